Source: an optimization exercise on an open RTL-to-GDS flow (aim: small area). Production flows keep margins and buffers that such runs may drop.
RTL that was checked went through simulation tests only; none was proved equivalent to the original.
Order is by start time. A run may have started before the one above it ended, and the first run may already hold edits.
The series may have gaps, and a smaller design here may also do less where the tests do not look.
No functional check of the RTL was part of runs 3, 4 and 7.
In runs 7 to 10 the design's own scripts or RTL, not TritonCTS, make the clock network.
The clock input has no modelled driver; a real chip could not lean on it and would need a root buffer or a full tree.

File: run.sh
#!/bin/bash
# synth_recipe.tcl (not shown) runs the flow's synth.tcl, then flattens the netlist and writes it again
# the make line also repeats each setting of config.mk as NAME=value (left out here)
make -C /OpenROAD-flow-scripts/flow DESIGN_CONFIG=/design/flow/config.mk WORK_HOME=/design/flow/orfs CLKGATE_MAP_FILE= SYNTH_SCRIPT=/design/flow/synth_recipe.tcl finish
File: config.mk
export PLATFORM = sky130hd
export DESIGN_NAME = uart
export DESIGN_NICKNAME = uart
export VERILOG_FILES = /design/flow/design.v
export SDC_FILE = /design/flow/constraint.sdc
export NUM_CORES = 4
export LEC_CHECK = 0
export CAP_MARGIN = 20
export CORE_MARGIN = 2
export CORE_UTILIZATION = 40
export SLEW_MARGIN = 20
File: constraint.sdc
create_clock -name core_clock -period 20.0 [get_ports {clock}]
set_input_delay 4.0000 -clock core_clock [delete_from_list [all_inputs] [get_ports {clock}]]
set_output_delay 4.0000 -clock core_clock [all_outputs]
set_load 0.01 [all_outputs]
File: design.v
module uart_rx #(
    parameter BAUD_RATE = 9600,
    parameter CLOCK_FREQ = 50000000,
    parameter DATA_BITS = 8
)
(
    input  logic clock, reset,
    input  logic rx,
    output logic [DATA_BITS-1:0] rx_data,
    output logic rx_valid
);
localparam int BIT_CYCLES = CLOCK_FREQ / BAUD_RATE;  
localparam int HALF_BIT_CYCLES = BIT_CYCLES / 2;  
int clock_count;
int bit_count;
logic HALF_BIT, FULL_BIT;
assign FULL_BIT = (clock_count == BIT_CYCLES);
assign HALF_BIT = (clock_count == HALF_BIT_CYCLES);
logic RX_COMPLETE;
assign RX_COMPLETE = (bit_count == DATA_BITS-1);
typedef enum logic [1:0] {
    IDLE,
    START,
    DATA,
    STOP
} state_t;
state_t state;
always_ff @(posedge clock, posedge reset) begin
    rx_valid <= 0;  
    if (reset) begin
        state <= IDLE;
    end
    else begin
        case (state) 
            IDLE: begin
                clock_count <= 0;
                bit_count <= 0;
                if (rx == 1'b0) begin
                    state <= START;
                end
                else begin
                    state <= IDLE;
                end
            end
            START: begin
                if (HALF_BIT) begin
                    if (rx == 1'b0) begin
                        clock_count <= 0;
                        bit_count <= 0;
                        state <= DATA;
                    end
                    else begin
                        state <= IDLE;  
                    end
                end
                else begin
                    clock_count <= clock_count + 1;
                    state <= START;
                end
            end
            DATA: begin
                if (FULL_BIT) begin
                    clock_count <= 0;
                    rx_data[bit_count] <= rx;
                    if (RX_COMPLETE) begin
                        state <= STOP;
                    end
                    else begin
                        bit_count <= bit_count + 1;
                        state <= DATA;
                    end
                end
                else begin
                    clock_count <= clock_count + 1;
                    state <= DATA;
                end
            end
            STOP: begin
                if (FULL_BIT) begin
                    if (rx == 1'b1) begin
                        rx_valid <= 1;
                    end
                    state <= IDLE;
                end
                else begin
                    clock_count <= clock_count + 1;
                    state <= STOP;
                end
            end
        endcase
    end
end
endmodule
module uart_tx #(
    parameter int BAUD_RATE = 9600,
    parameter int CLOCK_FREQ = 50000000,
    parameter int DATA_BITS = 8
)
(
    input  logic clock, reset,
    input  logic [DATA_BITS-1:0] tx_data,
    input  logic tx_send,
    output logic tx_busy,
    output logic tx
);
    localparam int BIT_CYCLES = CLOCK_FREQ / BAUD_RATE;
    int clock_count, bit_count;
    logic FULL_BIT;
    assign FULL_BIT = (clock_count == BIT_CYCLES);
    logic TX_COMPLETE;
    assign TX_COMPLETE = (bit_count == DATA_BITS-1);
    logic [DATA_BITS-1:0] tx_shift_reg;
    assign tx_busy = (state != IDLE);
    typedef enum logic [1:0] {
        IDLE,
        START,
        DATA,
        STOP
    } state_t;
    state_t state;
    always_ff @(posedge clock, posedge reset) begin
        if (reset) begin
            clock_count <= 0;
            bit_count <= 0;
            tx_shift_reg <= '0;
            tx <= 1;
            state <= IDLE;
        end
        else begin
            case (state)
                IDLE: begin
                    clock_count <= 0;
                    bit_count <= 0;
                    tx <= 1;
                    if (tx_send) begin
                        tx_shift_reg <= tx_data;
                        state <= START;
                    end
                    else
                        state <= IDLE;
                end
                START: begin
                    tx <= 0;
                    if (FULL_BIT) begin
                        clock_count <= 0;
                        state <= DATA;
                    end
                    else begin
                        clock_count <= clock_count + 1;
                        state <= START;
                    end
                end
                DATA: begin
                    tx <= tx_shift_reg[0];
                    if (FULL_BIT) begin
                        tx_shift_reg <= {1'b0, tx_shift_reg[DATA_BITS-1:1]};
                        clock_count <= 0;
                        if (TX_COMPLETE) begin
                            state <= STOP;
                        end
                        else begin
                            bit_count <= bit_count + 1;
                            state <= DATA;
                        end
                    end
                    else begin
                        clock_count <= clock_count + 1;
                        state <= DATA;
                    end
                end
                STOP: begin
                    tx <= 1;
                    if (FULL_BIT) begin
                        state <= IDLE;
                    end
                    else begin
                        clock_count <= clock_count + 1;
                        state <= STOP;
                    end
                end
                default: state <= IDLE;
            endcase
        end
    end
endmodule
module uart #(
    parameter BAUD_RATE   = 9600,
    parameter CLOCK_FREQ  = 50000000,
    parameter DATA_BITS   = 8
)
(   input  logic        clock,
    input  logic        reset,
    input  logic [DATA_BITS-1:0]  tx_data,
    input  logic        tx_send,
    output logic        tx_busy,
    output logic [DATA_BITS-1:0]  rx_data,
    output logic        rx_valid,
    input  logic        rx,      
    output logic        tx       
);
  uart_rx #(
    .BAUD_RATE   (BAUD_RATE),
    .CLOCK_FREQ  (CLOCK_FREQ),
    .DATA_BITS   (DATA_BITS)
  )
  rx_inst (.*);
  uart_tx #(
    .BAUD_RATE   (BAUD_RATE),
    .CLOCK_FREQ  (CLOCK_FREQ),
    .DATA_BITS   (DATA_BITS)
  ) 
  tx_inst (.*);
endmodule
==> summary.md, run 1 <==
| Metric | Value |
|---|---|
| Crit path from | `tx_inst.state[0]` |
| R2r startpoint | `rx_inst.bit_count[1]` |
| Transition time of the tightest slew-check pin | `901 ps` |
| First-pass GRT wire length | `about 35 mm` |
| Commonest non-fill, non-tap cell in the layout | `nor2_1` |
| Pre-Repair DR Iteration Count | `5` |
| Crit. End Element | `primary output` |
| Routed WL per cell | `14.9 um` |
| Worst Setup Start Kind | `flop` |
| Clk slew on worst S/H paths | `70 ps` |
| Detailed Place HPWL | `13.8 mm` |
| HP Class | `flop to flop` |
| Syn_nets | `1071` |
| Final ANT Viol Nets | `0` |
| Drt drc | `0` |
| Port bufs | `22` |
| Ant. Diodes | `0` |
| Slew Limit Fails | `0` |
| I/O pins | `23` |
| Worst R2R End | `rx_inst.rx_data[1]` |
| WHS Endpoint | `tx_inst.tx_shift_reg[6]` |
| Routability-driven placement congestion ratio | `0.828` |
| Initial antenna violation count | `0` |
| Clock Path Buffers | `2` |
| Row count | `56` |
| Post-Route Skew | `roughly 18 ps` |
| CP arrival | `roughly 1900 ps` |
| Core ar. | `23400 um^2` |
| All-Layer GR Usage | `17.3%` |
| CTS Hold Bufs | `0` |
| CTS sink cnt | `150` |
| Netlist Area Pre-Place | `between 9000 and 10000 um^2` |
| Number of synthesized flops with an enable pin | `72` |
| Maximum net fanout on the critical path | `6` |
| RSZ-0062 raised after global routing | `false` |
| Fin. Hold Viols | `0` |
| Critical Path RT | `16000 ps` |
| MaxCap Viol Count | `0` |
| Worst hold start | `tx_inst.tx_shift_reg[6]` |
| Vias per cell | `5.37` |
| Synth Register Bits | `150` |
| Synth Flop Type | `dfrtp_1` |
| F_max | `169 MHz` |
| CTS tree | `done` |
| Vias in the first global route | `7036` |
| Layout cell share with drive strength beyond 1 | `7.15%` |
| Setup TNS | `0 ps` |
| Post-synth ARST share | `between 50 and 60%` |
| Crit share post-route | `29.6%` |
| Detailed Route Iter0 Violations | `514` |
| Status | `finished clean` |
| Post-synth top area cell | `edfxtp_1` |
| Htree depth | `4` |
| Die area | `about 25000 um^2` |
| Post-cts resize count | `0` |
| Sequential fraction of the synthesis area | `~43%` |
| Reg2reg setup slack | `15750 ps` |
| Rel. slew slack | `39.4%` |
| Cells on worst reg2reg path | `11` |
| DIE WIDTH | `158 um` |
| Yosys top cell area share | `22.8%` |
| Clock latency (worst-skew pair) | `430 ps` |
| Mapped Cells | `around 1.0k` |
| Synth warn | `2` |
| Vias | `roughly 7.4k` |
| Largest net degree at the start of global routing | `79` |
| Crit Path Category | `flop to primary output` |
| Final setup fails | `0` |
| Root Buffer Master | `clkbuf_16` |
| Post-synth cell types | `70` |
| Area contributors post-synth | `edfxtp_1, dfrtp_1, nor2_1, xnor2_1, xor2_1` |
| Area Growth Syn to Fin | `10.9%` |
| Nets | `about 1.1k` |
| Total gr overflow | `0` |
| DIE HEIGHT | `158 um` |
| Initial Util | `40.6%` |
| Mapped Avg Cell Area | `9.09 um^2` |
| CTS Buf Count | `17` |
| Post-CTS Setup Bufs | `0` |
| Worst hold stages | `2` |
| Total wire length | `20.3 mm` |
| Most frequent cells in the layout | `nor2_1, nand2_1, dfrtp_1` |
| Clock period minus final worst setup slack | `5910 ps` |
[logic make-up after synthesis]
kind of cell               count (synthesis)  share of synthesized area [%]
buffers and inverters                     99                           4.44
and+or+nand+nor                          521                           29.1
DFF                                      150                           43.3
xor gates and xnor gates                 109                           10.1
adders and majority gates                 14                           1.84
muxes                                     20                           2.23
AOI/OAI and AO/OA                        132                           9.02
[worst max-delay path by stage]
stage | end | slack [ps] | cells past startpoint
after floorplan | rx_inst.bit_count[0] | 12150 | 2
final | tx_busy | 14090 | 4
after global placement | rx_inst.bit_count[21] | 14040 | 4
after CTS | tx_busy | 14060 | 4
after global routing | tx_busy | 13990 | 4
after detailed placement | rx_inst.bit_count[21] | 14010 | 4
[stage by stage]
step | setup slack, ps | util (%) | area, um^2 | hold WS (ps) | std cells
after floorplan | 12150 | - | 9500 | 450 | 1045
after global placement | 14040 | 42.5 | 9940 | 472 | 1336
after detailed placement | 14010 | 42.5 | 9950 | 474 | 1336
after CTS | 14060 | 45.0 | 10500 | 491 | 1368
after global routing | 13990 | 45.0 | 10500 | 535 | 1368
final | 14090 | 45.0 | 10500 | 488 | 1368
[synth_stat cells, drive strengths merged (9+ instances only)]
master,number
a21oi,27
and3,24
and4,10
buf,20
clkbuf,41
dfrtp,77
edfxtp,72
ha,14
inv,38
mux2,9
mux2i,11
nand2,94
nand3,50
nand4,44
nor2,159
nor3,30
nor4,32
nor4b,14
o21ai,42
or3,21
or4,12
xnor2,56
xor2,53
[area by class of cell]
| cell class | count | area (um^2) |
|---|---|---|
| fillers | 2266 | 12900 |
| multi-input cells | 796 | 4980 |
| flip-flops and latches | 150 | 4120 |
| clock buffers | 18 | 430 |
| well taps | 319 | 399 |
| repair buffers | 33 | 307 |
| clock inverters | 14 | 150 |
| inverters | 38 | 144 |
[per-layer routing]
metal  track usage [%]  vias up  share of wire (%)
li1                  -     3741                  -
met1              24.2     3473                 49
met2              27.9      124                 47
met3              3.12       13                3.1
met4              4.20        0               0.82
met5                 0        -                  0
[critical path: stages, from the launching register on]
cell	delay (ps)
dfrtp_1	420
inv_1	100
ha_1	290
inv_1	120
clkdlybuf4s50_1	550
Power of run 1 is not shown: the default activity estimate is doubtful for this run.
==> run 2: changes to the inputs <==
==> design.v (replaced) <==
module uart_rx (
    input  logic       clock, reset,
    input  logic       rx,
    output logic [7:0] rx_data,
    output logic       rx_valid
);
    localparam logic [12:0] T_MASK = 13'b0111011100111;
    localparam logic [12:0] T_END  = 13'b0000100011001;
    localparam logic [12:0] T_HALF = 13'b0101000000110;
    localparam logic [12:0] T_FULL = 13'b0100010000010;
    logic [12:0] t;
    logic [8:0]  r;
    logic        busy, start;
    wire tick = ((t & T_MASK) == (T_END & T_MASK));
    always_ff @(posedge clock)
        if (!busy)     t <= T_HALF;
        else if (tick) t <= T_FULL;
        else           t <= {t[11:0], t[11] ^ t[12]};
    always_ff @(posedge clock)
        start <= !busy || (start && !tick);
    always_ff @(posedge clock)
        if (!busy)               r <= 9'b1_0000_0000;
        else if (tick && !start) r <= {rx, r[8:1]};
    always_ff @(posedge clock, posedge reset)
        if (reset) busy <= 1'b0;
        else       busy <= busy ? !(tick && (start ? rx : r[0])) : !rx;
    always_ff @(posedge clock, posedge reset)
        if (reset) rx_valid <= 1'b0;
        else       rx_valid <= busy && tick && r[0] && rx;
    assign rx_data = r[7:0];
endmodule
module uart_tx (
    input  logic       clock, reset,
    input  logic [7:0] tx_data,
    input  logic       tx_send,
    output logic       tx_busy,
    output logic       tx
);
    localparam logic [12:0] T_MASK = 13'b0111011100111;
    localparam logic [12:0] T_END  = 13'b0000100011001;
    localparam logic [12:0] T_LOAD = 13'b0100010000010;
    logic [12:0] t;
    logic [9:0]  c;
    logic        busy;
    wire tick = ((t & T_MASK) == (T_END & T_MASK));
    wire done = tick & ~|c[9:1];
    always_ff @(posedge clock)
        if (!busy || tick) t <= T_LOAD;
        else               t <= {t[11:0], t[11] ^ t[12]};
    always_ff @(posedge clock)
        if (!busy)     c <= {1'b1, tx_data, 1'b0};
        else if (tick) c <= {1'b0, c[9:1]};
    always_ff @(posedge clock, posedge reset)
        if (reset) busy <= 1'b0;
        else       busy <= busy ? !done : tx_send;
    always_ff @(posedge clock, posedge reset)
        if (reset) tx <= 1'b1;
        else       tx <= !busy || c[0];
    assign tx_busy = busy;
endmodule
module uart #(
    parameter BAUD_RATE   = 9600,
    parameter CLOCK_FREQ  = 50000000,
    parameter DATA_BITS   = 8
)
(   input  logic        clock,
    input  logic        reset,
    input  logic [DATA_BITS-1:0]  tx_data,
    input  logic        tx_send,
    output logic        tx_busy,
    output logic [DATA_BITS-1:0]  rx_data,
    output logic        rx_valid,
    input  logic        rx,      
    output logic        tx       
);
  uart_rx rx_inst (.*);
  uart_tx tx_inst (.*);
endmodule
==> run 2 against run 1 <==
Compared with the run above:
- via count down 84%
- cell area down 80%
- clock-buffer cell count down 12
- global-route usage down 5.0 points
- sequential share of layout area up 12 points
- worst setup slack worse by 46 ps
- synthesized cell count down 84%
- sequential cell count down 100
- non-clock buffer count down 11
- core utilization up 3.9 points
==> summary.md, run 2 <==
| Metric | Value |
|---|---|
| Netlist Area Pre-Place | `1840 um^2` |
| Rel. slew slack | `a little under two fifths` |
| Final ANT Viol Nets | `0` |
| Post-cts resize count | `0` |
| Root Buffer Master | `clkbuf_8` |
| Critical-path top delay cell | `dfrtp_1` |
| Post-synth cell types | `36` |
| Routability-driven placement congestion ratio | `0.763` |
| CTS sink cnt | `50` |
| First-pass GRT wire length | `between 4 and 5 mm` |
| Area contributors post-synth | `dfxtp_1, edfxtp_1, mux2i_1, dfrtp_1, nand2_1` |
| Row count | `24` |
| Last element of the critical path | `tx_busy` |
| Worst hold start | `rx_inst.t[8]` |
| Detailed Route Iter0 Violations | `67` |
| Crit path from | `tx_inst.busy` |
| Most frequent cell after synthesis | `dfxtp_1` |
| Commonest non-fill, non-tap cell in the layout | `dfxtp_1` |
| Post-synth top area cell | `dfxtp_1` |
| Mapped Avg Cell Area | `around 11 um^2` |
| Crit. End Element | `primary output` |
| Clock period minus final worst setup slack | `5960 ps` |
| CP Cell Sequence | `clkdlybuf4s50_1` |
| CP Depth | `1` |
| Clock Path Buffers | `2` |
| Number of synthesized flops with an enable pin | `8` |
| Port bufs | `22` |
| CTS Hold Bufs | `0` |
| F_max | `168 MHz` |
| Buf+Inv Stages, Crit Path | `1` |
| Final setup fails | `0` |
| Mapped Cells | `170` |
| Synth Flop Type | `dfxtp_1` |
| CTS Buf Count | `5` |
| All-Layer GR Usage | `12.3%` |
| Ant. Diodes | `0` |
| Nets | `195` |
| Layout cell share with drive strength beyond 1 | `7.61%` |
| Worst hold stages | `1` |
| Fin area | `2140 um^2` |
| Slew Limit Fails | `0` |
| Crit Path Category | `flop to primary output` |
| Post-CTS Setup Bufs | `0` |
| Cells on worst reg2reg path | `3` |
| DIE HEIGHT | `71.9 um` |
| Clk slew on worst S/H paths | `around 90 ps` |
| HP Class | `flop to flop` |
| Fin. Hold Viols | `0` |
| Placed instance area | `between 2000 and 2500 um^2` |
| Worst path max stage delay | `960 ps` |
| Post-synth ARST share | `8.00%` |
| Top flop regs | `rx_inst.t x13, tx_inst.t x13, tx_inst.c x10` |
| Detailed Place HPWL | `roughly 2.1 mm` |
| I/O pins | `23` |
| Initial Util | `42.0%` |
| Syn_nets | `182` |
| Reg2reg setup slack | `17930 ps` |
| Synth warn | `2` |
| DIE WIDTH | `71.9 um` |
| Initial antenna violation count | `0` |
| Yosys top cell area share | `41.3%` |
| R2r startpoint | `tx_inst.t[10]` |
| Sequential fraction of the synthesis area | `59.8%` |
| MaxCap Viol Count | `0` |
| Pre-Repair DR Iteration Count | `4` |
| Worst Setup Start Kind | `flop` |
| Drt drc | `0` |
| Synth Register Bits | `50` |
| Most frequent cells in the layout | `dfxtp_1, clkdlybuf4s50_1, nand2_1` |
| Die area | `5170 um^2` |
| Setup TNS | `0 ps` |
| Transition time of the tightest slew-check pin | `approximately 940 ps` |
| CP arrival | `1960 ps` |
| Synth cell count leaders | `dfxtp_1, nand2_1, inv_1` |
| Vias | `1199` |
| Worst R2R End | `tx_inst.c[2]` |
| Routed WL per cell | `12.5 um` |
| Core ar. | `about 4400 um^2` |
| Clock latency (worst-skew pair) | `300 ps` |
| Vias in the first global route | `around 1.1k` |
| Crit share post-route | `29.8%` |
| Htree depth | `2` |
| Post-Route Skew | `7.31 ps` |
| Status | `finished clean` |
| Maximum net fanout on the critical path | `37` |
| Critical path's top delay family | `flip-flops` |
| Area Growth Syn to Fin | `16.2%` |
| Critical Path RT | `approximately 16000 ps` |
| Vias per cell | `5.08` |
| Total wire length | `2.95 mm` |
| RSZ-0062 raised after global routing | `false` |
| CTS tree | `done` |
| Largest net degree at the start of global routing | `38` |
| Total gr overflow | `0` |
## run 2: worst min-delay path by stage
stage	to	slack, ps
3_5_place_dp	rx_inst.t[9]	420
3_3_place_gp	rx_inst.t[1]	420
2_1_floorplan	rx_inst.t[1]	400
5_1_grt	tx_inst.tx	460
4_1_cts	rx_inst.t[9]	440
6_report	rx_inst.t[9]	440
## run 2: layer usage
metal / wire length, um / global-route usage (%) / vias to the layer above / share of wire [%]
met3: 173 / 4.22 / 5 / 5.9
met4: 51 / 5.66 / 0 / 1.7
met5: 0 / 0 / - / 0
li1: - / - / 589 / -
met1: 1420 / 15.4 / 571 / 48
met2: 1310 / 19.2 / 34 / 44
## run 2: area by class of cell
type | instances | area [um^2]
clock buffer | 6 | 72.6
clock inverter | 2 | 36.3
fill | 391 | 2240
inverter | 13 | 48.8
multi-input combinational | 91 | 597
sequential | 50 | 1100
tap | 52 | 65.1
timing repair buffer | 22 | 220
## run 2: kinds of logic after synthesis
kind of cell	share of synthesized area, %
DFF	59.8
muxes	4.89
and+or+nand+nor	20.0
AOI/OAI and AO/OA	6.59
buffers and inverters	7.81
xor gates and xnor gates	0.951
## run 2: metrics by stage
step / util, % / hold WS (ps) / setup WS [ps] / std cells
final: 48.9 / 437 / 14040 / 236
after global routing: 48.9 / 462 / 13890 / 236
after CTS: 48.9 / 441 / 14040 / 236
after detailed placement: 46.4 / 421 / 14390 / 228
after global placement: 46.4 / 423 / 14400 / 228
after floorplan: - / 400 / 15480 / 170
Power of run 2 is not shown: the default activity estimate is doubtful for this run.
==> run 3: changes to the inputs <==
--- a/design.v
+++ b/design.v
@@ -4,10 +4,10 @@
     output logic [7:0] rx_data,
     output logic       rx_valid
 );
-    localparam logic [12:0] T_MASK = 13'b0111011100111;
-    localparam logic [12:0] T_END  = 13'b0000100011001;
-    localparam logic [12:0] T_HALF = 13'b0101000000110;
-    localparam logic [12:0] T_FULL = 13'b0100010000010;
+    localparam logic [12:0] T_MASK = 13'b1110111111001;
+    localparam logic [12:0] T_END  = 13'b1100111100111;
+    localparam logic [12:0] T_HALF = 13'b0001000010000;
+    localparam logic [12:0] T_FULL = 13'b0000010001000;
     logic [12:0] t;
     logic [8:0]  r;
     logic        busy, start;
@@ -15,7 +15,7 @@
     always_ff @(posedge clock)
         if (!busy)     t <= T_HALF;
         else if (tick) t <= T_FULL;
-        else           t <= {t[11:0], t[11] ^ t[12]};
+        else           t <= {~t[11:0], t[2] ^ t[12]};
     always_ff @(posedge clock)
         start <= !busy || (start && !tick);
     always_ff @(posedge clock)
@@ -36,9 +36,9 @@
     output logic       tx_busy,
     output logic       tx
 );
-    localparam logic [12:0] T_MASK = 13'b0111011100111;
-    localparam logic [12:0] T_END  = 13'b0000100011001;
-    localparam logic [12:0] T_LOAD = 13'b0100010000010;
+    localparam logic [12:0] T_MASK = 13'b1110111111001;
+    localparam logic [12:0] T_END  = 13'b1100111100111;
+    localparam logic [12:0] T_LOAD = 13'b0000010001000;
     logic [12:0] t;
     logic [9:0]  c;
     logic        busy;
@@ -46,10 +46,9 @@
     wire done = tick & ~|c[9:1];
     always_ff @(posedge clock)
         if (!busy || tick) t <= T_LOAD;
-        else               t <= {t[11:0], t[11] ^ t[12]};
+        else               t <= {~t[11:0], t[2] ^ t[12]};
     always_ff @(posedge clock)
-        if (!busy)     c <= {1'b1, tx_data, 1'b0};
-        else if (tick) c <= {1'b0, c[9:1]};
+        if (!busy || tick) c <= busy ? {1'b0, c[9:1]} : {1'b1, tx_data, 1'b0};
     always_ff @(posedge clock, posedge reset)
         if (reset) busy <= 1'b0;
         else       busy <= busy ? !done : tx_send;
==> flow/run.sh (new file) <==
#!/bin/bash
# Own layout flow: the standard ORFS flow (standard.sh, unchanged synthesis,
# floorplan, power grid and tap cells), with three changes to how the layout
# is made:
#  - port buffers are the smallest buffer (buf_1) instead of the default pick;
#  - clock tree: small clock buffers and no dummy loads;
#  - power recovery downsizes gates that have slack to spare.
set -euo pipefail
cd "$(dirname "$0")/.."
export BUFFER_PORTS_ARGS="-buffer_cell sky130_fd_sc_hd__buf_1"
export CTS_ARGS="-sink_clustering_enable -repair_clock_nets -dont_use_dummy_load -buf_list sky130_fd_sc_hd__clkbuf_4 -root_buf sky130_fd_sc_hd__clkbuf_8"
bash standard.sh finish > standard_flow.log 2>&1
==> standard.sh (new file) <==
#!/bin/bash
# synth_recipe.tcl (not shown) runs the flow's synth.tcl, then flattens the netlist and writes it again
# the make line also repeats each setting of config.mk as NAME=value (left out here)
make -C /OpenROAD-flow-scripts/flow DESIGN_CONFIG=/design/flow/config.mk WORK_HOME=/design/flow/orfs CLKGATE_MAP_FILE= SYNTH_SCRIPT=/design/flow/synth_recipe.tcl "${@:-finish}"
removed: run.sh
==> run 3 against run 2 <==
Compared with the run above:
- still clean on timing, DRC and antenna
- critical path depth is the same
- non-clock buffer count is the same
- via count is 14% lower
- core utilization shrank 5.0 points
- final cell count fell by 9.7%
- first-iteration DRC count is 10% lower
- sequential share of layout area increased by 8.1 points
- critical endpoint unchanged
- largest cell class unchanged
==> summary.md, run 3 <==
| Metric | Value |
|---|---|
| Crit. End Element | `primary output` |
| RSZ-0062 raised after global routing | `false` |
| Post-synth ARST share | `8.00%` |
| Largest net degree at the start of global routing | `22` |
| Maximum net fanout on the critical path | `15` |
| Vias | `1037` |
| CTS tree | `done` |
| I/O pins | `23` |
| Placed cells | `208` |
| Crit share post-route | `25.7%` |
| Mapped Cells | `146` |
| Worst Setup Start Kind | `flop` |
| Vias in the first global route | `approximately 1.1k` |
| R2r startpoint | `rx_inst.t[4]` |
| Transition time of the tightest slew-check pin | `692 ps` |
| Total wire length | `2.67 mm` |
| Worst hold start | `rx_inst.t[8]` |
| DIE HEIGHT | `70.1 um` |
| Clk slew on worst S/H paths | `90 ps` |
| Final ANT Viol Nets | `0` |
| Mapped Avg Cell Area | `12.0 um^2` |
| Register Area | `1120 um^2` |
| WHS Endpoint | `rx_inst.t[9]` |
| Post-synth cell types | `32` |
| WHS | `372 ps` |
| Synth warn | `2` |
| Syn_nets | `158` |
| HP Class | `flop to flop` |
| CP arrival | `about 1100 ps` |
| Slew Limit Fails | `0` |
| Layout cell share with drive strength beyond 1 | `10.6%` |
| Total gr overflow | `0` |
| Vias per cell | `4.87` |
| Most frequent cell after synthesis | `dfxtp_1` |
| Post-synth top area cell | `dfxtp_1` |
| Detailed Route Iter0 Violations | `60` |
| CTS Hold Bufs | `0` |
| DIE WIDTH | `70.1 um` |
| Status | `finished clean` |
| Detailed Place HPWL | `1.89 mm` |
| Synth Flop Type | `dfxtp_1` |
| Initial antenna violation count | `0` |
| Pre-Repair DR Iteration Count | `4` |
| Worst hold stages | `1` |
| Most frequent cells in the layout | `dfxtp_1, buf_1, nor2_1` |
| Critical Path RT | `about 16000 ps` |
| Nets | `175` |
| Routability-driven placement congestion ratio | `between 0.7 and 0.8` |
| Area Growth Syn to Fin | `7.65%` |
| Die area | `a little under 5000 um^2` |
| Setup TNS | `0 ps` |
| Buf+Inv Stages, Crit Path | `1` |
| CTS sink cnt | `50` |
| CTS Buf Count | `5` |
| Core ar. | `4290 um^2` |
| Clock Path Buffers | `2` |
| CP Cell Sequence | `buf_1` |
| Critical path's top delay family | `flip-flops` |
| Port bufs | `22` |
| Htree depth | `2` |
| Clock latency (worst-skew pair) | `310 ps` |
| Clock period minus final worst setup slack | `just over 5000 ps` |
| Row count | `24` |
| Routed WL per cell | `12.5 um` |
| Initial Util | `40.7%` |
| Final setup fails | `0` |
| All-Layer GR Usage | `12.6%` |
| MaxCap Viol Count | `0` |
| Post-Route Skew | `24.2 ps` |
| Multi-input gate area | `526 um^2` |
| Commonest non-fill, non-tap cell in the layout | `dfxtp_1` |
| Fin. Hold Viols | `0` |
| Reg2reg setup slack | `18160 ps` |
| Critical-path top delay cell | `dfrtp_1` |
| Post-CTS Setup Bufs | `0` |
| Worst R2R End | `rx_inst.r[7]` |
| Crit Path Category | `flop to primary output` |
| FILL cells | `415` |
| Netlist Area Pre-Place | `1750 um^2` |
| Rel. slew slack | `about 54%` |
| Area contributors post-synth | `dfxtp_1, edfxtp_1, mux2_2, mux2i_1, dfrtp_1` |
| Synth Register Bits | `50` |
| Yosys top cell area share | `41.2%` |
| Post-Layout Cell Count | `213` |
| Worst path max stage delay | `roughly 650 ps` |
| Root Buffer Master | `clkbuf_8` |
| Post-cts resize count | `0` |
| Sequential fraction of the synthesis area | `64.2%` |
| Cells on worst reg2reg path | `3` |
| F_max | `a little under 200 MHz` |
| First-pass GRT wire length | `roughly 4.8 mm` |
| Ant. Diodes | `0` |
| Synth cell count leaders | `dfxtp_1, nor2_1, nand2_1` |
| Top flop regs | `rx_inst.t x13, tx_inst.t x13, tx_inst.c x10` |
| Drt drc | `0` |
| Number of synthesized flops with an enable pin | `10` |
## run 3: cell types whose count changed after synthesis, sizes merged, moves of 3 or more
cell    delta
inv        -8
nand2b     -3
clkbuf     -3
nor2      +12
and2       -9
mux2       +8
and3       -8
nor2b      +4
nand2      -6
o22ai      -8
## run 3: cell type report
| type | count | area share [%] |
|---|---|---|
| Tap cell | 52 | 3.46 |
| Multi-Input combinational cell | 79 | 27.9 |
| Inverter | 5 | 0.997 |
| Timing Repair Buffer | 22 | 4.39 |
| Sequential cell | 50 | 59.6 |
| Clock buffer | 5 | 3.65 |
## run 3: kinds of logic after synthesis
family                 synth area share, %
buffers and inverters                 5.79
XOR/XNOR                              1.00
AND/OR/NAND/NOR                       14.5
AO/OA/AOI/OAI                         4.79
flip-flops                            64.2
multiplexers                          9.73
## run 3: per-stage QoR
stage / util (%) / instance area [um^2] / setup slack (ps)
after floorplan: - / 1750 / 15480
after global placement: 42.2 / 1810 / 15190
after detailed placement: 42.2 / 1810 / 15160
after CTS: 43.9 / 1880 / 14830
after global routing: 43.9 / 1880 / 14760
final: 43.9 / 1880 / 14860
## run 3: how the worst max path moves through the flow
| stage | startpoint | endpoint | depth (start not counted) |
|---|---|---|---|
| 4_1_cts | tx_inst.busy | tx_busy | 1 |
| 6_report | tx_inst.busy | tx_busy | 1 |
| 2_1_floorplan | tx_inst.tx | tx | 0 |
| 5_1_grt | tx_inst.busy | tx_busy | 1 |
| 3_3_place_gp | tx_inst.busy | tx_busy | 1 |
| 3_5_place_dp | tx_inst.busy | tx_busy | 1 |
## run 3: routing by layer
metal | part of all wire [%] | vias up | GRT usage [%]
met5 | 0 | - | 0
met3 | 3.7 | 6 | 3.90
met1 | 45 | 493 | 15.5
met4 | 2.4 | 0 | 7.05
li1 | - | 523 | -
met2 | 49 | 15 | 19.5
Power of run 3 is not shown: the default activity estimate is doubtful for this run.
==> run 4: changes to the inputs <==
--- a/flow/run.sh
+++ b/flow/run.sh
@@ -9,4 +9,5 @@
 cd "$(dirname "$0")/.."
 export BUFFER_PORTS_ARGS="-buffer_cell sky130_fd_sc_hd__buf_1"
 export CTS_ARGS="-sink_clustering_enable -repair_clock_nets -dont_use_dummy_load -buf_list sky130_fd_sc_hd__clkbuf_4 -root_buf sky130_fd_sc_hd__clkbuf_8"
+export RECOVER_POWER=100
 bash standard.sh finish > standard_flow.log 2>&1
==> run 4 against run 3 <==
Compared with the run above:
- final cell count did not move
- routed wire length rose by 0.37%
- critical path type unchanged
- fmax barely moved
- sequential cell count did not move
- critical path depth did not move
- cell area fell by 1.0%
- first-iteration DRC count rose by 23%
- area after synthesis did not move
- now fails the layout checks on max-capacitance violations, max-slew violations
- global-route usage did not move
- clock-buffer cell count did not move
- via count barely moved
==> summary.md, run 4 <==
| Metric | Value |
|---|---|
| Status | `finished with violations` |
| Violated Checks | `max-capacitance violations, max-slew violations` |
| Synth Register Bits | `50` |
| Synth cell count leaders | `dfxtp_1, nor2_1, nand2_1` |
| WHS Endpoint | `rx_inst.t[9]` |
| Worst path max stage delay | `650 ps` |
| HP Class | `flop to flop` |
| Largest net degree at the start of global routing | `22` |
| Critical path's top delay family | `flip-flops` |
| RSZ-0062 raised after global routing | `false` |
| R2r startpoint | `rx_inst.t[4]` |
| Post-synth ARST share | `8.00%` |
| Post-Route Skew | `24.7 ps` |
| Clock period minus final worst setup slack | `5140 ps` |
| Initial Util | `40.7%` |
| Synth Flop Type | `dfxtp_1` |
| Sequential fraction of the synthesis area | `~64%` |
| Netlist Area Pre-Place | `1750 um^2` |
| Number of synthesized flops with an enable pin | `10` |
| Area contributors post-synth | `dfxtp_1, edfxtp_1, mux2_2, mux2i_1, dfrtp_1` |
| Worst R2R End | `rx_inst.r[7]` |
| Drt drc | `0` |
| Nets | `175` |
| Pre-Repair DR Iteration Count | `4` |
| Worst hold stages | `1` |
| Vias | `1038` |
| F_max | `195 MHz` |
| Core ar. | `4290 um^2` |
| CP Cell Sequence | `buf_1` |
| Cells on worst reg2reg path | `3` |
| Clock latency (worst-skew pair) | `310 ps` |
| CTS sink cnt | `50` |
| Yosys top cell area share | `41.2%` |
| Vias in the first global route | `1064` |
| Fin. Hold Viols | `0` |
| Layout cell share with drive strength beyond 1 | `8.70%` |
| Commonest non-fill, non-tap cell in the layout | `dfxtp_1` |
| CTS Hold Bufs | `0` |
| DIE HEIGHT | `70.1 um` |
| Slew Limit Fails | `9` |
| Critical-path top delay cell | `dfrtp_1` |
| Detailed Route Iter0 Violations | `74` |
| Routability-driven placement congestion ratio | `0.794` |
| Mapped Avg Cell Area | `12.0 um^2` |
| Maximum net fanout on the critical path | `15` |
| Crit share post-route | `about 26%` |
| Crit. End Element | `primary output` |
| Initial antenna violation count | `0` |
| Uppermost layer routed | `met4` |
| Setup TNS | `0 ps` |
| Routed WL per cell | `12.6 um` |
| Clk slew on worst S/H paths | `90 ps` |
| Post-synth cell types | `32` |
| Final ANT Viol Nets | `0` |
| CP arrival | `1140 ps` |
| MaxCap Viol Count | `1` |
| Most frequent cells in the layout | `dfxtp_1, buf_1, nor2_1` |
| Post-cts resize count | `0` |
| Mapped Cells | `146` |
| First-pass GRT wire length | `4.79 mm` |
| Clock Path Buffers | `2` |
| Worst hold start | `rx_inst.t[8]` |
| Reg2reg setup slack | `17120 ps` |
| Post-synth top area cell | `dfxtp_1` |
| Worst Setup Start Kind | `flop` |
| I/O pins | `23` |
| Die area | `a little under 5000 um^2` |
| Final setup fails | `0` |
| Rel. slew slack | `-30.3%` |
| Met1 WL | `1.22 mm` |
| CTS tree | `done` |
| Port bufs | `22` |
| Htree depth | `2` |
| Critical Path RT | `16000 ps` |
| Root Buffer Master | `clkbuf_8` |
| Crit Path Category | `flop to primary output` |
| Transition time of the tightest slew-check pin | `1940 ps` |
| Synth warn | `2` |
| Routed met2 length | `1.29 mm` |
| Post-CTS Setup Bufs | `0` |
| Wire length on met3 | `102 um` |
| CTS Buf Count | `5` |
| Row count | `24` |
| Vias per cell | `4.87` |
| Buf+Inv Stages, Crit Path | `1` |
| All-Layer GR Usage | `between 10% and 20%` |
| Detailed Place HPWL | `1.89 mm` |
| Top flop regs | `rx_inst.t x13, tx_inst.t x13, tx_inst.c x10` |
| DIE WIDTH | `~70 um` |
| FILL cells | `416` |
| Total wire length | `between 2 and 3 mm` |
| Area Growth Syn to Fin | `6.58%` |
| Total gr overflow | `0` |
| Ant. Diodes | `0` |
| Most frequent cell after synthesis | `dfxtp_1` |
| Syn_nets | `between 150 and 200` |
run 4: cell counts after synthesis:
Identical to the previous run, type by type.
run 4: logic make-up after synthesis:
logic type / count (synthesis) / share of synthesized area, %
simple gates: 50 / 14.5
flops: 50 / 64.2
compound gates: 11 / 4.79
xor+xnor: 2 / 1.00
mux: 16 / 9.73
buf+inv: 17 / 5.79
run 4: layout make-up:
type	count	area [um^2]	share of cell area (%)
Clock buffer	5	68.8	3.69
Tap cell	52	65.1	3.49
Multi-Input combinational cell	79	507	27.2
Sequential cell	50	1120	60.2
Timing Repair Buffer	22	82.6	4.43
Inverter	5	18.8	1.01
run 4: how the worst max path moves through the flow:
| stage | startpoint | slack, ps | to | cells after the start |
|---|---|---|---|---|
| after detailed placement | tx_inst.busy | 15160 | tx_busy | 1 |
| final | tx_inst.busy | 14860 | tx_busy | 1 |
| after floorplan | tx_inst.tx | 15480 | tx | 0 |
| after global placement | tx_inst.busy | 15190 | tx_busy | 1 |
| after CTS | tx_inst.busy | 14830 | tx_busy | 1 |
| after global routing | tx_inst.busy | 14760 | tx_busy | 1 |
run 4: stage by stage:
step	util (%)	hold slack (ps)	cell area, um^2	std cells	setup slack, ps
after floorplan	-	358	1750	146	15480
after global placement	42.2	365	1810	208	15190
after detailed placement	42.2	371	1810	208	15160
after CTS	43.9	372	1880	213	14830
after global routing	43.4	370	1860	213	14760
final	43.4	371	1860	213	14860
run 4: per-layer routing:
metal,global-route usage [%],vias to the layer above
li1,-,521
met1,15.5,494
met2,19.5,17
met3,3.90,6
met4,7.05,0
met5,0,-
Power of run 4 is not shown: the default activity estimate is doubtful for this run.
==> run 5: changes to the inputs <==
--- a/design.v
+++ b/design.v
@@ -16,17 +16,16 @@
         if (!busy)     t <= T_HALF;
         else if (tick) t <= T_FULL;
         else           t <= {~t[11:0], t[2] ^ t[12]};
-    always_ff @(posedge clock)
-        start <= !busy || (start && !tick);
+    always_ff @(posedge clock, posedge reset)
+        if (reset) start <= 1'b1;
+        else       start <= !busy || (start && !(tick && !rx));
     always_ff @(posedge clock)
         if (!busy)               r <= 9'b1_0000_0000;
         else if (tick && !start) r <= {rx, r[8:1]};
     always_ff @(posedge clock, posedge reset)
         if (reset) busy <= 1'b0;
         else       busy <= busy ? !(tick && (start ? rx : r[0])) : !rx;
-    always_ff @(posedge clock, posedge reset)
-        if (reset) rx_valid <= 1'b0;
-        else       rx_valid <= busy && tick && r[0] && rx;
+    assign rx_valid = !busy && !start && r[8];
     assign rx_data = r[7:0];
 endmodule
 module uart_tx (
==> flow/run.sh (replaced) <==
#!/bin/bash
# Own layout flow: the standard ORFS flow (standard.sh: unchanged
# synthesis, floorplan, power grid and tap cells), with these changes to how
# the layout is made:
#  - port buffers are the smallest buffer (buf_1) instead of the default pick;
#  - clock tree: clkbuf_8 from CTS, no dummy loads, then shrunk further
#    where the clock pin slew allows (flow/post_cts.tcl);
#  - gates with slack to spare are downsized after CTS (flow/post_cts.tcl).
# standard.sh's full output goes to standard_flow.log here; each ORFS step
# also keeps its own log under orfs/logs/.
set -euo pipefail
cd "$(dirname "$0")/.."
export BUFFER_PORTS_ARGS="-buffer_cell sky130_fd_sc_hd__buf_1"
export CTS_ARGS="-sink_clustering_enable -repair_clock_nets -dont_use_dummy_load -buf_list sky130_fd_sc_hd__clkbuf_8 -root_buf sky130_fd_sc_hd__clkbuf_8"
export POST_CTS_TCL="$PWD/flow/post_cts.tcl"
bash standard.sh finish > standard_flow.log 2>&1
==> flow/post_cts.tcl (new file) <==
# Runs at the end of ORFS's CTS step (POST_CTS_TCL).
# 1. Shrink the clock tree that CTS built: the root buffer only drives the
#    leaf buffers, so it becomes clkbuf_1; each leaf buffer becomes clkbuf_4
#    unless that leaves a clock pin slew above the limit below, in which case
#    it stays as CTS made it.
# 2. Downsize gates with slack to spare (repair_timing -recover_power), then
#    repair slew and capacitance again.
set db [ord::get_db]
set block [ord::get_db_block]
set slew_limit 0.105

proc leaf_worst_slew { inst } {
  set w 0
  foreach it [[[$inst findITerm X] getNet] getITerms] {
    if {[$it isInputSignal]} {
      set p [get_pins [[$it getInst] getName]/[[$it getMTerm] getName]]
      set s [get_property $p slew_max]
      if {$s > $w} { set w $s }
    }
  }
  return $w
}

set_propagated_clock [all_clocks]
set root ""
set leaves {}
foreach it [[$block findNet clock] getITerms] {
  if {[$it isInputSignal]} { set root [$it getInst] }
}
foreach it [[[$root findITerm X] getNet] getITerms] {
  if {[$it isInputSignal] && [string match *clkbuf* [[[$it getInst] getMaster] getName]]} {
    lappend leaves [$it getInst]
  }
}
if {[llength $leaves] > 0} {
  $root swapMaster [$db findMaster sky130_fd_sc_hd__clkbuf_1]
  estimate_parasitics -placement
  if {[leaf_worst_slew [lindex $leaves 0]] > $slew_limit} {
    $root swapMaster [$db findMaster sky130_fd_sc_hd__clkbuf_2]
  }
  foreach leaf $leaves {
    set old [$leaf getMaster]
    $leaf swapMaster [$db findMaster sky130_fd_sc_hd__clkbuf_4]
    estimate_parasitics -placement
    if {[leaf_worst_slew $leaf] > $slew_limit} { $leaf swapMaster $old }
  }
}
estimate_parasitics -placement
foreach leaf $leaves { puts "clock leaf [$leaf getName] [[$leaf getMaster] getName] slew [leaf_worst_slew $leaf]" }
puts "clock root [$root getName] [[$root getMaster] getName]"

repair_timing -recover_power 100 -verbose
estimate_parasitics -placement
repair_design -verbose -slew_margin 20 -cap_margin 20 -match_cell_footprint
detailed_placement
check_placement -verbose
estimate_parasitics -placement
report_check_types -max_slew -max_capacitance -violators
==> run 5 against run 4 <==
Compared with the run above:
- the run now finishes clean
- fmax is 9.0% lower
- synthesized cell count is 0.68% lower
- final cell count stayed put
- sequential share of layout area is 0.97 points lower
- critical path depth is 1 higher
==> summary.md, run 5 <==
| Metric | Value |
|---|---|
| Status | `finished clean` |
| Syn_nets | `157` |
| Crit share post-route | `28.2%` |
| MaxCap Viol Count | `0` |
| Synth Register Bits | `49` |
| Initial antenna violation count | `0` |
| Sequential fraction of the synthesis area | `between 60 and 70%` |
| Clk slew on worst S/H paths | `100 ps` |
| Slew Limit Fails | `0` |
| Port bufs | `22` |
| Transition time of the tightest slew-check pin | `830 ps` |
| Final ANT Viol Nets | `0` |
| Synth warn | `2` |
| Ant. Diodes | `0` |
| Detailed Route Iter0 Violations | `37` |
| Drt drc | `0` |
| Core ar. | `4290 um^2` |
| Routability-driven placement congestion ratio | `roughly 0.7` |
| Crit. End Element | `primary output` |
| Crit Path Category | `flop to primary output` |
| Row count | `24` |
| Met1 WL | `1.23 mm` |
| RSZ-0062 raised after global routing | `false` |
| Post-Layout Cell Count | `213` |
| Fin. Hold Viols | `0` |
| HP Class | `flop to flop` |
| Worst hold start | `rx_inst.t[9]` |
| Top flop regs | `rx_inst.t x13, tx_inst.t x13, tx_inst.c x10` |
| Vias per cell | `4.84` |
| Layout cell share with drive strength beyond 1 | `10.6%` |
| Placed cells | `207` |
| Number of synthesized flops with an enable pin | `10` |
| Die area | `4960 um^2` |
| Mapped Cells | `145` |
| Setup TNS | `0 ps` |
| First-pass GRT wire length | `4.64 mm` |
| Worst Setup Start Kind | `flop` |
| Clock period minus final worst setup slack | `5640 ps` |
| Netlist Area Pre-Place | `1770 um^2` |
| CP Cell Sequence | `nor3b_1 -> buf_1` |
| Nets | `175` |
| Post-synth ARST share | `8.16%` |
| Placed instance area | `1830 um^2` |
| Clock latency (worst-skew pair) | `~520 ps` |
| Wire length on met3 | `128 um` |
| Final setup fails | `0` |
| All-Layer GR Usage | `12.1%` |
| FILL cells | `400` |
| CTS tree | `done` |
| Detailed Place HPWL | `roughly 1.9 mm` |
| Synth cell count leaders | `dfxtp_1, nor2_1, edfxtp_1, nand2_1, mux2i_1` |
| Crit path from | `rx_inst.busy` |
| Routed met2 length | `around 1.3 mm` |
| Total gr overflow | `0` |
| Post-Place Worst Slack | `14920 ps` |
| Total wire length | `2.68 mm` |
| Commonest non-fill, non-tap cell in the layout | `dfxtp_1` |
| Post-synth cell types | `34` |
| F_max | `177 MHz` |
| Area contributors post-synth | `dfxtp_1, edfxtp_1, mux2i_1, mux2_2, nor2_1` |
| Maximum net fanout on the critical path | `23` |
| Largest net degree at the start of global routing | `24` |
| Worst path max stage delay | `610 ps` |
| Yosys top cell area share | `39.7%` |
| Synth Flop Type | `dfxtp_1` |
| Critical Path RT | `16000 ps` |
| Post-Route Skew | `approximately 28 ps` |
| R2r startpoint | `tx_inst.t[12]` |
| Rel. slew slack | `44.2%` |
| DIE HEIGHT | `roughly 70 um` |
| I/O pins | `23` |
| Uppermost layer routed | `met4` |
| Vias | `1030` |
| CP arrival | `between 1500 and 2000 ps` |
| Mapped Avg Cell Area | `12.2 um^2` |
| Final WS setup | `between 10000 and 15000 ps` |
| Area Growth Syn to Fin | `5.53%` |
| DIE WIDTH | `70.4 um` |
| Most frequent cells in the layout | `dfxtp_1, buf_1, nor2_1` |
| Pre-Repair DR Iteration Count | `3` |
| Critical-path top delay cell | `dfrtp_1` |
| CTS sink cnt | `49` |
| Routed WL per cell | `about 13 um` |
| Fin area | `1860 um^2` |
| Post-synth top area cell | `dfxtp_1` |
| Vias in the first global route | `1042` |
| Most frequent cell after synthesis | `dfxtp_1` |
| Initial Util | `41.1%` |
-- run 5: critical path: cells and delay by family (launching register included) --
family | cells | cell delay [ps]
and+or+nand+nor | 1 | 330
buffers and inverters | 1 | 180
DFF | 1 | 610
-- run 5: final cells by class --
class | count | area, um^2 | area share (%)
multi-input cells | 80 | 537 | 28.8
inverters | 3 | 11.3 | 0.604
clock buffers | 5 | 52.6 | 2.82
flip-flops and latches | 49 | 1100 | 59.2
repair buffers | 24 | 93.8 | 5.04
well taps | 52 | 65.1 | 3.49
-- run 5: logic make-up after synthesis --
logic type	Yosys count	share of synthesized area (%)
and+or+nand+nor	52	16.2
DFF	49	62.5
muxes	17	10.2
buffers and inverters	16	5.67
AOI/OAI and AO/OA	9	4.39
xor gates and xnor gates	2	0.992
-- run 5: path summary, 6_finish.rpt --
check | endpoint | slack (ps) | cells after the start
max | rx_valid | 14360 | 2
min | rx_inst.t[10] | 380 | 1
max reg2reg | tx_inst.c[7] | 17890 | 3
min reg2reg | rx_inst.t[10] | 380 | 1
max in group asynchronous | rx_inst.start | 16420 | 2
min in group asynchronous | rx_inst.busy | 3320 | 2
-- run 5: per-layer routing --
layer,up-vias,global-route usage [%]
met1,488,14.4
met4,0,5.77
li1,519,-
met2,17,18.8
met3,6,5.19
met5,-,0
-- run 5: stage by stage --
step	hold slack (ps)	utilization [%]
3_5_place_dp	375	42.7
6_report	385	43.4
5_1_grt	407	43.4
2_1_floorplan	368	-
3_3_place_gp	371	42.7
Power of run 5 is not shown: the default activity estimate is doubtful for this run.
==> run 6: changes to the inputs <==
==> flow/run.sh (replaced) <==
#!/bin/bash
# Own layout flow: the standard ORFS flow (standard.sh: unchanged
# synthesis, floorplan, power grid and tap cells), with these changes to how
# the layout is made:
#  - the gates between the standard synthesis's flip-flops are mapped again
#    for area (flow/resyn.sh); the flip-flops are kept as they are;
#  - port buffers are the smallest buffer (buf_1) instead of the default pick;
#  - clock tree: clkbuf_8 from CTS, no dummy loads, then shrunk further
#    where the clock pin slew allows (flow/post_cts.tcl);
#  - gates with slack to spare are downsized after CTS (flow/post_cts.tcl).
# Each tool's output goes to its own log here (synth.log, resyn_yosys.log,
# standard_flow.log); each ORFS step also keeps its log under orfs/logs/.
set -euo pipefail
cd "$(dirname "$0")/.."
export BUFFER_PORTS_ARGS="-buffer_cell sky130_fd_sc_hd__buf_1"
export CTS_ARGS="-sink_clustering_enable -repair_clock_nets -dont_use_dummy_load -buf_list sky130_fd_sc_hd__clkbuf_8 -root_buf sky130_fd_sc_hd__clkbuf_8"
export POST_CTS_TCL="$PWD/flow/post_cts.tcl"
R=orfs/results/$FLOW_PLATFORM/uart/base
bash standard.sh synth > synth.log 2>&1
cp $R/1_2_yosys.v standard_synth.v
bash flow/resyn.sh standard_synth.v resyn.v "$FLOW_HOME/platforms/$FLOW_PLATFORM/lib/sky130_fd_sc_hd__tt_025C_1v80.lib"
sleep 1
cp resyn.v $R/1_2_yosys.v
bash standard.sh finish > standard_flow.log 2>&1
==> flow/resyn.sh (new file) <==
#!/bin/bash
# Re-map the combinational logic of the standard synthesis for area.
# The flip-flops of the standard synthesis are kept as they are (same
# instances, names and cell types): they are read as black boxes, and only
# the gates between them are flattened and mapped again by ABC with an
# area-oriented script.
# usage: resyn.sh IN.v OUT.v LIB
set -euo pipefail
IN=$1; OUT=$2; LIB=$3
YOSYS=yosys
if [[ -x "$FLOW_HOME/../tools/install/yosys/bin/yosys" ]]; then YOSYS="$FLOW_HOME/../tools/install/yosys/bin/yosys"; fi
printf 'strash\ndc2\ndch -f\nmap -a\namap\n' > resyn.abc
cat > resyn.ys <<EOF
read_liberty -ignore_miss_func $LIB
blackbox =sky130_fd_sc_hd__df* =sky130_fd_sc_hd__edf* =sky130_fd_sc_hd__sdf* =sky130_fd_sc_hd__sedf* =sky130_fd_sc_hd__dl* =sky130_fd_sc_hd__sdl*
read_verilog $IN
hierarchy -check -top uart
flatten
rename -hide w:_*_.*
opt_clean
tee -o resyn_before.txt stat -liberty $LIB
abc -liberty $LIB -dont_use *lpflow* -dont_use *probe* -script resyn.abc
setundef -zero
splitnets
opt_clean -purge
hilomap -singleton -hicell sky130_fd_sc_hd__conb_1 HI -locell sky130_fd_sc_hd__conb_1 LO
insbuf -buf sky130_fd_sc_hd__buf_4 A X
tee -o resyn_after.txt stat -liberty $LIB
tee -o resyn_check.txt check
write_verilog -noattr -nohex -nodec $OUT
EOF
"$YOSYS" -s resyn.ys > resyn_yosys.log 2>&1
==> run 6 against run 5 <==
Compared with the run above:
- final cell count increased by 7.0%
- sequential cell count unchanged
- clock skew fell by 22 ps
- cell area is 3.6% lower
- synthesized cell count grew 9.0%
- non-clock buffer count down 1
- first-iteration DRC count rose by 70%
- register-to-register slack got worse by 540 ps
- area after synthesis is 6.7% lower
- global-route usage grew 1.1 points
- clock-buffer cell count did not move
- largest cell class unchanged
==> summary.md, run 6 <==
| Metric | Value |
|---|---|
| Status | `finished clean` |
| Mapped Avg Cell Area | `10.4 um^2` |
| Maximum net fanout on the critical path | `13` |
| Top flop regs | `rx_inst.t x13, tx_inst.t x13, tx_inst.c x10` |
| CP arrival | `1470 ps` |
| Post-layout util | `a little under half` |
| Worst R2R End | `tx_inst.busy` |
| WHS | `382 ps` |
| WHS Endpoint | `tx_inst.t[7]` |
| Netlist Area Pre-Place | `1650 um^2` |
| F_max | `about 180 MHz` |
| All-Layer GR Usage | `a little over an eighth` |
| Placed cells | `between 200 and 250` |
| Die area | `4650 um^2` |
| Vias per cell | `4.80` |
| Syn_nets | `170` |
| Worst hold start | `tx_inst.t[6]` |
| Slew Limit Fails | `0` |
| CTS tree | `done` |
| Clk slew on worst S/H paths | `approximately 80 ps` |
| Worst Setup Start Kind | `flop` |
| Fin. Hold Viols | `0` |
| Port bufs | `22` |
| First-pass GRT wire length | `4.40 mm` |
| Critical Path RT | `~16000 ps` |
| Post-Layout Cell Count | `between 200 and 250` |
| Total gr overflow | `0` |
| HP Class | `flop to flop` |
| Area Growth Syn to Fin | `8.96%` |
| Routed WL per cell | `11.8 um` |
| Transition time of the tightest slew-check pin | `750 ps` |
| Commonest non-fill, non-tap cell in the layout | `dfxtp_1` |
| DIE HEIGHT | `68.2 um` |
| Clock period minus final worst setup slack | `5470 ps` |
| Initial antenna violation count | `0` |
| Mapped Cells | `158` |
| MaxCap Viol Count | `0` |
| Largest net degree at the start of global routing | `25` |
| Layout cell share with drive strength beyond 1 | `between 3 and 4%` |
| Core ar. | `3970 um^2` |
| Vias in the first global route | `1030` |
| R2r startpoint | `tx_inst.t[4]` |
| Initial Util | `about two fifths` |
| Synth warn | `2` |
| Most frequent cells in the layout | `dfxtp_1, clkinv_1, nor2_1` |
| Final ANT Viol Nets | `0` |
| Pre-Repair DR Iteration Count | `4` |
| Drt drc | `0` |
| Final setup fails | `0` |
| Routability-driven placement congestion ratio | `0.754` |
| Reg2reg setup slack | `between 15000 and 20000 ps` |
| Clock latency (worst-skew pair) | `~530 ps` |
| DIE WIDTH | `about 68 um` |
| Ant. Diodes | `0` |
| Cells on worst reg2reg path | `5` |
| RSZ-0062 raised after global routing | `false` |
| CTS sink cnt | `49` |
| Crit Path Category | `flop to primary output` |
| Detailed Place HPWL | `~1.9 mm` |
| Nets | `192` |
| Worst hold stages | `1` |
| Total wire length | `2.69 mm` |
| Row count | `23` |
| I/O pins | `23` |
| Crit share post-route | `27.3%` |
| Rel. slew slack | `49.3%` |
| Setup TNS | `0 ps` |
| Detailed Route Iter0 Violations | `63` |
| Crit. End Element | `primary output` |
| Vias | `~1.1k` |
| Post-Route Skew | `6.21 ps` |
## run 6: cell count changes in the layout (fill, tap and decap cells not counted), sizes merged, moves of 3 or more
cell and change:
mux2 -8, nand4 +3, a21oi +6, o21ai +7, nor2b -5, o32ai +3, clkinv +23, o22ai +3
nor2 +5, mux2i -9, inv -3, nand2 +5
## run 6: critical path, cell delays in order (launching register included)
cell and delay (ps):
dfrtp_1 530, nor3_1 240, buf_1 170
## run 6: cell type report
cell class                      instances  area (um^2)
Inverter                               23         86.3
Sequential cell                        49         1100
Multi-Input combinational cell         78          398
Tap cell                               50         62.6
Timing Repair Buffer                   23         86.3
Clock buffer                            5         58.8
Fill cell                             385         2180
## run 6: worst max-delay path by stage
stage                       from        to  slack, ps  cells past startpoint
floorplan           rx_inst.busy  rx_valid      15190                      1
global placement    rx_inst.busy  rx_valid      15120                      2
detailed placement  rx_inst.busy  rx_valid      15100                      2
global route        rx_inst.busy  rx_valid      14440                      2
finish              rx_inst.busy  rx_valid      14530                      2
## run 6: stage by stage
stage               area (um^2)  worst slack (ps)
finish                     1800             14530
global route               1800             14440
detailed placement         1750             15100
global placement           1750             15120
floorplan                  1650             15190
## run 6: per-layer routing
layer  GRT usage (%)  routed length (um)  vias up
met4            8.50                  59        0
li1                -                   -      563
met2            20.1                1170       25
met3            4.11                 131        6
met5               0                   0        -
met1            16.1                1330      501
Power of run 6 is not shown: the default activity estimate is doubtful for this run.
==> run 7: changes to the inputs <==
--- a/design.v
+++ b/design.v
@@ -46,8 +46,13 @@
     always_ff @(posedge clock)
         if (!busy || tick) t <= T_LOAD;
         else               t <= {~t[11:0], t[2] ^ t[12]};
+    wire ld = !busy;            
+    wire sh = busy && tick;     
+    wire hd = busy && !tick;    
     always_ff @(posedge clock)
-        if (!busy || tick) c <= busy ? {1'b0, c[9:1]} : {1'b1, tx_data, 1'b0};
+        c <= ({10{ld}} & {1'b1, tx_data, 1'b0}) |
+             ({10{sh}} & {1'b0, c[9:1]}) |
+             ({10{hd}} & c);
     always_ff @(posedge clock, posedge reset)
         if (reset) busy <= 1'b0;
         else       busy <= busy ? !done : tx_send;
--- a/flow/run.sh
+++ b/flow/run.sh
@@ -5,8 +5,8 @@
 #  - the gates between the standard synthesis's flip-flops are mapped again
 #    for area (flow/resyn.sh); the flip-flops are kept as they are;
 #  - port buffers are the smallest buffer (buf_1) instead of the default pick;
-#  - clock tree: clkbuf_8 from CTS, no dummy loads, then shrunk further
-#    where the clock pin slew allows (flow/post_cts.tcl);
+#  - clock tree: CTS's tree is replaced by 3 or 4 leaf buffers driven from
+#    the clock port (flow/post_cts.tcl, flow/clock_tree.tcl);
 #  - gates with slack to spare are downsized after CTS (flow/post_cts.tcl).
 # Each tool's output goes to its own log here (synth.log, resyn_yosys.log,
 # standard_flow.log); each ORFS step also keeps its log under orfs/logs/.
==> flow/clock_tree.tcl (new file) <==
# Replace the clock tree that CTS built with K leaf buffers driven straight
# from the clock port (no root buffer). The clock sinks are split into K
# groups by position (k-means); each group gets one buffer at its centre.
proc my_rebuild_clock_tree { k master } {
  set db [ord::get_db]
  set block [ord::get_db_block]
  set clk [$block findNet clock]
  # collect sinks: every register clock pin reachable through CTS buffers
  set sinks {}
  set bufs {}
  set front [list $clk]
  while {[llength $front]} {
    set net [lindex $front 0]; set front [lrange $front 1 end]
    foreach it [$net getITerms] {
      if {![$it isInputSignal] && ![$it isClocked]} { continue }
      set inst [$it getInst]
      set m [[$inst getMaster] getName]
      if {[string match *clkbuf* $m] || [string match *clkinv* $m]} {
        if {[lsearch -exact $bufs $inst] < 0} {
          lappend bufs $inst
          lappend front [[$inst findITerm X] getNet]
        }
      } else {
        lappend sinks $it
      }
    }
  }
  foreach it $sinks { $it disconnect }
  foreach b $bufs {
    set on [[$b findITerm X] getNet]
    odb::dbInst_destroy $b
    if {$on ne $clk} { odb::dbNet_destroy $on }
  }
  # positions
  set pts {}
  foreach it $sinks {
    set bb [[$it getInst] getBBox]
    lappend pts [list [expr {([$bb xMin]+[$bb xMax])/2}] [expr {([$bb yMin]+[$bb yMax])/2}]]
  }
  # init centres: spread along x
  set n [llength $pts]
  set order [lsort -real -indices [lmap p $pts {lindex $p 0}]]
  set cs {}
  for {set j 0} {$j < $k} {incr j} {
    lappend cs [lindex $pts [lindex $order [expr {int(($j + 0.5) * $n / $k)}]]]
  }
  for {set iter 0} {$iter < 50} {incr iter} {
    set asg {}
    foreach p $pts {
      set best 0; set bd 1e30
      for {set j 0} {$j < $k} {incr j} {
        set c [lindex $cs $j]
        set d [expr {abs([lindex $p 0]-[lindex $c 0]) + abs([lindex $p 1]-[lindex $c 1])}]
        if {$d < $bd} { set bd $d; set best $j }
      }
      lappend asg $best
    }
    set ncs {}
    for {set j 0} {$j < $k} {incr j} {
      set sx 0; set sy 0; set m 0
      foreach p $pts a $asg { if {$a == $j} { incr sx [lindex $p 0]; incr sy [lindex $p 1]; incr m } }
      if {$m} { lappend ncs [list [expr {$sx/$m}] [expr {$sy/$m}]] } else { lappend ncs [lindex $cs $j] }
    }
    set cs $ncs
  }
  set mm [$db findMaster $master]
  set made {}
  for {set j 0} {$j < $k} {incr j} {
    set inst [odb::dbInst_create $block $mm "clkbuf_leaf_$j"]
    set net [odb::dbNet_create $block "clknet_leaf_$j"]
    $net setSigType CLOCK
    [$inst findITerm A] connect $clk
    [$inst findITerm X] connect $net
    set c [lindex $cs $j]
    $inst setLocation [lindex $c 0] [lindex $c 1]
    $inst setPlacementStatus PLACED
    foreach it $sinks a $asg { if {$a == $j} { $it connect $net } }
    lappend made $inst
  }
  puts "clock tree rebuilt: [llength $bufs] CTS buffers removed, $k x $master for [llength $sinks] sinks"
  return $made
}
==> flow/post_cts.tcl (replaced) <==
# Runs at the end of ORFS's CTS step (POST_CTS_TCL).
# 1. Replace the clock tree that CTS built with a few leaf buffers driven
#    straight from the clock port (flow/clock_tree.tcl), as few as keep every
#    register clock pin's slew under slew_limit; a leaf whose slew allows it
#    is made smaller still.
# 2. Downsize gates with slack to spare (repair_timing -recover_power), then
#    repair slew and capacitance again.
source [file join [file dirname [info script]] clock_tree.tcl]
set db [ord::get_db]
set slew_limit 0.110

proc leaf_worst_slew { inst } {
  set w 0
  foreach it [[[$inst findITerm X] getNet] getITerms] {
    if {[$it isInputSignal]} {
      set p [get_pins [[$it getInst] getName]/[[$it getMTerm] getName]]
      set s [get_property $p slew_max]
      if {$s > $w} { set w $s }
    }
  }
  return $w
}

set_propagated_clock [all_clocks]
foreach k {3 4} {
  set leaves [my_rebuild_clock_tree $k sky130_fd_sc_hd__clkbuf_8]
  detailed_placement
  estimate_parasitics -placement
  set worst 0
  foreach leaf $leaves { set s [leaf_worst_slew $leaf]; if {$s > $worst} { set worst $s } }
  puts "clock tree with $k leaves: worst clock pin slew $worst"
  if {$worst <= $slew_limit} { break }
}
foreach leaf $leaves {
  set old [$leaf getMaster]
  $leaf swapMaster [$db findMaster sky130_fd_sc_hd__clkbuf_4]
  estimate_parasitics -placement
  if {[leaf_worst_slew $leaf] > $slew_limit} { $leaf swapMaster $old }
}
detailed_placement
estimate_parasitics -placement
foreach leaf $leaves { puts "clock leaf [$leaf getName] [[$leaf getMaster] getName] slew [leaf_worst_slew $leaf]" }

repair_timing -recover_power 100 -verbose
estimate_parasitics -placement
repair_design -verbose -slew_margin 20 -cap_margin 20 -match_cell_footprint
repair_timing -hold -verbose
detailed_placement
check_placement -verbose
estimate_parasitics -placement
report_check_types -max_slew -max_capacitance -violators
report_checks -path_delay min -format end
==> run 7 against run 6 <==
Compared with the run above:
- still clean on timing, DRC and antenna
- first-iteration DRC count down 16%
- clock skew up 16 ps
- synthesized cell count up 9.5%
- global-route usage up 0.11 points
- routed wire length up 2.6%
==> summary.md, run 7 <==
| Metric | Value |
|---|---|
| Status | `finished clean` |
| Setup TNS | `0 ps` |
| Fin. Hold Viols | `0` |
| Ant. Diodes | `0` |
| I/O pins | `23` |
| Total gr overflow | `0` |
| Vias per cell | `4.90` |
| Critical-path top delay cell | `dfrtp_1` |
| CP Cell Sequence | `buf_1` |
| First-pass GRT wire length | `about 4.6 mm` |
| CTS sink cnt | `49` |
| Final ANT Viol Nets | `0` |
| Critical Path RT | `16000 ps` |
| DIE WIDTH | `68.0 um` |
| Die area | `between 4000 and 5000 um^2` |
| Most frequent cells in the layout | `dfxtp_1, nor2_1, buf_1` |
| Final setup fails | `0` |
| Port bufs | `22` |
| Core ar. | `3970 um^2` |
| All-Layer GR Usage | `13.3%` |
| Critical path's top delay family | `flip-flops` |
| Total wire length | `2.76 mm` |
| Worst path max stage delay | `750 ps` |
| Vias | `1181` |
| Fin area | `1770 um^2` |
| Drt drc | `0` |
| Largest net degree at the start of global routing | `24` |
| Synth warn | `2` |
| CP arrival | `1110 ps` |
| Nets | `205` |
| Placed instance area | `1720 um^2` |
| Initial antenna violation count | `0` |
| Commonest non-fill, non-tap cell in the layout | `dfxtp_1` |
| Post-Route Skew | `21.8 ps` |
| Final WS setup | `14890 ps` |
| Clk slew on worst S/H paths | `100 ps` |
| Layout cell share with drive strength beyond 1 | `3.14%` |
| Initial Util | `41.2%` |
| Area Growth Syn to Fin | `8.18%` |
| Top flop regs | `rx_inst.t x13, tx_inst.t x13, tx_inst.c x10` |
| Clock period minus final worst setup slack | `5110 ps` |
| Mapped Avg Cell Area | `9.46 um^2` |
| Crit Path Category | `flop to primary output` |
| Detailed Place HPWL | `2.03 mm` |
| F_max | `196 MHz` |
| MaxCap Viol Count | `0` |
| Slew Limit Fails | `0` |
| Syn_nets | `185` |
| Netlist Area Pre-Place | `roughly 1600 um^2` |
| Crit share post-route | `25.5%` |
| Buf+Inv Stages, Crit Path | `1` |
| Maximum net fanout on the critical path | `23` |
| RSZ-0062 raised after global routing | `false` |
| Post-Place Worst Slack | `roughly 15000 ps` |
| Vias in the first global route | `1101` |
| Mapped Cells | `173` |
| Detailed Route Iter0 Violations | `53` |
| Pre-Repair DR Iteration Count | `4` |
| Clock latency (worst-skew pair) | `160 ps` |
| Crit. End Element | `primary output` |
| Worst Setup Start Kind | `flop` |
| Transition time of the tightest slew-check pin | `approximately 950 ps` |
| Routed WL per cell | `11.5 um` |
| HP Class | `flop to flop` |
| Routability-driven placement congestion ratio | `0.742` |
| Row count | `23` |
| WHS | `385 ps` |
| Rel. slew slack | `36.2%` |
| DIE HEIGHT | `slightly below 70 um` |
## run 7: stage by stage
step | std cells | util [%]
after floorplan | 173 | -
after global placement | 237 | 43.4
after detailed placement | 237 | 43.4
after global routing | 241 | 44.6
final | 241 | 44.6
## run 7: area by class of cell
cell class / instances / area, um^2
Fill cell: 397 / 2200
Sequential cell: 49 / 1000
Multi-Input combinational cell: 97 / 502
Timing Repair Buffer: 22 / 82.6
Inverter: 19 / 71.3
Tap cell: 50 / 62.6
Buffer: 4 / 48.8
## run 7: worst paths after layout
check	from	end	slack [ps]	cells after the start
max	tx_inst.busy	tx_busy	14890	1
min	tx_inst.t[3]	tx_inst.t[4]	380	1
max reg2reg	tx_inst.t[5]	tx_inst.c[0]	17560	5
min reg2reg	tx_inst.t[3]	tx_inst.t[4]	380	1
max in group asynchronous	reset	rx_inst.start	16070	2
min in group asynchronous	reset	tx_inst.busy	3690	2
## run 7: layer usage
metal	part of all wire (%)	GRT usage [%]	vias up
li1	-	-	616
met1	46	15.9	536
met2	47	22.3	27
met3	5.4	5.10	2
met4	1.0	3.75	0
met5	0	0	-
Power of run 7 is not shown: the default activity estimate is doubtful for this run.
==> run 8: changes to the inputs <==
--- a/design.v
+++ b/design.v
@@ -20,11 +20,10 @@
         if (reset) start <= 1'b1;
         else       start <= !busy || (start && !(tick && !rx));
     always_ff @(posedge clock)
-        if (!busy)               r <= 9'b1_0000_0000;
-        else if (tick && !start) r <= {rx, r[8:1]};
+        if (!busy || start || tick) r <= {!(busy && tick) || rx, r[8:1]};
     always_ff @(posedge clock, posedge reset)
         if (reset) busy <= 1'b0;
-        else       busy <= busy ? !(tick && (start ? rx : r[0])) : !rx;
+        else       busy <= busy ? !(tick && (start ? rx : !r[0])) : !rx;
     assign rx_valid = !busy && !start && r[8];
     assign rx_data = r[7:0];
 endmodule
==> run 8 against run 7 <==
Compared with the run above:
- die area fell by 1.3%
- global-route usage fell by 0.45 points
- critical path type unchanged
- critical endpoint unchanged
- first-iteration DRC count rose by 30%
- register-to-register slack improved by 240 ps
- via count fell by 11%
- clock skew fell by 7.0 ps
- synthesized cell count fell by 14%
- cell area fell by 1.7%
- sequential cell count did not move
- largest cell class unchanged
- final cell count fell by 10%
- routed wire length fell by 4.3%
- area after synthesis fell by 1.4%
- still clean on timing, DRC and antenna
==> summary.md, run 8 <==
| Metric | Value |
|---|---|
| Post-Layout Cell Count | `216` |
| Ant. Diodes | `0` |
| Routed WL per cell | `between 10 and 15 um` |
| Detailed Place HPWL | `1.93 mm` |
| Netlist Area Pre-Place | `1610 um^2` |
| CTS sink cnt | `49` |
| Routability-driven placement congestion ratio | `0.778` |
| First-pass GRT wire length | `4.35 mm` |
| Total gr overflow | `0` |
| Vias per cell | `4.86` |
| Rel. slew slack | `a little over two fifths` |
| Initial Util | `40.9%` |
| Critical path's top delay family | `flip-flops` |
| Crit Path Category | `flop to primary output` |
| Drt drc | `0` |
| MaxCap Viol Count | `0` |
| Nets | `180` |
| Placed cells | `213` |
| Fin. Hold Viols | `0` |
| Worst Setup Start Kind | `flop` |
| DIE WIDTH | `67.5 um` |
| FILL cells | `386` |
| Slew Limit Fails | `0` |
| Clk slew on worst S/H paths | `90 ps` |
| CP arrival | `1040 ps` |
| Layout cell share with drive strength beyond 1 | `3.01%` |
| Transition time of the tightest slew-check pin | `836 ps` |
| Row count | `23` |
| Die area | `approximately 4600 um^2` |
| Core ar. | `3940 um^2` |
| Port bufs | `22` |
| Multi-input gate area | `408 um^2` |
| Synth warn | `2` |
| F_max | `199 MHz` |
| Register Area | `roughly 1100 um^2` |
| Most frequent cells in the layout | `dfxtp_1, nor2_1, buf_1` |
| Maximum net fanout on the critical path | `19` |
| Critical Path RT | `16000 ps` |
| Setup TNS | `0 ps` |
| Status | `finished clean` |
| Crit. End Element | `primary output` |
| Pre-Repair DR Iteration Count | `4` |
| Critical-path top delay cell | `dfrtp_1` |
| Clock latency (worst-skew pair) | `160 ps` |
| Post-Route Skew | `roughly 15 ps` |
| Total wire length | `2.64 mm` |
| Crit share post-route | `25.2%` |
| Syn_nets | `roughly 160` |
| Mapped Avg Cell Area | `between 10 and 15 um^2` |
| Final ANT Viol Nets | `0` |
| Commonest non-fill, non-tap cell in the layout | `dfxtp_1` |
| Area Growth Syn to Fin | `7.83%` |
| Initial antenna violation count | `0` |
| CP Cell Sequence | `buf_1` |
| HP Class | `flop to flop` |
| Top flop regs | `rx_inst.t x13, tx_inst.t x13, tx_inst.c x10` |
| DIE HEIGHT | `67.5 um` |
| Worst path max stage delay | `roughly 680 ps` |
| Clock period minus final worst setup slack | `5040 ps` |
| Largest net degree at the start of global routing | `20` |
| Final setup fails | `0` |
| Vias in the first global route | `979` |
| I/O pins | `23` |
| Mapped Cells | `149` |
| RSZ-0062 raised after global routing | `false` |
| All-Layer GR Usage | `12.9%` |
| Vias | `between 1k and 1.5k` |
| Detailed Route Iter0 Violations | `69` |
| Buf+Inv Stages, Crit Path | `1` |
[run 8: cell count changes in the layout (fill, tap and decap cells not counted), moves of 3 or more]
cell	delta
nand3_1	-4
nand2_1	-5
o221ai_1	-3
dfxtp_1	-9
clkinv_1	-5
a21oi_1	-8
edfxtp_1	+9
[run 8: cell type report]
| class | count | area share, % |
|---|---|---|
| tap | 50 | 3.59 |
| multi-input combinational | 78 | 23.4 |
| buffer | 3 | 2.37 |
| sequential | 49 | 62.8 |
| timing repair buffer | 22 | 4.74 |
| inverter | 14 | 3.02 |
[run 8: final timing paths]
path                               startpoint             to  slack [ps]  cells after the start
worst max-delay path             tx_inst.busy        tx_busy       14960                      1
worst min-delay path             rx_inst.t[1]   rx_inst.t[2]         390                      1
worst max register to register  tx_inst.t[12]   tx_inst.c[5]       17800                      5
worst min register to register   rx_inst.t[1]   rx_inst.t[2]         390                      1
max in group asynchronous               reset  rx_inst.start       16120                      2
min in group asynchronous               reset   rx_inst.busy        3670                      2
[run 8: metrics by stage]
| stage | utilization (%) | worst slack (ps) | hold slack [ps] | instance area, um^2 |
|---|---|---|---|---|
| floorplan | - | 15270 | 358 | 1610 |
| global placement | 43.1 | 15150 | 370 | 1700 |
| detailed placement | 43.1 | 15140 | 366 | 1700 |
| global route | 44.1 | 14890 | 391 | 1740 |
| finish | 44.1 | 14960 | 388 | 1740 |
[run 8: per-layer routing]
metal | routed length, um | track usage (%)
met1 | 1200 | 15.1
met2 | 1310 | 22.1
met3 | 105 | 3.50
met4 | 24 | 5.36
met5 | 0 | 0
Power of run 8 is not shown: the default activity estimate is doubtful for this run.
==> run 9: changes to the inputs <==
--- a/flow/run.sh
+++ b/flow/run.sh
@@ -8,7 +8,8 @@
 #  - clock tree: CTS's tree is replaced by 3 or 4 leaf buffers driven from
 #    the clock port (flow/post_cts.tcl, flow/clock_tree.tcl);
 #  - gates with slack to spare are downsized after CTS (flow/post_cts.tcl).
-# Each tool's output goes to its own log here (synth.log, resyn_yosys.log,
+# Each tool's output goes to its own log here (synth.log, resyn.log and
+# resyn_yosys_N.log,
 # standard_flow.log); each ORFS step also keeps its log under orfs/logs/.
 set -euo pipefail
 cd "$(dirname "$0")/.."
@@ -18,7 +19,7 @@
 R=orfs/results/$FLOW_PLATFORM/uart/base
 bash standard.sh synth > synth.log 2>&1
 cp $R/1_2_yosys.v standard_synth.v
-bash flow/resyn.sh standard_synth.v resyn.v "$FLOW_HOME/platforms/$FLOW_PLATFORM/lib/sky130_fd_sc_hd__tt_025C_1v80.lib"
+bash flow/resyn.sh standard_synth.v resyn.v "$FLOW_HOME/platforms/$FLOW_PLATFORM/lib/sky130_fd_sc_hd__tt_025C_1v80.lib" > resyn.log 2>&1
 sleep 1
 cp resyn.v $R/1_2_yosys.v
 bash standard.sh finish > standard_flow.log 2>&1
==> flow/resyn.sh (replaced) <==
#!/bin/bash
# Re-map the combinational logic of the standard synthesis for area.
# The flip-flops of the standard synthesis are kept as they are (same
# instances, names and cell types): they are read as black boxes, and only
# the gates between them are flattened and mapped again by ABC with
# area-oriented scripts. Several scripts are tried and the netlist with the
# smallest cell area is kept.
# usage: resyn.sh IN.v OUT.v LIB
set -euo pipefail
IN=$1; OUT=$2; LIB=$3
YOSYS=yosys
if [[ -x "$FLOW_HOME/../tools/install/yosys/bin/yosys" ]]; then YOSYS="$FLOW_HOME/../tools/install/yosys/bin/yosys"; fi
SCRIPTS=(
  'strash\ndc2\ndch -f\nmap -a\namap\n'
  'strash\ndc2\ndc2\ndch -f\nmap -a\namap\n'
  'strash\ndc2\ndc2\ndc2\ndch -f\nmap -a\namap\n'
  'strash\ndc2\ndc2\ndc2\ndc2\ndch -f\nmap -a\namap\n'
  'strash\ndc2\ndc2\ndch -f\namap\n'
  'strash\ndch -f\nmap -a\n'
)
best=""; best_area=""
for i in "${!SCRIPTS[@]}"; do
  printf "${SCRIPTS[$i]}" > resyn_$i.abc
  cat > resyn_$i.ys <<EOF
read_liberty -ignore_miss_func $LIB
blackbox =sky130_fd_sc_hd__df* =sky130_fd_sc_hd__edf* =sky130_fd_sc_hd__sdf* =sky130_fd_sc_hd__sedf* =sky130_fd_sc_hd__dl*
read_verilog $IN
hierarchy -check -top uart
flatten
rename -hide w:_*_.*
opt_clean
tee -o resyn_before.txt stat -liberty $LIB
abc -liberty $LIB -dont_use *lpflow* -dont_use *probe* -script resyn_$i.abc
setundef -zero
splitnets
opt_clean -purge
hilomap -singleton -hicell sky130_fd_sc_hd__conb_1 HI -locell sky130_fd_sc_hd__conb_1 LO
tee -o resyn_after_$i.txt stat -liberty $LIB
insbuf -buf sky130_fd_sc_hd__buf_4 A X
write_verilog -noattr -nohex -nodec resyn_out_$i.v
EOF
  if "$YOSYS" -s resyn_$i.ys > resyn_yosys_$i.log 2>&1; then
    a=$(awk '/Chip area/ {print $NF}' resyn_after_$i.txt)
    echo "script $i: area $a"
    if [[ -z "$best" ]] || awk -v a="$a" -v b="$best_area" 'BEGIN{exit !(a<b)}'; then best=$i; best_area=$a; fi
  else
    echo "script $i: failed"
  fi
done
echo "kept script $best: area $best_area"
cp resyn_out_$best.v $OUT
==> run 9 against run 8 <==
Compared with the run above:
- worst setup slack gained 56 ps
- still clean on timing, DRC and antenna
- worst hold slack better by 1.8 ps
- global-route usage up 0.24 points
- largest cell class unchanged
- routed wire length shrank 5.1%
- core utilization is 1.4 points higher
- clock skew is 3.1 ps higher
- register-to-register slack improved by 50 ps
- first-iteration DRC count is 16% higher
- synthesized cell count down 4.0%
- critical path type unchanged
==> summary.md, run 9 <==
| Metric | Value |
|---|---|
| Status | `finished clean` |
| Rel. slew slack | `60.3%` |
| Final ANT Viol Nets | `0` |
| MaxCap Viol Count | `0` |
| Commonest non-fill, non-tap cell in the layout | `dfxtp_1` |
| Crit Path Category | `flop to primary output` |
| Syn_nets | `155` |
| Crit path from | `rx_inst.busy` |
| Top flop regs | `rx_inst.t x13, tx_inst.t x13, tx_inst.c x10` |
| Drt drc | `0` |
| FILL cells | `370` |
| Critical-path top delay cell | `dfrtp_1` |
| Initial antenna violation count | `0` |
| Clk slew on worst S/H paths | `100 ps` |
| Crit. End Element | `primary output` |
| Post-Route Skew | `18.0 ps` |
| Mapped Cells | `143` |
| Area Growth Syn to Fin | `7.90%` |
| Pre-Repair DR Iteration Count | `4` |
| Setup TNS | `0 ps` |
| Worst hold start | `rx_inst.t[9]` |
| Initial Util | `a little over two fifths` |
| Critical Path RT | `16000 ps` |
| Most frequent cells in the layout | `dfxtp_1, nor2_1, buf_1` |
| First-pass GRT wire length | `between 4 and 5 mm` |
| Row count | `22` |
| Layout cell share with drive strength beyond 1 | `3.13%` |
| Fin. Hold Viols | `0` |
| Routed WL per cell | `12.1 um` |
| Netlist Area Pre-Place | `approximately 1600 um^2` |
| Worst Setup Start Kind | `flop` |
| Synth warn | `2` |
| Largest net degree at the start of global routing | `19` |
| CTS sink cnt | `49` |
| Total gr overflow | `0` |
| Mapped Avg Cell Area | `between 10 and 15 um^2` |
| F_max | `201 MHz` |
| Vias per cell | `4.88` |
| DIE WIDTH | `66.6 um` |
| RSZ-0062 raised after global routing | `false` |
| Clock period minus final worst setup slack | `4980 ps` |
| Die area | `4440 um^2` |
| CP Cell Sequence | `nor3b_1 -> buf_1` |
| Core ar. | `3720 um^2` |
| Detailed Place HPWL | `between 1.5 and 2 mm` |
| Slew Limit Fails | `0` |
| Vias in the first global route | `980` |
| Port bufs | `22` |
| DIE HEIGHT | `66.6 um` |
| All-Layer GR Usage | `around an eighth` |
| Vias | `1014` |
| Crit share post-route | `roughly 25%` |
| Detailed Route Iter0 Violations | `80` |
| Routability-driven placement congestion ratio | `0.799` |
| Worst path max stage delay | `430 ps` |
| Nets | `174` |
| I/O pins | `23` |
| Ant. Diodes | `0` |
| Clock latency (worst-skew pair) | `160 ps` |
| Transition time of the tightest slew-check pin | `588 ps` |
| Maximum net fanout on the critical path | `5` |
| HP Class | `flop to flop` |
| Final setup fails | `0` |
| CP arrival | `980 ps` |
| Total wire length | `about 2.5 mm` |
| R2r startpoint | `tx_inst.busy` |
-- run 9: critical path, delay by kind of cell (launching register included) --
| family | cells | cell delay, ps |
|---|---|---|
| flops | 1 | 430 |
| simple gates | 1 | 220 |
| buf+inv | 1 | 170 |
-- run 9: metal layers --
layer  track usage, %  vias to the layer above  wire length, um
met4             7.65                        0               63
met3             3.21                        5              115
li1                 -                      511                -
met5                0                        -                0
met2             21.1                       24             1180
met1             15.8                      474             1150
-- run 9: layout make-up --
class | instances | area [um^2] | share of cell area (%)
Tap cell | 48 | 60.1 | 3.55
Sequential cell | 49 | 1090 | 64.6
Buffer | 3 | 41.3 | 2.44
Inverter | 12 | 45.0 | 2.66
Multi-Input combinational cell | 74 | 369 | 21.8
Timing Repair Buffer | 22 | 82.6 | 4.88
-- run 9: stage by stage --
step                      hold WS [ps]  instance area, um^2  cells  utilization (%)  worst slack, ps
final                              390                 1690    208             45.5            15020
after global routing               406                 1690    208             45.5            14940
after detailed placement           372                 1650    205             44.4            15200
after global placement             366                 1650    205             44.4            15220
after floorplan                    358                 1570    143                -            15270
-- run 9: worst paths after layout --
| check | end | cells after the start | slack [ps] |
|---|---|---|---|
| min in group asynchronous | rx_inst.busy | 2 | 3670 |
| max in group asynchronous | rx_inst.start | 2 | 16100 |
| min reg2reg | rx_inst.t[10] | 1 | 390 |
| max | rx_valid | 2 | 15020 |
| max reg2reg | tx_inst.c[2] | 5 | 17850 |
| min | rx_inst.t[10] | 1 | 390 |
Power of run 9 is not shown: the default activity estimate is doubtful for this run.
==> run 10: changes to the inputs <==
--- a/flow/resyn.sh
+++ b/flow/resyn.sh
@@ -17,6 +17,9 @@
   'strash\ndc2\ndc2\ndc2\ndc2\ndch -f\nmap -a\namap\n'
   'strash\ndc2\ndc2\ndch -f\namap\n'
   'strash\ndch -f\nmap -a\n'
+  'strash\nbalance\ndc2\ndc2\ndch -f\nmap -a -B 0.1\namap\n'
+  'strash\nbalance\ndc2\ndc2\ndch -f\nmap -a\namap\n'
+  'strash\ndc2\ndc2\ndc2\ndc2\ndc2\ndch -f\nmap -a -B 0.1\namap\n'
 )
 best=""; best_area=""
 for i in "${!SCRIPTS[@]}"; do
==> run 10 against run 9 <==
Compared with the run above:
- final cell count is 3.4% lower
- fmax is 0.16% lower
- synthesized cell count shrank 4.9%
- cell area decreased by 0.30%
- critical endpoint unchanged
- highest routed layer unchanged
==> summary.md, run 10 <==
| Metric | Value |
|---|---|
| CP Cell Sequence | `nor3b_1 -> buf_1` |
| Clock latency (worst-skew pair) | `approximately 150 ps` |
| First-pass GRT wire length | `3.98 mm` |
| All-Layer GR Usage | `11.8%` |
| Critical Path RT | `16000 ps` |
| Final ANT Viol Nets | `0` |
| Critical-path top delay cell | `dfrtp_1` |
| Row count | `22` |
| Commonest non-fill, non-tap cell in the layout | `dfxtp_1` |
| WHS | `approximately 390 ps` |
| Mapped Cells | `roughly 140` |
| I/O pins | `23` |
| Vias in the first global route | `918` |
| Transition time of the tightest slew-check pin | `589 ps` |
| Largest net degree at the start of global routing | `19` |
| Mapped Avg Cell Area | `approximately 11 um^2` |
| Total wire length | `roughly 2.4 mm` |
| Worst Setup Start Kind | `flop` |
| Crit path from | `rx_inst.busy` |
| MaxCap Viol Count | `0` |
| Pre-Repair DR Iteration Count | `4` |
| R2r startpoint | `tx_inst.busy` |
| CP arrival | `990 ps` |
| Top flop regs | `rx_inst.t x13, tx_inst.t x13, tx_inst.c x10` |
| Reg2reg setup slack | `17730 ps` |
| Syn_nets | `148` |
| Clk slew on worst S/H paths | `100 ps` |
| Synth warn | `2` |
| Initial Util | `42.1%` |
| Rel. slew slack | `roughly three fifths` |
| Total gr overflow | `0` |
| CP Depth | `2` |
| Crit Path Category | `flop to primary output` |
| Layout cell share with drive strength beyond 1 | `3.27%` |
| Core ar. | `3720 um^2` |
| Last element of the critical path | `rx_valid` |
| Vias | `1000` |
| Crit share post-route | `24.9%` |
| DIE WIDTH | `66.5 um` |
| Routability-driven placement congestion ratio | `0.780` |
| Register Area | `1090 um^2` |
| Worst R2R End | `tx_inst.c[3]` |
| Worst path max stage delay | `430 ps` |
| Nets | `between 150 and 200` |
| Cells on worst reg2reg path | `4` |
| Routed WL per cell | `12.1 um` |
| Most frequent cells in the layout | `dfxtp_1, nor2_1, buf_1` |
| Fin. Hold Viols | `0` |
| Area Growth Syn to Fin | `7.93%` |
| Slew Limit Fails | `0` |
| DIE HEIGHT | `66.5 um` |
| Ant. Diodes | `0` |
| FILL cells | `353` |
| RSZ-0062 raised after global routing | `false` |
| HP Class | `flop to flop` |
| Drt drc | `0` |
| Vias per cell | `4.98` |
| Clock period minus final worst setup slack | `4990 ps` |
| Netlist Area Pre-Place | `1560 um^2` |
| Final setup fails | `0` |
| Buf+Inv Stages, Crit Path | `1` |
| Die area | `4420 um^2` |
| Post-Route Skew | `13.1 ps` |
| CTS sink cnt | `49` |
| Multi-input gate area | `between 300 and 400 um^2` |
| Critical path's top delay family | `flip-flops` |
| Port bufs | `22` |
| Maximum net fanout on the critical path | `5` |
| Initial antenna violation count | `0` |
| Detailed Place HPWL | `~1.8 mm` |
| Detailed Route Iter0 Violations | `between 100 and 150` |
| F_max | `200 MHz` |
| Setup TNS | `0 ps` |
| Status | `finished clean` |
| Crit. End Element | `primary output` |
==> run 10: cell types whose count changed in the layout (fill, tap and decap cells not counted), sizes merged, moves of 2 or more <==
| cell | delta |
|---|---|
| o22ai | -4 |
| nor2 | -3 |
| a21oi | -4 |
| clkinv | +2 |
| a222oi | +6 |
| o21ai | -2 |
==> run 10: metrics by stage <==
stage / setup WS [ps] / std cells / cell area (um^2) / util [%]
after floorplan: 15270 / 136 / 1560 / -
after global placement: 15230 / 198 / 1650 / 44.3
after detailed placement: 15190 / 198 / 1650 / 44.3
after global routing: 14960 / 201 / 1690 / 45.4
final: 15010 / 201 / 1690 / 45.4
==> run 10: per-layer routing <==
metal | up-vias | part of all wire, % | routed length, um | track usage (%)
li1 | 494 | - | - | -
met1 | 469 | 49 | 1180 | 15.7
met2 | 35 | 45 | 1090 | 18.6
met3 | 2 | 6.0 | 147 | 3.04
met4 | 0 | 0.70 | 17 | 3.83
met5 | - | 0 | 0 | 0
==> run 10: worst min path at each step <==
stage            startpoint      endpoint  slack (ps)  depth (start not counted)
3_5_place_dp   tx_inst.t[6]  tx_inst.t[7]         370                          1
6_report       tx_inst.t[6]  tx_inst.t[7]         390                          1
2_1_floorplan  tx_inst.t[6]  tx_inst.t[7]         360                          1
3_3_place_gp   tx_inst.t[6]  tx_inst.t[7]         370                          1
5_1_grt        rx_inst.t[1]  rx_inst.t[2]         410                          1
==> run 10: cell type report <==
type                            instances  share of cell area [%]
Multi-Input combinational cell         65                    21.1
Timing Repair Buffer                   22                    4.90
Buffer                                  3                    2.45
Sequential cell                        49                    64.8
Tap cell                               48                    3.56
Inverter                               14                    3.12
Power of run 10 is not shown: the default activity estimate is doubtful for this run.

what the ideal ports hide:
The flow's constraints put no driver on any port. The routed layouts listed below were extracted and timed again, unchanged, in two steps. Step 1: set_driving_cell puts a clkbuf_16 on clock and a buf_2 on each other input, an assumption about the parent block. Step 2, shift: input delay + t, output delay - t, t = (earliest + latest rising clock arrival at the registers) / 2. This alone moves slack from input paths to output paths. a / b / c = ideal ports / drivers / drivers and shift; a / b = the first two.
| run | shift t [ns] | setup slack, ns | hold slack, ns | worst setup path after step 2 |
|---|---|---|---|---|
| run 1 | 0.472 | 14.086 / 14.038 / 14.021 | 0.488 / 0.488 / 0.488 | input to register |
| run 2 | 0.325 | 14.040 / 14.014 / 14.339 | 0.437 / 0.437 / 0.437 | register to output |
| run 3 | 0.319 | 14.863 / 14.837 / 15.156 | 0.372 / 0.372 / 0.372 | register to output |
| run 4 | 0.319 | 14.862 / 14.836 / 15.155 | 0.371 / 0.371 / 0.371 | register to output |
| run 5 | 0.529 | 14.356 / 14.333 / 14.862 | 0.385 / 0.385 / 0.385 | register to output |
| run 6 | 0.552 | 14.532 / 14.510 / 15.063 | 0.382 / 0.382 / 0.382 | register to output |
| run 7 | 0.198 | 14.893 / 14.843 / 15.040 | 0.385 / 0.384 / 0.384 | register to output |
| run 8 | 0.196 | 14.963 / 14.919 / 15.115 | 0.388 / 0.388 / 0.388 | register to output |
| run 9 | 0.197 | 15.019 / 14.971 / 15.168 | 0.390 / 0.390 / 0.390 | register to output |
| run 10 | 0.187 | 15.011 / 14.971 / 15.158 | 0.386 / 0.386 / 0.386 | register to output |
For run 1, which loses most, drivers alone change the setup slack by -0.048 ns; drivers and shift together by -0.065 ns.
